From an optimization exercise on the open Yosys and OpenROAD flow, aimed at small area and few clock cycles; shortcuts taken in it are not production practice. Where RTL was checked, it was by simulation tests only, not by an equivalence proof against the original. Runs are listed by start time; runs that overlapped did not see each other's results, and the first one shown may already differ from the original design. The series may have gaps, and a smaller design here may also do less where the tests do not look. For run 2, only the layout was checked, not whether the RTL still works. Power is estimated from default activity; no workload was simulated.

==> design/flow/design.v <==
module alu (
  input [32-1:0] a, b, 
  input [6-1:0] s,
  output [32-1:0] y,
  output zero );
  assign y = s==6'b100000 ? a+b:
  			 s==6'b100010 ? a-b:
             s==6'b100100 ? a & b:
             s==6'b100101 ? a | b:
             s==6'b100110 ? a ^ b:
             s==6'b100111 ? ~ (a | b):
  			 s==6'b100001 ? a+b:
			 b;
  assign zero = (y == 32'b0);
endmodule
module rfile (
 input clk,
 input [5-1:0] a1, a2, a3,
 output [32-1:0] rd1, rd2,
 input [32-1:0] wd3,
 input we3);
	reg [32-1:0] rf[0:32-1];
	assign rd1 = |a1 == 0 ? 0: rf[a1];
	assign rd2 = |a2 == 0 ? 0: rf[a2];
	always @(posedge clk) 
		if(we3) rf[a3] <= wd3;
endmodule
module mipse(
input clk, rst_n,
input [32-1:0] instr,
input [32-1:0] readdata,
output reg [32-1:0] pc, 
output [32-1:0] aluresult,
output [32-1:0] writedata,
output memwrite);
wire [32-1:0] srca, srcb, result;
wire [6-1:0] opcode;
wire [5-1:0] shamt;
wire [6-1:0] func;
wire [5-1:0] rs, rd, rt, writereg;
wire [6-1:0] com;
wire [32-1:0] signimm;
wire [32-1:0] unsignimm;
wire [32-1:0] pcplus4;
wire regwrite;
wire sw_op, beq_op, bne_op, addi_op, lw_op, j_op, jal_op, jr_op, alu_op;
wire ori_op, lui_op;
wire slt_op, slti_op, sltiu_op;
wire zero;
wire addiu_op, sltu_op, bltz_op, bgez_op, blez_op, sll_op, movz_op, movz_en;
assign {opcode, rs, rt, rd, shamt, func} = instr;
assign signimm = {{16{instr[15]}},instr[15:0]};
assign unsignimm = {16'b0,instr[15:0]};
assign sw_op = (opcode == 6'b101011);
assign lw_op = (opcode == 6'b100011);
assign alu_op = (opcode == 6'b000000) & (func[5:3] == 3'b100);
assign addi_op = (opcode == 6'b001000);
assign addiu_op = (opcode == 6'b001001);
assign slti_op = (opcode == 6'b001010);
assign sltiu_op = (opcode == 6'b001011);
assign ori_op = (opcode == 6'b001101);
assign lui_op = (opcode == 6'b001111);
assign beq_op = (opcode == 6'b000100);
assign bne_op = (opcode == 6'b000101);
assign j_op = (opcode == 6'b000010);
assign jal_op = (opcode == 6'b000011);
assign jr_op = (opcode == 6'b000000) & (func == 6'b001000);
assign slt_op = (opcode == 6'b000000) & (func == 6'b101010);
assign sltu_op = (opcode == 6'b000000) & (func == 6'b101001);
assign memwrite = sw_op;
assign bltz_op = (opcode == 6'b000001) & (rt == 5'b00000);
assign bgez_op = (opcode == 6'b000001) & (rt == 5'b00001);
assign blez_op = (opcode == 6'b000110);
assign sll_op = (opcode == 6'b000000) & (func == 6'b000000);
assign movz_op = (opcode == 6'b000000) & (func == 6'b010000);
assign srcb = (addi_op | lw_op | sw_op | slti_op) ? signimm : 
				lui_op ? {instr[15:0], 16'b0}:
				(ori_op | addiu_op | sltiu_op) ? unsignimm : 
								writedata;
assign com = (addi_op | addiu_op | lw_op | sw_op) ? 6'b100000: 
			ori_op ? 6'b100101:
			lui_op ? 6'b000001:
			(beq_op | bne_op | slt_op | sltu_op | slti_op | sltiu_op ) ? 6'b100010: func;
assign movz_en = movz_op & (writedata == 0);
assign result = slt_op | sltu_op | slti_op | sltiu_op ? {31'b0,aluresult[31]} :
		movz_en ?  srca:
		sll_op ? (writedata << shamt) :
		jal_op ? pcplus4:
		lw_op  ? readdata :
		aluresult;
assign regwrite = lw_op | alu_op | addi_op | addiu_op | jal_op | slt_op | sltu_op | slti_op | sltiu_op | sll_op | movz_en | ori_op | lui_op;
assign writereg = jal_op ? 5'b11111: alu_op | slt_op | sltu_op | sll_op | movz_en ? rd : rt;
alu alu_1(.a(srca), .b(srcb), .s(com), .y(aluresult), .zero(zero));
rfile rfile_1(.clk(clk), .rd1(srca), .a1(rs), .rd2(writedata), .a2(rt), 
	.wd3(result), .a3(writereg), .we3(regwrite));
assign pcplus4 = pc+4;
always @(posedge clk or negedge rst_n) 
begin 
   if(!rst_n) pc <= 0;
   else if (j_op | jal_op) 
   	 pc	<= {pc[31:28],instr[25:0],2'b0};
   else if (jr_op) 
   	 pc	<= srca;
   else if ((beq_op & zero) | (bne_op & !zero))
     pc <= pcplus4 +{signimm[29:0],2'b0} ;
	else if ((bltz_op & (srca < 0)) | (blez_op & (srca <= 0)) | (bgez_op & (srca > 0)))
     pc <= pcplus4 +{signimm[29:0],2'b0} ;
   else 
     pc <= pcplus4;
end
endmodule
==> design/flow/run.sh <==
#!/bin/bash
# synth_recipe.tcl (not shown) runs the flow's synth.tcl, then flattens the netlist and writes it again
# the make line also repeats each setting of config.mk as NAME=value (left out here)
make -C /OpenROAD-flow-scripts/flow DESIGN_CONFIG=/design/flow/config.mk WORK_HOME=/design/flow/orfs CLKGATE_MAP_FILE= SYNTH_SCRIPT=/design/flow/synth_recipe.tcl finish
==> design/flow/config.mk <==
export PLATFORM = sky130hd
export DESIGN_NAME = mipse
export DESIGN_NICKNAME = mipse
export VERILOG_FILES = /design/flow/design.v
export SDC_FILE = /design/flow/constraint.sdc
export NUM_CORES = 4
export LEC_CHECK = 0
export CAP_MARGIN = 20
export CORE_MARGIN = 2
export CORE_UTILIZATION = 40
export SLEW_MARGIN = 20
==> design/flow/constraint.sdc <==
create_clock -name core_clock -period 10.0 [get_ports {clk}]
set_input_delay 2.0000 -clock core_clock [delete_from_list [all_inputs] [get_ports {clk}]]
set_output_delay 2.0000 -clock core_clock [all_outputs]
set_load 0.01 [all_outputs]
==> run notes, run 1 <==
The max-slew violation count is 0, and the gate count after technology mapping is 4,546. TritonCTS built the clock tree. The initial DRC count is 7,144. The starting density of the core came out at 40.3%. In this run, the clock network consumes 31.0% of the power. Relative to the synthesized area, the layout overhead comes to 20.8%.

In this run, CTS created clock tree buffers numbering 111. In this design, the stage delay of the slowest critical-path cell is 490 ps. The final layout contains 5,351 nets. The endpoint identified for the worst register-to-register timing path is pc[9].

In this run the power spent charging and discharging nets is 0.00448 W. Among all stages on the critical path, the largest delay is contributed by clkdlybuf4s50_1. Across the run, the number of max-cap violations was 0.

Clock transition at the register clock pins on the worst setup and hold paths after CTS: 70 ps. The origin of the critical flop-to-flop path is rfile_1.rf[3][0]. The cell accounting for the most synthesized area was edfxtp_1. Power spread over the standard cell area amounts to 187 mW/mm^2. The worst path needs 9840 ps of the cycle, external delays included. STA classifies the critical path startpoint as a primary input. The total placed cells including tap cells is 7,112, and the highest attainable clock frequency is 102 MHz. Top-area cell type share of the netlist area: 50.3%. The post-route netlist has 28.3% of its cells at a drive strength greater than 1. The tools report the end of the worst hold path as pc[31].

Overall power consumption after layout is estimated at 0.0138 W. The top-level I/O count is 163. The post-synthesis cell area is 0.0612 mm^2, and the number of synthesized register bits is 1,056. After detailed routing, the average wire length per cell comes to 35.8 um. Yosys attributes the largest share of cell area to edfxtp_1 (50%), mux4_2 (16%), mux2i_1 (5.5%). Summed over all cells, the static leakage comes to 26.1 nW. In this run the number of H-tree levels came out at 3. Summed over all layers, the routed wires come to 262,000 um. Along the worst path, the maximum fanout reaches 20. Measured against its own limit, the worst slew margin works out to 21.0%. Global routing consumed, over all layers together, 32.9% of the routing resources.

The worst min-delay path startpoint was pc[31]. After synthesis, the mean cell area works out to 13.5 um^2. The total core area was 0.152 mm^2; the area used by multi-input combinational logic was 0.0281 mm^2. The share of flip-flops with an asynchronous set or reset after synthesis is 3.03%.

Cell at the root of the clock tree: clkbuf_16. The first detailed-routing pass took 7 iterations. The HPWL after detailed placement was 185,000 um; the part of the power in combinational logic was 30.0%. The worst-case vdd ir drop was 0.148 mV; the overall die height was 395 um. For the clock network latency to the later pin of the worst-skew pair, the log shows 770 ps. Across the routed clock network, the largest skew measured is 51.2 ps. The die is 395 um wide. The run gives 8000 ps as the required time at the worst-slack endpoint. The number of hold buffers added after CTS was 0. The first global-routing pass estimated 362,000 um of wire. The logs give 51.6% for the fraction of the yosys area taken by sequential cells and 0 for the number of nets still failing antenna checks after routing. Type of the most critical hold path: flip-flop to flip-flop. The via count of the first global-routing pass is 46,805, and the period utilization is 98.4%. The initial antenna violation count was 5; the worst-case clock buffer depth was 3. Clock tree synthesis found a total of 1,056 sinks.

The worst setup path is captured at an output port. The hold-critical path depth was 2; the overflow left after global routing was 0. The run gives 0 as the final number of setup-violating endpoints. Counting the fill cells in the layout gives 13,159. Registers are responsible for 39.0% of the overall power. The die covers 0.156 mm^2. For the pin with the worst max-slew slack, the measured transition is 1180 ps. For the remaining design rule violation count, the log shows 0. For this run, the number of standard cells in the final layout without fillers is 7,326.

The unique cell type count in the Yosys netlist is 112, and the number of failing hold endpoints at the final stage is 0. Prevailing post-synth register cell: edfxtp_1. Setup repair after global routing left no endpoint under its margin. The run gives 51 as the maximum number of pins on one net before global-route repair. In the routed layout, each cell is associated on average with a via count of 6.61. On the final layout, the worst hold slack is 660 ps. The switching part of the total works out to 32.5%. In this design, the critical path's most frequently occurring cell is buf_4.

Buffers placed on the I/O ports in this run total 162. The final weighted congestion of routability-driven global placement was 1.04. The tools report the data arrival time of the critical path as 7840 ps. The routed layout has 48,414 vias. By startpoint and endpoint, the worst setup path is classified as primary input to output port.

The internal power component is 0.00932 W. Row count: 143. The number of cells on the worst reg-to-reg path is 31. In this run, synthesis inferred 1,024 flip-flops with an integrated enable.

The minimum setup slack among reg-to-reg paths is 2410 ps. For the number of warnings issued by yosys, the log shows 2. The run finished with no timing, DRC or antenna violations.

Area occupied by registers: 0.0316 mm^2.
-- stage by stage --
step | util (%) | worst slack, ps | area, um^2 | TNS (ps)
2_1_floorplan | - | 5.25 | 61200 | 0
3_3_place_gp | 46.1 | -122 | 70000 | -411
3_5_place_dp | 46.1 | -106 | 70000 | -378
4_1_cts | 48.5 | 10.6 | 73700 | 0
5_1_grt | 48.7 | 9.89 | 73900 | 0
6_report | 48.7 | 162 | 73900 | 0
-- power groups by stage --
| stage | combinational, W | sequential, W | clock, W |
|---|---|---|---|
| after detailed placement | 0.00401 | 0.00548 | 0 |
| after global routing | 0.00436 | 0.00539 | 0.00447 |
| final | 0.00414 | 0.00539 | 0.00428 |
| after CTS | 0.00402 | 0.00538 | 0.00431 |
| after floorplan | 0.00212 | 0.00549 | 0 |
| after global placement | 0.00398 | 0.00547 | 0 |
-- cells in the final DEF (no fill, tap or decap), types with 20 or more instances in the layout --
master / synthesis / layout
a22oi_1: 137 / 136
nand2_1: 290 / 288
buf_4: 32 / 624
a21oi_2: 3 / 21
ha_1: 87 / 86
a21oi_1: 217 / 195
and2_1: 36 / 36
dfrtp_1: 32 / 32
o22ai_1: 52 / 52
xnor2_1: 76 / 76
nor2_1: 299 / 257
nand2b_1: 29 / 29
o221ai_1: 25 / 24
buf_12: 1 / 55
a21o_1: 22 / 22
mux2_2: 34 / 34
o21ai_1: 25 / 30
mux4_2: 431 / 431
nor2_4: 0 / 33
nand4_1: 31 / 31
a221oi_1: 25 / 25
clkinv_1: 2 / 20
xor2_1: 31 / 31
nand3_1: 112 / 112
mux2i_1: 334 / 333
clkdlybuf4s50_1: 0 / 150
o21ai_0: 158 / 153
a31oi_1: 46 / 38
nor3_1: 52 / 48
o211ai_1: 63 / 63
nor4_1: 23 / 20
nor2b_1: 34 / 32
edfxtp_1: 1024 / 1024
inv_1: 123 / 121
and3_1: 25 / 24
clkinv_2: 0 / 23
clkbuf_16: 0 / 112
a211oi_1: 49 / 45
-- how the worst max path moves through the flow --
stage                   start       endpoint  slack [ps]  depth (start not counted)
floorplan           instr[21]  aluresult[31]           5                         30
global placement    instr[16]  aluresult[29]        -120                         23
detailed placement  instr[16]  aluresult[23]        -110                         25
CTS                 instr[21]  aluresult[30]          10                         26
global route        instr[16]  aluresult[31]          10                         29
finish              instr[16]  aluresult[31]         160                         27
-- kinds of logic (layout without fill, tap and decap cells) --
family                   Yosys count  after routing  share of synthesized area, %
buffers and inverters            437           1184                          3.42
adder cells (fa/ha/maj)           88             88                          1.81
XOR/XNOR                         107            107                          1.53
AO/OA/AOI/OAI                   1025           1025                          11.4
AND/OR/NAND/NOR                 1026           1026                          8.03
multiplexers                     807            807                          22.3
other                              0              3                             0
flip-flops                      1056           1056                          51.6
-- routing by layer --
| layer | vias up | global-route usage (%) | share of wire (%) |
|---|---|---|---|
| met5 | - | 0 | 0.0050 |
| met4 | 2 | 18.8 | 6.7 |
| met3 | 720 | 6.04 | 11 |
| met2 | 3446 | 50.6 | 45 |
| met1 | 24568 | 43.9 | 37 |
| li1 | 19678 | - | - |
-- repair_timing --
item,CTS,global route
setup endpoints to repair,6,13
buffers inserted,0,3
resized for setup,4,39
-- state kept, by name (all words and copies together) (netlist names) --
register,cells
rfile_1.rf,1024
pc,32
-- worst max-delay path: cells and delay by family --
kind                     cells  cell delay, ps
adder cells (fa/ha/maj)      1             270
AND/OR/NAND/NOR              2             370
XOR/XNOR                     1             160
AO/OA/AOI/OAI               13            2470
multiplexers                 2             830
buffers and inverters        8            1680
-- final cells by class --
type / instances / area share [%]
Multi-Input combinational cell: 3053 / 38.1
Antenna cell: 3 / 0.0102
Sequential cell: 1056 / 42.7
Timing Repair Buffer: 846 / 10.1
Clock buffer: 129 / 3.88
Tap cell: 2030 / 3.44
Inverter: 129 / 0.657
Clock inverter: 80 / 1.18
-- synthesized netlist by cell type (87+ instances only) --
cell      count
edfxtp_1   1024
mux4_2      431
mux2i_1     334
nor2_1      299
nand2_1     290
a21oi_1     217
clkbuf_1    167
o21ai_0     158
a22oi_1     137
inv_1       123
nand3_1     112
ha_1         87
==> inputs of run 2 (changes only) <==
==> design/flow/design.v (replaced) <==
module alu (
  input [32-1:0] a, b,
  input sub,
  input [1:0] lsel,
  output [32-1:0] sum,
  output [32-1:0] lg);
  assign sum = a + (b ^ {32{sub}}) + {31'b0, sub};
  assign lg = lsel == 2'd0 ? a & b :
              lsel == 2'd1 ? a | b :
              lsel == 2'd2 ? a ^ b :
                             ~(a | b);
endmodule
module rfile (
 input clk,
 input [5-1:0] a1, a2, a3,
 output [32-1:0] rd1, rd2,
 input [32-1:0] wd3,
 input we3);
  wire [31:0] s1 = 32'b1 << a1;
  wire [31:0] s2 = 32'b1 << a2;
  wire [31:0] s3 = 32'b1 << a3;
  wire [32*32-1:0] q;
  assign q[31:0] = 32'b0;
  genvar i, b;
  generate
    for (i = 1; i < 32; i = i + 1) begin : r
      reg [32-1:0] v;
      always @(posedge clk)
        if (we3 & s3[i]) v <= wd3;
      assign q[i*32 +: 32] = v;
    end
    for (b = 0; b < 32; b = b + 1) begin : rb
      wire [31:0] col;
      for (i = 0; i < 32; i = i + 1) begin : c
        assign col[i] = q[i*32 + b];
      end
      rsel p1(.d(col), .s(s1), .y(rd1[b]));
      rsel p2(.d(col), .s(s2), .y(rd2[b]));
    end
  endgenerate
endmodule
module rsel (
  input [31:0] d,
  input [31:0] s,
  output y);
  wire [10:0] t;
  ao2n g0(.a0(d[1]), .s0(s[1]), .a1(d[2]), .s1(s[2]), .y(t[0]));
  genvar k;
  generate
    for (k = 1; k < 10; k = k + 1) begin : g
      ao3n g(.a0(d[3*k]), .s0(s[3*k]), .a1(d[3*k+1]), .s1(s[3*k+1]),
             .a2(d[3*k+2]), .s2(s[3*k+2]), .y(t[k]));
    end
  endgenerate
  ao2n g10(.a0(d[30]), .s0(s[30]), .a1(d[31]), .s1(s[31]), .y(t[10]));
  assign y = ~&t;
endmodule
module ao3n (input a0, s0, a1, s1, a2, s2, output y);
  assign y = ~((a0 & s0) | (a1 & s1) | (a2 & s2));
endmodule
module ao2n (input a0, s0, a1, s1, output y);
  assign y = ~((a0 & s0) | (a1 & s1));
endmodule
module mipse(
input clk, rst_n,
input [32-1:0] instr,
input [32-1:0] readdata,
output [32-1:0] pc,
output [32-1:0] aluresult,
output [32-1:0] writedata,
output memwrite);
wire [5:0] op = instr[31:26];
wire [4:0] rs = instr[25:21];
wire [4:0] rt = instr[20:16];
wire [4:0] rd = instr[15:11];
wire [4:0] sh = instr[10:6];
wire [5:0] fn = instr[5:0];
wire [15:0] imm = instr[15:0];
wire op0x  = op[5:3] == 3'b000;
wire r_t   = op == 6'b000000;
wire i_alu = ~op[5] & op[3];               
wire ld    = op[5] & ~op[3];               
wire st    = op[5] & op[3];                
wire jmp   = op0x & ~op[2] & op[1];        
wire jal   = jmp & op[0];
wire bcmp  = op0x & op[2] & ~op[1];        
wire blez  = op0x & op[2] & op[1];
wire bgez  = op0x & ~op[2] & ~op[1] & op[0] & rt[0];
wire jr    = r_t & ~fn[5] & fn[3];
wire movz  = r_t & ~fn[5] & fn[4];
wire [32-1:0] srca, rtv;
assign writedata = rtv;
wire sel_rt  = r_t | bcmp;
wire sel_imm = i_alu | ld | st;
wire se      = ~op[0] | op[5];
wire [32-1:0] srcb;
assign srcb[15:0]  = ({16{sel_rt}} & rtv[15:0]) | ({16{sel_imm}} & imm);
assign srcb[31:16] = ({16{sel_rt}} & rtv[31:16]) | {16{sel_imm & se & imm[15]}};
wire sub = r_t ? (fn[3] | fn[1]) : (i_alu & op[1]);
wire [1:0] lsel = r_t ? fn[1:0] : 2'b01;
wire [32-1:0] sum, lg;
alu alu_1(.a(srca), .b(srcb), .sub(sub), .lsel(lsel), .sum(sum), .lg(lg));
assign aluresult = sum;
wire eq = (srca ^ srcb) == 0;
wire rtz = rtv == 0;
reg [31:2] pcr;
assign pc = {pcr, 2'b00};
wire [31:2] pc4 = pcr + 30'd1;
wire [31:2] bt = pc4 + {{14{imm[15]}}, imm};
wire s_sum = (r_t & ((fn[5] & ~fn[3] & ~fn[2]) | movz)) | (i_alu & ~op[2] & ~op[1]);
wire s_slt = (r_t & fn[5] & fn[3]) | (i_alu & ~op[2] & op[1]);
wire s_log = (r_t & fn[5] & fn[2]) | (i_alu & op[2] & ~op[1]);
wire s_lui = i_alu & op[2] & op[1];
wire s_sll = r_t & ~fn[5] & ~fn[4];
wire [32-1:0] shv = rtv << sh;
wire [32-1:0] result =
    ({32{s_sum}} & sum) |
    {31'b0, s_slt & sum[31]} |
    ({32{s_log}} & lg) |
    {{16{s_lui}} & imm, 16'b0} |
    ({32{s_sll}} & shv) |
    ({32{jal}} & {pc4, 2'b00}) |
    ({32{ld}} & readdata);
wire regwrite = r_t ? (fn[5] | (~fn[3] & (~fn[4] | rtz))) : (i_alu | ld | jal);
wire [4:0] writereg = jal ? 5'd31 : r_t ? rd : rt;
rfile rfile_1(.clk(clk), .rd1(srca), .a1(rs), .rd2(rtv), .a2(rt),
  .wd3(result), .a3(writereg), .we3(regwrite));
assign memwrite = st;
wire taken = (bcmp | blez) & (op[0] ^ eq) | bgez & ~eq;
always @(posedge clk or negedge rst_n)
  if (!rst_n) pcr <= 30'd0;
  else if (jmp) pcr <= {pcr[31:28], instr[25:0]};
  else if (jr) pcr <= srca[31:2];
  else if (taken) pcr <= bt;
  else pcr <= pc4;
endmodule
--- a/design/flow/config.mk
+++ b/design/flow/config.mk
@@ -9,3 +9,5 @@
 export CORE_MARGIN = 2
 export CORE_UTILIZATION = 40
+export GPL_TIMING_DRIVEN = 0
 export SLEW_MARGIN = 20
+export SYNTH_HIERARCHICAL = 1
==> run notes, run 2 <==
The run gives 163 (unchanged) as the top-level I/O count. Total power after layout: 0.0119 W (-14%). The worst setup margin was -8.72 ps (-171 ps).

The leading cell type in the layout, fill and taps excluded was edfxtp_1. The max-slew violation count came out at 0 (unchanged). Highest attainable clock frequency: 99.9 MHz (-1.7%).

For the final number of setup-violating endpoints, the log shows 1 (+1). Setup repair after global routing left no endpoint under its margin. The per-instance average area after synthesis was 13.7 um^2 (+1.5%); the number of failing hold endpoints at the final stage was 0 (unchanged).

For the post-synthesis cell area, the log shows 0.0508 mm^2 (-17%). The cell at the root of the clock tree is clkbuf_16. The number of max-cap violations is 0 (unchanged), and the proportion of layout cells with a drive suffix above 1 is 16.5% (-12 points).

The run gives 20.1% (-0.84 points) as the worst slew margin relative to its limit. The worst setup path category is primary input to output port. The initial antenna violation count is 7 (+2), and the via count is 42,514 (-12%). The clock transition at the register clock pins on the worst setup and hold paths after CTS is 60 ps (about the same). The run gives 105 (-5.4%) as the number of clock buffers inserted by TritonCTS. The number of warnings issued by yosys was 8 (+6); the average wire length per cell after detail routing was 37.5 um (+4.9%). The overflow left after global routing was 0 (unchanged). The floorplan die width came out at 360 um (-8.8%). The period utilization was 100% (+1.7 points); the gate count after technology mapping was 3,719 (-18%). The clock network latency to the later pin of the worst-skew pair came out at 720 ps (-50 ps). The highest net fanout along the worst path is 16 (-20%), and the power density over the cells is 190 mW/mm^2 (+1.9%). The die area was 0.130 mm^2 (-17%); the standby leakage power was 20.7 nW (-21%). TritonCTS built the clock tree. The clock period minus worst slack came out at 10,010 ps (+171 ps). The largest register by flop count is rfile_1.r.v.

The final weighted congestion of routability-driven global placement is 1.07 (+3.3%), and the remaining design rule violation count is 0 (unchanged). The startpoint class of the critical path is a primary input. The overall die height was 360 um (-8.8%). The tightest min-delay check is of the flip-flop to flip-flop type.

The tools report the endpoint class of the critical path as an output port. For the layout net count, the log shows 4,362 (-18%). Post-route non-filler standard cell count: 5,896 (-20%). The number of port buffers was 159 (-1.9%).

In the final layout, the registers with the most flip-flops are rfile_1.r.v: 992 flops, pcr: 30 flops. The first-pass GRT wire length was 306,000 um (-16%); the fill cell instance count of the final layout was 10,759 (-18%). The worst-case vdd ir drop is 0.158 mV (+6.4%). The post-layout instance area was 0.0625 mm^2 (-15%). The tools report the required time at the worst-slack endpoint as 8000 ps (about the same). The placed instance area is 0.0588 mm^2 (-16%), and the flip-flop count of the largest register, all copies and words added is 992 (-3.1%). The slew at the pin closest to its max-slew limit was 1200 ps (+17.0 ps). The via density per instance works out to 7.21 (+9.1%).

The run gives 130 (-9.1%) as the row count. Initial DRC count: 8,837 (+24%). The total core area came out at 0.126 mm^2 (-17%). The cts-stage hold buffer count was 0 (unchanged). The number of detailed-route iterations in the first pass was 13 (+6); the area occupied by registers was 0.0305 mm^2 (-3.2%). Clock net sink count: 1,022 (-3.2%). Area used by multi-input combinational logic: 0.0206 mm^2 (-27%). The checks that failed were setup timing. The setup clock skew after layout is 41.4 ps (-9.81 ps).

The data arrival time of the critical path was 8010 ps (+170 ps). The via count of the first global-routing pass was 40,566 (-13%); the starting density of the core was 40.4% (+0.076 points). The overall fraction of global-route tracks in use is 32.8% (-0.092 points). The total wire length is 221,000 um (-16%).

The logs give 3 (unchanged) for the worst-case clock buffer depth and 3 (unchanged) for the deepest level of the CTS H-tree. The run gives 5,692 (-20%) as the total placed cells including tap cells. HPWL after detailed placement: 158,000 um (-15%). The flow ran to the end, but the layout failed its checks.

The area growth from synthesis to layout is 23.0%. The maximum number of pins on one net before global-route repair was 32 (-37%); the number of nets still failing antenna checks after routing was 0 (unchanged). In the layout the commonest cells are edfxtp_1 (992), a222oi_1 (603), nand2_1 (211), clkdlybuf4s50_1 (151), nand4_1 (149).
==> run 2: changes by cell type in the layout (fill, tap and decap cells not counted), sizes merged, moves of 81 or more <==
cell	previous run	this run
buf	696	206
mux2i	334	54
o21ai	183	96
a222oi	1	603
nor2	300	167
a21oi	220	137
clkbuf	129	210
nand4	32	149
mux4	438	18
==> run 2: per-stage QoR <==
| step | TNS [ps] | util, % | hold slack [ps] | worst slack (ps) |
|---|---|---|---|---|
| floorplan | 0 | - | 621 | 1000 |
| global placement | -4656190 | 43.3 | 701 | -5210 |
| detailed placement | -40670 | 46.7 | 702 | -1330 |
| CTS | 0 | 49.5 | 716 | 18.8 |
| global route | 0 | 49.6 | 775 | 0.417 |
| finish | -8.72 | 49.6 | 726 | -8.72 |
==> run 2: layout make-up <==
cell class / count / share of cell area, %
flip-flops and latches: 1022 / 48.9
multi-input cells: 2483 / 32.9
repair buffers: 335 / 8.28
clock buffers: 133 / 4.44
well taps: 1650 / 3.30
plain buffers: 101 / 0.751
clock inverters: 59 / 0.749
inverters: 112 / 0.673
diodes: 1 / 0.00400
==> run 2: timing repair <==
item                       in CTS  in global routing
gates cloned                    0                  1
pin swaps                       4                  3
setup endpoints to repair      29                 20
setup buffers                  10                  3
resized for setup              56                 49
==> run 2: per-layer routing <==
layer  GRT usage [%]  part of all wire, %
met4            21.8                  7.7
met5               0                0.035
met2            48.7                   43
met1            41.2                   35
met3            10.2                   14
==> run 2: critical path, stage by stage <==
cell and delay (ps):
clkdlybuf4s50_1 720, or3b_1 660, nor2_4 710, a222oi_1 240, nand4_1 260, or3_1 760
ha_1 450, a211oi_2 240, nor2_1 100, or3_1 390, o21ai_0 300, o21ai_1 160
xor2_2 360, clkdlybuf4s50_1 610
==> run 2: final timing paths <==
path	start	to	slack, ps	cells past startpoint
setup / recovery	instr[24]	aluresult[24]	-9	14
hold / removal	pcr[30]	pcr[30]	730	2
setup reg to reg	rfile_1.r[21].v[2]	rfile_1.r[27].v[22]	3380	18
hold reg to reg	pcr[30]	pcr[30]	730	2
max in group asynchronous	rst_n	pcr[28]	8420	2
min in group asynchronous	rst_n	pcr[20]	1160	1
==> run 2: power by group <==
part	leakage [nW]	switching (W)	total [W]	internal [W]
combinational	9.65	0.00197	0.00308	0.00111
sequential	9.46	0.000129	0.00502	0.00489
clock	1.58	0.00167	0.00379	0.00211
==> inputs of run 3 (changes only) <==
--- a/design/flow/design.v
+++ b/design/flow/design.v
@@ -5,9 +5,135 @@
   output [32-1:0] sum,
   output [32-1:0] lg);
-  assign sum = a + (b ^ {32{sub}}) + {31'b0, sub};
+  wire [31:0] bb = b ^ {32{sub}};
+  wire [31:0] p = a ^ bb;
+  wire [31:0] g = a & bb;
+  wire [31:0] c;
+  bk32 bk(.p(p), .g(g), .cin(sub), .c(c));
+  assign sum = p ^ c;
   assign lg = lsel == 2'd0 ? a & b :
               lsel == 2'd1 ? a | b :
               lsel == 2'd2 ? a ^ b :
                              ~(a | b);
+endmodule
+module bk32 (
+  input [31:0] p, g,
+  input cin,
+  output [31:0] c);
+  wire g0c = g[0] | (p[0] & cin);
+  wire G0 = g[1] | (p[1] & g0c);
+  wire P0 = p[1] & p[0];
+  wire G1 = g[3] | (p[3] & g[2]);
+  wire P1 = p[3] & p[2];
+  wire G2 = g[5] | (p[5] & g[4]);
+  wire P2 = p[5] & p[4];
+  wire G3 = g[7] | (p[7] & g[6]);
+  wire P3 = p[7] & p[6];
+  wire G4 = g[9] | (p[9] & g[8]);
+  wire P4 = p[9] & p[8];
+  wire G5 = g[11] | (p[11] & g[10]);
+  wire P5 = p[11] & p[10];
+  wire G6 = g[13] | (p[13] & g[12]);
+  wire P6 = p[13] & p[12];
+  wire G7 = g[15] | (p[15] & g[14]);
+  wire P7 = p[15] & p[14];
+  wire G8 = g[17] | (p[17] & g[16]);
+  wire P8 = p[17] & p[16];
+  wire G9 = g[19] | (p[19] & g[18]);
+  wire P9 = p[19] & p[18];
+  wire G10 = g[21] | (p[21] & g[20]);
+  wire P10 = p[21] & p[20];
+  wire G11 = g[23] | (p[23] & g[22]);
+  wire P11 = p[23] & p[22];
+  wire G12 = g[25] | (p[25] & g[24]);
+  wire P12 = p[25] & p[24];
+  wire G13 = g[27] | (p[27] & g[26]);
+  wire P13 = p[27] & p[26];
+  wire G14 = g[29] | (p[29] & g[28]);
+  wire P14 = p[29] & p[28];
+  wire G15 = g[31] | (p[31] & g[30]);
+  wire P15 = p[31] & p[30];
+  wire G16 = G1 | (P1 & G0);
+  wire P16 = P1 & P0;
+  wire G17 = G3 | (P3 & G2);
+  wire P17 = P3 & P2;
+  wire G18 = G5 | (P5 & G4);
+  wire P18 = P5 & P4;
+  wire G19 = G7 | (P7 & G6);
+  wire P19 = P7 & P6;
+  wire G20 = G9 | (P9 & G8);
+  wire P20 = P9 & P8;
+  wire G21 = G11 | (P11 & G10);
+  wire P21 = P11 & P10;
+  wire G22 = G13 | (P13 & G12);
+  wire P22 = P13 & P12;
+  wire G23 = G15 | (P15 & G14);
+  wire P23 = P15 & P14;
+  wire G24 = G17 | (P17 & G16);
+  wire P24 = P17 & P16;
+  wire G25 = G19 | (P19 & G18);
+  wire P25 = P19 & P18;
+  wire G26 = G21 | (P21 & G20);
+  wire P26 = P21 & P20;
+  wire G27 = G23 | (P23 & G22);
+  wire P27 = P23 & P22;
+  wire G28 = G25 | (P25 & G24);
+  wire P28 = P25 & P24;
+  wire G29 = G27 | (P27 & G26);
+  wire P29 = P27 & P26;
+  wire G30 = G29 | (P29 & G28);
+  wire P30 = P29 & P28;
+  wire G31 = G26 | (P26 & G28);
+  wire P31 = P26 & P28;
+  wire G32 = G18 | (P18 & G24);
+  wire P32 = P18 & P24;
+  wire G33 = G20 | (P20 & G28);
+  wire P33 = P20 & P28;
+  wire G34 = G22 | (P22 & G31);
+  wire P34 = P22 & P31;
+  wire G35 = G2 | (P2 & G16);
+  wire P35 = P2 & P16;
+  wire G36 = G4 | (P4 & G24);
+  wire P36 = P4 & P24;
+  wire G37 = G6 | (P6 & G32);
+  wire P37 = P6 & P32;
+  wire G38 = G8 | (P8 & G28);
+  wire P38 = P8 & P28;
+  wire G39 = G10 | (P10 & G33);
+  wire P39 = P10 & P33;
+  wire G40 = G12 | (P12 & G31);
+  wire P40 = P12 & P31;
+  wire G41 = G14 | (P14 & G34);
+  wire P41 = P14 & P34;
+  wire G42 = g[2] | (p[2] & G0);
+  wire P42 = p[2] & P0;
+  wire G43 = g[4] | (p[4] & G16);
+  wire P43 = p[4] & P16;
+  wire G44 = g[6] | (p[6] & G35);
+  wire P44 = p[6] & P35;
+  wire G45 = g[8] | (p[8] & G24);
+  wire P45 = p[8] & P24;
+  wire G46 = g[10] | (p[10] & G36);
+  wire P46 = p[10] & P36;
+  wire G47 = g[12] | (p[12] & G32);
+  wire P47 = p[12] & P32;
+  wire G48 = g[14] | (p[14] & G37);
+  wire P48 = p[14] & P37;
+  wire G49 = g[16] | (p[16] & G28);
+  wire P49 = p[16] & P28;
+  wire G50 = g[18] | (p[18] & G38);
+  wire P50 = p[18] & P38;
+  wire G51 = g[20] | (p[20] & G33);
+  wire P51 = p[20] & P33;
+  wire G52 = g[22] | (p[22] & G39);
+  wire P52 = p[22] & P39;
+  wire G53 = g[24] | (p[24] & G31);
+  wire P53 = p[24] & P31;
+  wire G54 = g[26] | (p[26] & G40);
+  wire P54 = p[26] & P40;
+  wire G55 = g[28] | (p[28] & G34);
+  wire P55 = p[28] & P34;
+  wire G56 = g[30] | (p[30] & G41);
+  wire P56 = p[30] & P41;
+  assign c = {G56, G41, G55, G34, G54, G40, G53, G31, G52, G39, G51, G33, G50, G38, G49, G28, G48, G37, G47, G32, G46, G36, G45, G24, G44, G35, G43, G16, G42, G0, g0c, cin};
 endmodule
 module rfile (
@@ -45,20 +171,16 @@
   output y);
   wire [10:0] t;
-  ao2n g0(.a0(d[1]), .s0(s[1]), .a1(d[2]), .s1(s[2]), .y(t[0]));
   genvar k;
   generate
-    for (k = 1; k < 10; k = k + 1) begin : g
-      ao3n g(.a0(d[3*k]), .s0(s[3*k]), .a1(d[3*k+1]), .s1(s[3*k+1]),
-             .a2(d[3*k+2]), .s2(s[3*k+2]), .y(t[k]));
+    for (k = 0; k < 10; k = k + 1) begin : g
+      ao3n g(.a0(d[3*k+1]), .s0(s[3*k+1]), .a1(d[3*k+2]), .s1(s[3*k+2]),
+             .a2(d[3*k+3]), .s2(s[3*k+3]), .y(t[k]));
     end
   endgenerate
-  ao2n g10(.a0(d[30]), .s0(s[30]), .a1(d[31]), .s1(s[31]), .y(t[10]));
+  assign t[10] = ~(d[31] & s[31]);
   assign y = ~&t;
 endmodule
 module ao3n (input a0, s0, a1, s1, a2, s2, output y);
   assign y = ~((a0 & s0) | (a1 & s1) | (a2 & s2));
-endmodule
-module ao2n (input a0, s0, a1, s1, output y);
-  assign y = ~((a0 & s0) | (a1 & s1));
 endmodule
 module mipse(
--- a/design/flow/config.mk
+++ b/design/flow/config.mk
@@ -10,4 +10,5 @@
 export CORE_UTILIZATION = 40
 export GPL_TIMING_DRIVEN = 0
+export SETUP_SLACK_MARGIN = 0.3
 export SLEW_MARGIN = 20
 export SYNTH_HIERARCHICAL = 1
==> run notes, run 3 <==
Gate count after technology mapping: 3,495 (-6.0%). The endpoint class of the critical path was an output port. The data arrival time of the critical path is 7760 ps (-250 ps), and the critical path buffer and inverter count is 7 (+5). Slew at the pin closest to its max-slew limit: 1130 ps (-71.2 ps). The highest cell delay on the worst timing path is 720 ps (-40 ps).

The starting density of the core was 40.3% (about the same); the worst slew margin relative to its limit was 24.9% (+4.7 points). The logs give 3170 ps (-210 ps) for the minimum setup slack among reg-to-reg paths and 0 (unchanged) for the cts-stage hold buffer count. The final number of setup-violating endpoints is 0 (-1).

The logs give 9,476 (+7.2%) for the initial DRC count and 0 (unchanged) for the number of nets still failing antenna checks after routing. The post-route non-filler standard cell count was 5,675 (-3.7%). The per-instance average area after synthesis was 14.3 um^2 (+4.6%). Highest attainable clock frequency: 102 MHz (+2.5%). The run gives 14 (+1) as the number of detailed-route iterations in the first pass.

In the final layout, the registers with the most flip-flops are rfile_1.r.v: 992 flops, pcr: 30 flops. The logs give -1950 ps (-620 ps) for the post-place setup slack and 21.4 nW (+3.3%) for the standby leakage power. The critical path starts at instr[18]. The proportion of layout cells with a drive suffix above 1 is 16.0% (-0.49 points), and the layout net count is 4,181 (-4.1%). The slowest stage of the critical path belongs to the cell a2111o_2. The type of the most critical hold path was flip-flop to flip-flop. The first-pass GRT wire length came out at 290,000 um (-5.3%). The via density per instance is 7.24 (+0.40%), and the highest net fanout along the worst path is 21 (+5). Total core area: 0.124 mm^2 (-1.7%). The family with the most delay on the worst path is compound AO/OA/AOI/OAI gates. The tools report the total placed cells including tap cells as 5,429 (-4.6%). Top-level I/O count: 163 (unchanged).

Setup repair after global routing could not meet its margin everywhere. The final core utilization came out at 49.8% (+0.18 points). The logs give 102 (-2.9%) for the number of clock buffers inserted by TritonCTS and 0.0499 mm^2 (-1.7%) for the post-synthesis cell area. The via count of the first global-routing pass is 38,793 (-4.4%).

The overall fraction of global-route tracks in use is 31.9% (-0.87 points), and the period utilization is 97.6% (-2.4 points). The worst setup margin was 236 ps (+245 ps). Walking the worst path, the cells encountered are buf_4 > nand2b_1 > clkbuf_8 > nor2_4 > buf_8 > a222oi_1 > nand4_1 > a2111o_2 > a41oi_2 > inv_1 > xor2_1 > ha_1 > nand3_1 > a2111o_1 > buf_4 > a31oi_1 > or2_2 > buf_4 > xor2_2 > clkdlybuf4s50_1. The library cells used most frequently in the layout, excluding fill and tap cells, are edfxtp_1 (992), a222oi_1 (672), nand2_1 (246), ha_1 (164), nand4_1 (147). The overall die height came out at 357 um (-0.85%). The tools report the clock network latency to the later pin of the worst-skew pair as 740 ps (+20 ps). The flip-flop count of the largest register, all copies and words added was 992 (unchanged). CTS placed an instance of clkbuf_16 at the clock tree root. The floorplan die width is 357 um (-0.85%).

The clock transition at the register clock pins on the worst setup and hold paths after CTS is 60 ps (about the same), and the die area is 0.128 mm^2 (-1.7%). The run gives 8 (unchanged) as the number of warnings issued by yosys. The power density over the cells is 189 mW/mm^2 (-0.52%). The library cell used most frequently in the layout, excluding fill and tap cells, is edfxtp_1.

For the worst hold slack across all endpoints, the log shows 674 ps (-51.9 ps). For the row count, the log shows 129 (-0.77%). Relative to the synthesized area, the layout overhead comes to 23.5%.

The worst register-to-register path begins at rfile_1.r[10].v[3]. The average wire length per cell after detail routing is 37.3 um (-0.68%). The largest register by flop count was rfile_1.r.v. The tools report the maximum number of pins on one net before global-route repair as 32 (unchanged).

The max-slew violation count came out at 0 (unchanged). The clock period minus worst slack works out to 9760 ps (-245 ps). For the setup clock skew after layout, the log shows 63.6 ps (+22.2 ps). The critical path's most frequent cell is buf_4.

The logs give 12 (+5) for the initial antenna violation count and 148,000 um (-6.4%) for the HPWL after detailed placement. The worst setup path is of the primary input to output port kind. The tools report the number of max-cap violations as 0 (unchanged). The run gives 0.138 mV (-13%) as the worst-case vdd ir drop. The clock net sink count came out at 1,022 (unchanged). The deepest level of the CTS H-tree was 3 (unchanged). The flow ran to the end and the layout has no timing, DRC or antenna violations.

The run gives 0.0117 W (-1.8%) as the total power after layout. The total wire length is 212,000 um (-4.4%). The run gives 8000 ps (about the same) as the required time at the worst-slack endpoint.

Number of port buffers: 160 (+0.63%). The worst hold path begins at pcr[29]. For the via count, the log shows 41,083 (-3.4%).

The worst setup path is launched from a primary input. Overflow left after global routing: 0 (unchanged). The worst-case clock buffer depth is 3 (unchanged). Number of failing hold endpoints at the final stage: 0 (unchanged). Final weighted congestion of routability-driven global placement: 1.03 (-4.1%). TritonCTS built the clock tree. For the remaining design rule violation count, the log shows 0 (unchanged).
## run 3: cell types whose count changed in the layout (fill, tap and decap cells not counted), moves of 34 or more
cell      delta
nor3_1      -38
nand2_1     +35
o21bai_1    -36
a2111o_1    +58
or3_1       -36
a21oi_1     -34
a222oi_1    +69
nor2b_1     -57
a22oi_2    -127
nand3_1     -48
buf_4       +62
## run 3: power by group
| group | internal, W | total [W] | switching (W) |
|---|---|---|---|
| logic | 0.00107 | 0.00283 | 0.00176 |
| clock network | 0.00217 | 0.00386 | 0.00169 |
| registers | 0.00489 | 0.00498 | 0.0000904 |
## run 3: path summary, 6_finish.rpt
path                                            end  depth (start not counted)
worst max register to register  rfile_1.r[19].v[26]                         20
worst max-delay path                  aluresult[24]                         20
max in group asynchronous                    pcr[4]                          2
worst min register to register              pcr[29]                          2
worst min-delay path                        pcr[29]                          2
min in group asynchronous                   pcr[13]                          1
## run 3: stage by stage
stage               cell area (um^2)  setup TNS [ps]
finish                         61700               0
global route                   61700               0
CTS                            61400               0
detailed placement             57500         -167770
global placement               53600        -4723920
floorplan                      49900               0
## run 3: timing repair
item | CTS | global route
endpoints found under the setup margin | 111 | 24
buffers inserted | 32 | 21
gates resized for setup | 115 | 28
pin swaps | 36 | 28
## run 3: routing by layer
layer | track usage (%) | vias to the layer above | share of wire (%)
li1 | - | 16532 | -
met1 | 40.8 | 20461 | 35
met2 | 48.2 | 3420 | 44
met3 | 8.44 | 658 | 14
met4 | 20.4 | 12 | 7.5
met5 | 0 | - | 0.038
## run 3: area by class of cell
class | count | area [um^2]
diodes | 6 | 15.0
plain buffers | 125 | 751
clock buffers | 123 | 2630
clock inverters | 64 | 711
fillers | 10468 | 62100
inverters | 129 | 484
multi-input cells | 2220 | 19400
flip-flops and latches | 1022 | 30500
well taps | 1637 | 2050
repair buffers | 349 | 5070
## run 3: worst min-delay path, stage by stage, from the launching register on
cell	delay (ps)
dfrtp_1	410
o22ai_1	110
a21oi_1	110
Testbench counts for the RTL of run 3, summed over its fixed seeds: cycles 115,339.
==> inputs of run 4 (changes only) <==
--- a/design/flow/config.mk
+++ b/design/flow/config.mk
@@ -9,4 +9,6 @@
 export CORE_MARGIN = 2
 export CORE_UTILIZATION = 40
+export CTS_BUF_LIST = sky130_fd_sc_hd__clkbuf_8
+export CTS_CLUSTER_SIZE = 40
 export GPL_TIMING_DRIVEN = 0
 export SETUP_SLACK_MARGIN = 0.3
==> run notes, run 4 <==
The post-layout instance area is 0.0613 mm^2 (-0.66%), and the fill cell instance count of the final layout is 10,630 (+1.5%). The busiest metal layer after global routing was met2. The overflow left after global routing came out at 0 (unchanged). The clock period minus worst slack was 9790 ps (+27.1 ps); the worst reg2reg path depth was 20 (unchanged). The average wire length per cell after detail routing was 36.9 um (-1.1%); the gate count after technology mapping was 3,495 (unchanged). The run gives 48.5% (+0.33 points) as the met2 capacity usage during global routing. The library cell used most frequently in the layout, excluding fill and tap cells, is edfxtp_1. The net load switching power was 0.00358 W (+0.99%).

The endpoint class of the critical path was an output port. The initial DRC count is 9,714 (+2.5%). The cell at the root of the clock tree was clkbuf_8. The tools report the required time at the worst-slack endpoint as 8000 ps (about the same).

The largest individual stage delay along the critical path comes from the cell a2111o_2. The global routing met1 resource utilization was 41.5% (+0.62 points). The area growth from synthesis to layout is 22.7%.

The post-place setup slack was -1950 ps (unchanged). The overall die height is 357 um (unchanged). The worst setup margin was 209 ps (-27.1 ps); the floorplan die width was 357 um (unchanged). The proportion of layout cells with a drive suffix above 1 is 17.0% (+0.96 points), and the layout net count is 4,231 (+1.2%).

The run gives 0 (unchanged) as the remaining design rule violation count. In this run the most critical hold path is launched from pcr[30]. In the layout the commonest cells are edfxtp_1 (992), a222oi_1 (672), nand2_1 (246), inv_1 (171), ha_1 (165). The logs give 0.124 mm^2 (unchanged) for the total core area and 30.8% (-2.3 points) for the share of power burned in the clock network.

In the final layout, the registers with the most flip-flops are rfile_1.r.v: 992 flops, pcr: 30 flops. The via count is 41,270 (+0.46%). The largest register by flop count is rfile_1.r.v. The final number of setup-violating endpoints was 0 (unchanged); the power density over the cells was 184 mW/mm^2 (-2.8%).

The deepest level of the CTS H-tree was 4 (+1); the worst slew margin relative to its limit was 24.4% (-0.46 points). The startpoint class of the critical path was a primary input. The tools report the minimum setup slack among reg-to-reg paths as 2980 ps (-190 ps). The tools report the number of nets still failing antenna checks after routing as 0 (unchanged). The run finished with no timing, DRC or antenna violations. The number of failing hold endpoints at the final stage is 0 (unchanged).

For the clock net sink count, the log shows 1,022 (unchanged). The clock network latency to the later pin of the worst-skew pair is 900 ps (+160 ps), and the HPWL after detailed placement is 148,000 um (unchanged). The final weighted congestion of routability-driven global placement was 1.03 (unchanged); the routing usage on met3 was 8.43% (-0.010 points).

The via density per instance is 7.15 (-1.2%), and the setup clock skew after layout is 54.5 ps (-9.11 ps). The worst-case clock buffer depth came out at 3 (unchanged). For the sequential share of power, the log shows 44.2% (+1.5 points). The signal on the critical path passes through buf_6 > nand3b_1 > buf_4 > nor2_4 > buf_16 > a222oi_1 > nand4_1 > a2111o_2 > a22o_2 > xor2_1 > ha_1 > and4_4 > nand2_1 > a2111o_1 > a311o_1 > o21ai_2 > a31o_1 > buf_4 > xor2_4 > buf_6. Data arrival time of the critical path: 7790 ps (+30 ps). The row count was 129 (unchanged).

The first-pass GRT wire length was 292,000 um (+0.81%); the starting density of the core was 40.3% (unchanged). The logs give 0.0499 mm^2 (unchanged) for the post-synthesis cell area and 675 ps (+0.823 ps) for the worst hold slack across all endpoints. Origin of the critical flop-to-flop path: rfile_1.r[19].v[3]. The logs give 161 (+58%) for the number of clock buffers inserted by TritonCTS and 32 (unchanged) for the maximum number of pins on one net before global-route repair.

The per-instance average area after synthesis works out to 14.3 um^2 (unchanged). The placed instance area was 0.0575 mm^2 (unchanged); the switching part of the total was 31.7% (+1.4 points). The worst-case vdd ir drop came out at 0.133 mV (-3.2%). Initial antenna violation count: 15 (+3). The highest cell delay on the worst timing path was 760 ps (+40 ps). The tools report the die area as 0.128 mm^2 (unchanged).

The path with the worst hold slack has its endpoint at pcr[30]. The part of the power in combinational logic is 25.0% (+0.8 points). The endpoint identified for the worst register-to-register timing path is rfile_1.r[21].v[26].

The total wire length is 213,000 um (+0.60%), and the total power after layout is 0.0113 W (-3.4%). The max-slew violation count was 0 (unchanged); the highest net fanout along the worst path was 17 (-19%). TritonCTS built the clock tree. The top-level I/O count was 163 (unchanged). The type of the most critical hold path was flip-flop to flip-flop. The number of port buffers is 160 (unchanged). The internal power component is 0.00770 W (-5.3%).

Setup repair after global routing left no endpoint under its margin. Flip-flop count of the largest register, all copies and words added: 992 (unchanged). The critical path is of the primary input to output port type. The hold-critical path depth was 2 (unchanged); the cts-stage hold buffer count was 0 (unchanged).

The highest attainable clock frequency was 102 MHz (-0.28%); the number of warnings issued by yosys was 8 (unchanged). The standby leakage power is 21.4 nW (+0.23%), and the slew at the pin closest to its max-slew limit is 1130 ps (+6.92 ps). The period utilization is 97.9% (+0.27 points). The number of detailed-route iterations in the first pass is 11 (-3), and the via count of the first global-routing pass is 39,225 (+1.1%).

Overall fraction of global-route tracks in use: 32.3% (+0.36 points). The final core utilization is 49.5% (-0.33 points), and the clock transition at the register clock pins on the worst setup and hold paths after CTS is 60 ps (about the same). The number of max-cap violations was 0 (unchanged).
[run 4: layout make-up]
type	count	area (um^2)	share of cell area, %
flip-flops and latches	1022	30500	49.8
multi-input cells	2220	19400	31.7
repair buffers	340	4960	8.09
clock buffers	163	2240	3.66
well taps	1637	2050	3.34
clock inverters	130	826	1.35
plain buffers	125	759	1.24
inverters	129	484	0.790
diodes	5	12.5	0.0204
[run 4: how the worst max path moves through the flow]
stage,startpoint,endpoint,slack (ps)
detailed placement,instr[19],aluresult[31],-1950
global route,instr[16],aluresult[31],270
floorplan,instr[16],aluresult[31],1510
global placement,instr[16],aluresult[31],-3500
CTS,instr[19],aluresult[20],210
finish,instr[16],aluresult[31],210
[run 4: critical path, delay by kind of cell]
family / cells / cell delay, ps
buffers and inverters: 5 / 850
and+or+nand+nor: 5 / 1320
xor gates and xnor gates: 2 / 460
adders and majority gates: 1 / 370
AOI/OAI and AO/OA: 7 / 2720
[run 4: power groups by stage]
stage	combinational, W	clock [W]	sequential, W
6_report	0.00282	0.00347	0.00498
5_1_grt	0.00295	0.00368	0.00499
4_1_cts	0.00273	0.00350	0.00498
3_5_place_dp	0.00266	0	0.00507
3_3_place_gp	0.00252	0	0.00508
2_1_floorplan	0.00141	0	0.00508
[run 4: stage by stage]
step / setup TNS [ps] / instances
global route: 0 / 5768
global placement: -4723920 / 5293
finish: 0 / 5771
detailed placement: -167770 / 5429
CTS: 0 / 5752
floorplan: 0 / 3496
[run 4: layer usage]
layer  wire length (um)  up-vias  part of all wire [%]
met2              93000     3488                    44
met4              15400       12                   7.3
met5                 85        -                 0.040
met3              29600      634                    14
met1              74700    20482                    35
li1                   -    16654                     -
[run 4: repair_timing]
item,in CTS,in global routing
pin swaps,35,23
setup endpoints to repair,62,25
gates resized for setup,110,43
buffers inserted,30,14
==> inputs of run 5 (changes only) <==
--- a/design/flow/design.v
+++ b/design/flow/design.v
@@ -2,17 +2,11 @@
   input [32-1:0] a, b,
   input sub,
-  input [1:0] lsel,
-  output [32-1:0] sum,
-  output [32-1:0] lg);
+  output [32-1:0] sum, p, g);
   wire [31:0] bb = b ^ {32{sub}};
-  wire [31:0] p = a ^ bb;
-  wire [31:0] g = a & bb;
   wire [31:0] c;
+  assign p = a ^ bb;
+  assign g = a & bb;
   bk32 bk(.p(p), .g(g), .cin(sub), .c(c));
   assign sum = p ^ c;
-  assign lg = lsel == 2'd0 ? a & b :
-              lsel == 2'd1 ? a | b :
-              lsel == 2'd2 ? a ^ b :
-                             ~(a | b);
 endmodule
 module bk32 (
@@ -170,5 +164,6 @@
   input [31:0] s,
   output y);
-  wire [10:0] t;
+  wire [11:0] t;
+  wire [2:0] n;
   genvar k;
   generate
@@ -178,9 +173,24 @@
     end
   endgenerate
-  assign t[10] = ~(d[31] & s[31]);
-  assign y = ~&t;
+  nand2c g10(.a(d[31]), .b(s[31]), .y(t[10]));
+  nand4c n0(.a(t[0]), .b(t[1]), .c(t[2]), .d(t[3]), .y(n[0]));
+  nand4c n1(.a(t[4]), .b(t[5]), .c(t[6]), .d(t[7]), .y(n[1]));
+  nand3c n2(.a(t[8]), .b(t[9]), .c(t[10]), .y(n[2]));
+  or3c o(.a(n[0]), .b(n[1]), .c(n[2]), .y(y));
 endmodule
 module ao3n (input a0, s0, a1, s1, a2, s2, output y);
   assign y = ~((a0 & s0) | (a1 & s1) | (a2 & s2));
+endmodule
+module nand2c (input a, b, output y);
+  assign y = ~(a & b);
+endmodule
+module nand3c (input a, b, c, output y);
+  assign y = ~(a & b & c);
+endmodule
+module nand4c (input a, b, c, d, output y);
+  assign y = ~(a & b & c & d);
+endmodule
+module or3c (input a, b, c, output y);
+  assign y = a | b | c;
 endmodule
 module mipse(
@@ -211,4 +221,6 @@
 wire jr    = r_t & ~fn[5] & fn[3];
 wire movz  = r_t & ~fn[5] & fn[4];
+wire rlog  = r_t & fn[5] & fn[2];          
+wire ori   = i_alu & op[2] & ~op[1];
 wire [32-1:0] srca, rtv;
 assign writedata = rtv;
@@ -219,29 +231,27 @@
 assign srcb[15:0]  = ({16{sel_rt}} & rtv[15:0]) | ({16{sel_imm}} & imm);
 assign srcb[31:16] = ({16{sel_rt}} & rtv[31:16]) | {16{sel_imm & se & imm[15]}};
-wire sub = r_t ? (fn[3] | fn[1]) : (i_alu & op[1]);
-wire [1:0] lsel = r_t ? fn[1:0] : 2'b01;
-wire [32-1:0] sum, lg;
-alu alu_1(.a(srca), .b(srcb), .sub(sub), .lsel(lsel), .sum(sum), .lg(lg));
+wire sub = r_t ? (fn[3] | (fn[1] & ~fn[2])) : (i_alu & ~op[2] & op[1]);
+wire [32-1:0] sum, p, g;
+alu alu_1(.a(srca), .b(srcb), .sub(sub), .sum(sum), .p(p), .g(g));
 assign aluresult = sum;
-wire eq = (srca ^ srcb) == 0;
-wire rtz = rtv == 0;
+wire eq = ~|p;
+wire rtz = ~|rtv;
 reg [31:2] pcr;
 assign pc = {pcr, 2'b00};
-wire [31:2] pc4 = pcr + 30'd1;
-wire [31:2] bt = pc4 + {{14{imm[15]}}, imm};
+wire [31:2] pc4, bt;
+pcadd pcadd_1(.pc(pcr), .imm(imm), .pc4(pc4), .bt(bt));
 wire s_sum = (r_t & ((fn[5] & ~fn[3] & ~fn[2]) | movz)) | (i_alu & ~op[2] & ~op[1]);
 wire s_slt = (r_t & fn[5] & fn[3]) | (i_alu & ~op[2] & op[1]);
-wire s_log = (r_t & fn[5] & fn[2]) | (i_alu & op[2] & ~op[1]);
+wire s_g   = (rlog & ~fn[1]) | ori;
+wire s_p   = (rlog & (fn[1] ^ fn[0])) | ori;
+wire s_nor = rlog & fn[1] & fn[0];
 wire s_lui = i_alu & op[2] & op[1];
 wire s_sll = r_t & ~fn[5] & ~fn[4];
-wire [32-1:0] shv = rtv << sh;
-wire [32-1:0] result =
-    ({32{s_sum}} & sum) |
-    {31'b0, s_slt & sum[31]} |
-    ({32{s_log}} & lg) |
-    {{16{s_lui}} & imm, 16'b0} |
-    ({32{s_sll}} & shv) |
-    ({32{jal}} & {pc4, 2'b00}) |
-    ({32{ld}} & readdata);
+wire [32-1:0] shv;
+sll16 sll_1(.x(rtv), .sh(sh[3:0]), .y(shv));
+wire [32-1:0] result;
+wbmux wbmux_1(.sum(sum), .p(p), .g(g), .shv(shv), .pc4(pc4), .rdata(readdata), .imm(imm),
+  .s_sum(s_sum), .s_slt(s_slt), .s_g(s_g), .s_p(s_p), .s_nor(s_nor), .s_lui(s_lui),
+  .s_sll0(s_sll & ~sh[4]), .s_sll16(s_sll & sh[4]), .s_jal(jal), .s_ld(ld), .y(result));
 wire regwrite = r_t ? (fn[5] | (~fn[3] & (~fn[4] | rtz))) : (i_alu | ld | jal);
 wire [4:0] writereg = jal ? 5'd31 : r_t ? rd : rt;
@@ -250,9 +260,79 @@
 assign memwrite = st;
 wire taken = (bcmp | blez) & (op[0] ^ eq) | bgez & ~eq;
+wire [31:2] npc;
+pcmux pcmux_1(.pc(pcr), .instr(instr[25:0]), .rs(srca[31:2]), .bt(bt), .pc4(pc4),
+  .jmp(jmp), .jr(jr), .taken(taken), .y(npc));
 always @(posedge clk or negedge rst_n)
   if (!rst_n) pcr <= 30'd0;
-  else if (jmp) pcr <= {pcr[31:28], instr[25:0]};
-  else if (jr) pcr <= srca[31:2];
-  else if (taken) pcr <= bt;
-  else pcr <= pc4;
-endmodule
+  else pcr <= npc;
+endmodule
+module sll16(input [31:0] x, input [3:0] sh, output [31:0] y);
+  wire [3:0] d0 = 4'b1 << sh[1:0];
+  wire [3:0] d1 = 4'b1 << sh[3:2];
+  wire [34:0] xe = {x, 3'b0};
+  wire [31:0] s1;
+  wire [43:0] s1e = {s1, 12'b0};
+  genvar i;
+  generate
+    for (i = 0; i < 32; i = i + 1) begin : b
+      assign s1[i] = (xe[i+3] & d0[0]) | (xe[i+2] & d0[1]) | (xe[i+1] & d0[2]) | (xe[i] & d0[3]);
+      assign y[i] = (s1e[i+12] & d1[0]) | (s1e[i+8] & d1[1]) | (s1e[i+4] & d1[2]) | (s1e[i] & d1[3]);
+    end
+  endgenerate
+endmodule
+module pcadd(input [31:2] pc, input [15:0] imm, output [31:2] pc4, bt);
+  wire [32:2] t;
+  assign t[2] = 1'b1;
+  genvar i;
+  generate
+    for (i = 2; i < 32; i = i + 1) begin : inc
+      assign pc4[i] = pc[i] ^ t[i];
+      assign t[i+1] = pc[i] & t[i];
+    end
+  endgenerate
+  wire [7:0] sa, s0, s1;
+  wire ca, c0, c1;
+  assign {ca, sa} = {1'b0, pc[9:2]} + {1'b0, imm[7:0]} + 9'd1;
+  assign {c0, s0} = {1'b0, pc[17:10]} + {1'b0, imm[15:8]};
+  assign {c1, s1} = {1'b0, pc[17:10]} + {1'b0, imm[15:8]} + 9'd1;
+  wire c18 = ca ? c1 : c0;
+  assign bt[9:2] = sa;
+  assign bt[17:10] = ca ? s1 : s0;
+  wire [32:18] q;
+  assign q[18] = 1'b1;
+  generate
+    for (i = 18; i < 32; i = i + 1) begin : hi
+      assign q[i+1] = q[i] & (pc[i] ^ imm[15]);
+      assign bt[i] = pc[i] ^ (q[i] & (c18 ^ imm[15]));
+    end
+  endgenerate
+endmodule
+module wbmux(
+  input [31:0] sum, p, g, shv, rdata,
+  input [31:2] pc4,
+  input [15:0] imm,
+  input s_sum, s_slt, s_g, s_p, s_nor, s_lui, s_sll0, s_sll16, s_jal, s_ld,
+  output [31:0] y);
+  assign y =
+    ({32{s_sum}} & sum) |
+    {31'b0, s_slt & sum[31]} |
+    ({32{s_g}} & g) |
+    ({32{s_p}} & p) |
+    ({32{s_nor}} & ~(p | g)) |
+    {{16{s_lui}} & imm, 16'b0} |
+    ({32{s_sll0}} & shv) |
+    {{16{s_sll16}} & shv[15:0], 16'b0} |
+    ({32{s_jal}} & {pc4, 2'b00}) |
+    ({32{s_ld}} & rdata);
+endmodule
+module pcmux(
+  input [31:2] pc, rs, bt, pc4,
+  input [25:0] instr,
+  input jmp, jr, taken,
+  output [31:2] y);
+  wire s_r = ~jmp & jr;
+  wire s_b = ~jmp & ~jr & taken;
+  wire s_4 = ~jmp & ~jr & ~taken;
+  assign y = ({30{jmp}} & {pc[31:28], instr}) | ({30{s_r}} & rs) |
+             ({30{s_b}} & bt) | ({30{s_4}} & pc4);
+endmodule
==> design/flow/flow/run.sh (new file) <==
#!/bin/bash
# Own layout flow.
#  - Synthesis: the standard synthesis script (ORFS synth.tcl, -nofsm -noshare,
#    hierarchical, then flattened and renamed) with only ABC's final mapping
#    changed: the modules that are off the critical paths are mapped with an
#    area-oriented ABC script (flow/area.abc); registers are untouched.
#  - Layout: the standard ORFS steps, with ports buffered by buf_2 instead of the
#    default pick (a slow delay cell) and clock tree synthesis without dummy loads, with clkbuf_16 and larger sink clusters.
# Each step's full output goes to a log file here; ORFS's own logs are in orfs/logs.
set -uo pipefail
here=$(pwd)
bash standard.sh "SYNTH_SCRIPT=$here/flow/synth.tcl" "MY_ABC_SCRIPT=$here/flow/area.abc" \
  "AREA_MODULES=sll16 pcadd rsel ao3n nand2c nand3c nand4c or3c wbmux pcmux" synth \
  > log_synth.txt 2>&1 || { tail -50 log_synth.txt; exit 1; }
bash standard.sh \
  "BUFFER_PORTS_ARGS=-buffer_cell sky130_fd_sc_hd__buf_2" \
  "CTS_ARGS=-sink_clustering_enable -repair_clock_nets -dont_use_dummy_load -buf_list sky130_fd_sc_hd__clkbuf_16 -sink_clustering_size 20 -sink_clustering_max_diameter 80" \
  finish > log_layout.txt 2>&1 || { tail -50 log_layout.txt; exit 1; }
tail -5 log_layout.txt
==> design/flow/flow/area.abc (new file) <==
strash; ifraig; dc2; strash; &get -n; &st; &dch; &nf -a -R 1000; &put; topo; stime -c
==> design/flow/flow/synth.tcl (new file) <==
proc synth {args} { yosys synth -nofsm -noshare {*}$args }
# ORFS's synth.tcl, with the final ABC mapping split in two: the modules named in
# AREA_MODULES are mapped with an area-oriented script (MY_ABC_SCRIPT), the rest
# with ORFS's own script and arguments (it leaves the area-mapped modules alone).
set f [open $::env(SCRIPTS_DIR)/synth.tcl]
set s [read $f]
close $f
set old {log_cmd abc {*}$abc_args}
set new {
  log_cmd abc {*}[lreplace $abc_args 1 1 $::env(MY_ABC_SCRIPT)] {*}$::env(AREA_MODULES)
  log_cmd abc {*}$abc_args
}
if { [string first $old $s] < 0 } { error "synth.tcl: abc call not found" }
set s [string map [list $old $new] $s]
uplevel #0 $s
# left out here: clear keep_hierarchy, flatten, clean up, hide names made inside functions, write 1_2_yosys.v
==> design/flow/standard.sh (new file) <==
#!/bin/bash
# synth_recipe.tcl (not shown) runs the flow's synth.tcl, then flattens the netlist and writes it again
# the make line also repeats each setting of config.mk as NAME=value (left out here)
make -C /OpenROAD-flow-scripts/flow DESIGN_CONFIG=/design/flow/config.mk WORK_HOME=/design/flow/orfs CLKGATE_MAP_FILE= SYNTH_SCRIPT=/design/flow/synth_recipe.tcl "${@:-finish}"
==> design/flow/config.mk (replaced) <==
export PLATFORM = sky130hd
export DESIGN_NAME = mipse
export DESIGN_NICKNAME = mipse
export VERILOG_FILES = /design/flow/design.v
export SDC_FILE = /design/flow/constraint.sdc
export NUM_CORES = 4
export LEC_CHECK = 0
export CAP_MARGIN = 10
export CORE_MARGIN = 2
export CORE_UTILIZATION = 40
export GPL_TIMING_DRIVEN = 0
export SETUP_SLACK_MARGIN = 0.3
export SLEW_MARGIN = 10
export SYNTH_HIERARCHICAL = 1
removed: design/flow/run.sh
==> run notes, run 5 <==
The run gives 1 (+1) as the number of nets still failing antenna checks after routing. Number of max-cap violations: 1 (+1). The run gives 32.2% (-0.054 points) as the overall fraction of global-route tracks in use.

The initial antenna violation count came out at 18 (+3). For the overflow left after global routing, the log shows 0 (unchanged). The power density over the cells was 172 mW/mm^2 (-6.4%). The share of power burned in the clock network was 25.4% (-5.4 points); the post-synthesis cell area was 0.0463 mm^2 (-7.3%). The library cell used most frequently in the layout, excluding fill and tap cells, is edfxtp_1.

The switching part of the total came out at 30.0% (-1.7 points). Relative to the synthesized area, the layout overhead comes to 18.0%. The part of the power in combinational logic was 21.8% (-3.2 points). The floorplan die width was 344 um (-3.7%). The overall die height came out at 344 um (-3.7%).

The run finished, with violations left. For the sequential share of power, the log shows 52.8% (+8.6 points). The worst slew margin relative to its limit came out at -0.864% (-25 points). rfile_1.r.v holds more flip-flops than any other register. The per-instance average area after synthesis came out at 15.0 um^2 (+4.8%). The largest registers in the layout are rfile_1.r.v: 992 flops, pcr: 30 flops.

The worst-case vdd ir drop is 0.157 mV (+18%). The highest net fanout along the worst path was 24 (+7). The run gives 1,022 (unchanged) as the clock net sink count.

The setup clock skew after layout was 138 ps (+84.0 ps). The tools report the layout net count as 3,610 (-15%). The data arrival time of the critical path is 7700 ps (-90 ps).

The required time at the worst-slack endpoint was 8000 ps (about the same). For the top-level I/O count, the log shows 163 (unchanged). The cell sitting at the root of the clock tree is a clkbuf_16.

Area occupied by registers: 0.0305 mm^2 (unchanged). The post-place setup slack was -914 ps (+1030 ps); the number of detailed-route iterations in the first pass was 14 (+3). The worst-case clock buffer depth is 3 (unchanged), and the via count is 38,149 (-7.6%). The tools report the total power after layout as 0.00941 W (-17%). Setup repair after global routing left no endpoint under its margin.

The slew at the pin closest to its max-slew limit was 1510 ps (+373 ps). The setup path with the least slack is of type primary input to output port. The via density per instance was 7.65 (+7.0%); the starting density of the core was 40.4% (+0.059 points).

For the fill cell instance count of the final layout, the log shows 9,772 (-8.1%). The proportion of layout cells with a drive suffix above 1 works out to 17.1% (+0.084 points). The via count of the first global-routing pass was 35,440 (-9.6%); the number of warnings issued by yosys was 8 (unchanged). The startpoint class of the critical path is a primary input. Worst setup margin: 302 ps (+93.0 ps). Average wire length per cell after detail routing: 39.7 um (+7.6%). The logs give 124 (-3.9%) for the row count and 1.02 (-1.0%) for the final weighted congestion of routability-driven global placement. The standby leakage power came out at 18.4 nW (-14%). The tools report the area used by multi-input combinational logic as 0.0163 mm^2 (-16%).

The highest attainable clock frequency is 103 MHz (+0.96%). The min-delay analysis places its worst path in the category flip-flop to flip-flop. The total core area was 0.115 mm^2 (-7.4%); the max-slew violation count was 9 (+9). The top cell types in the final layout, fill and taps aside, are edfxtp_1 (992), a222oi_1 (748), nand2_1 (273), buf_2 (162), nand4_1 (145). The number of failing hold endpoints at the final stage is 0 (unchanged), and the clock period minus worst slack is 9700 ps (-93.0 ps). The endpoint class of the critical path is an output port. The clock transition at the register clock pins on the worst setup and hold paths after CTS is 60 ps (about the same), and the period utilization is 97.0% (-0.93 points). The tools report the maximum number of pins on one net before global-route repair as 36 (+13%). The tools report the net load switching power as 0.00283 W (-21%).

The layout checks failed on antenna rules, capacitance limit, slew limit. The logs give 3,093 (-12%) for the gate count after technology mapping and 198,000 um (-7.0%) for the total wire length. The number of port buffers was 157 (-1.9%). The deepest level of the CTS H-tree was 2 (-2); the flip-flop count of the largest register, all copies and words added was 992 (unchanged). The die area is 0.119 mm^2 (-7.2%). The tools report the first-pass GRT wire length as 271,000 um (-7.3%). For the remaining design rule violation count, the log shows 0 (unchanged). The run gives 59 (-63%) as the number of clock buffers inserted by TritonCTS. The tools report the final number of setup-violating endpoints as 0 (unchanged).

The HPWL after detailed placement was 136,000 um (-8.1%). The tools report the initial DRC count as 9,747 (+0.34%). The run gives 750 ps (-150 ps) as the clock network latency to the later pin of the worst-skew pair.

The internal power component came out at 0.00659 W (-14%). TritonCTS built the clock tree.
[run 5: what timing repair did]
| item | 4_1_cts | 5_1_grt |
|---|---|---|
| pin swaps | 7 | 8 |
| buffers inserted | 2 | 8 |
| gates resized for setup | 26 | 18 |
| cloned | 1 | 0 |
| setup endpoints to repair | 24 | 9 |
| hold buffers | 0 | 0 |
[run 5: worst paths after layout]
check / cells after the start / endpoint / startpoint / slack [ps]
worst max-delay path: 22 / aluresult[31] / instr[16] / 300
min in group asynchronous: 1 / pcr[30] / rst_n / 1380
worst min register to register: 3 / pcr[18] / pcr[18] / 630
worst max register to register: 29 / rfile_1.r[25].v[29] / pcr[3] / 2440
max in group asynchronous: 1 / pcr[2] / rst_n / 8040
worst min-delay path: 3 / pcr[18] / pcr[18] / 630
[run 5: final cells by class]
| cell class | instances | share of cell area [%] |
|---|---|---|
| repair buffers | 305 | 6.98 |
| diodes | 14 | 0.0641 |
| clock buffers | 59 | 2.70 |
| flip-flops and latches | 1022 | 55.9 |
| well taps | 1512 | 3.46 |
| multi-input cells | 1985 | 29.9 |
| plain buffers | 57 | 0.808 |
| inverters | 31 | 0.213 |
[run 5: metal layers]
layer | part of all wire, % | up-vias | global-route usage [%]
li1 | - | 15042 | -
met1 | 36 | 19161 | 42.5
met2 | 42 | 3441 | 47.3
met3 | 16 | 497 | 11.0
met4 | 5.9 | 8 | 16.4
met5 | 0.023 | - | 0
[run 5: power groups by stage]
stage | Sequential, W | Combinational (W) | Clock (W)
after global routing | 0.00498 | 0.00213 | 0.00254
after floorplan | 0.00507 | 0.00101 | 0
after detailed placement | 0.00507 | 0.00192 | 0
after CTS | 0.00497 | 0.00194 | 0.00240
after global placement | 0.00508 | 0.00180 | 0
final | 0.00497 | 0.00205 | 0.00240
[run 5: metrics by stage]
stage               cells  util [%]  area [um^2]  hold WS (ps)  setup TNS, ps
floorplan            3094         -        46300           640              0
global placement     4763      42.7        49000           619       -2211490
detailed placement   4900      46.1        52800           617         -14490
CTS                  4962      47.5        54400           628              0
global route         4971      47.6        54600           688              0
finish               4985      47.7        54600           630              0
[run 5: worst max-delay path: stages]
cell and delay (ps):
buf_2 400, or3b_4 320, nor2_4 110, buf_12 200
a222oi_1 450, nand4_1 490, or3_4 650, nand2_1 80
o21ai_0 100, xor2_1 170, ha_1 380, a21oi_1 190
nand2_1 130, o211ai_4 250, o21ai_2 140, a2111oi_4 450
o31ai_4 160, o311ai_4 310, a21oi_1 120, buf_4 170
xor2_4 200, buf_2 180
==> inputs of run 6 (changes only) <==
--- a/design/flow/design.v
+++ b/design/flow/design.v
@@ -137,15 +137,25 @@
  input [32-1:0] wd3,
  input we3);
-  wire [31:0] s1 = 32'b1 << a1;
-  wire [31:0] s2 = 32'b1 << a2;
-  wire [31:0] s3 = 32'b1 << a3;
+  wire [3:0] l1, l2, l3;
+  wire [7:0] h1, h2, h3;
+  predec pd1(.a(a1), .en(1'b1), .lo_n(l1), .hi_n(h1));
+  predec pd2(.a(a2), .en(1'b1), .lo_n(l2), .hi_n(h2));
+  predec pd3(.a(a3), .en(we3), .lo_n(l3), .hi_n(h3));
   wire [32*32-1:0] q;
   assign q[31:0] = 32'b0;
-  genvar i, b;
+  wire [4*32-1:0] s1, s2, s3;
+  genvar i, b, k;
   generate
+    for (k = 0; k < 4; k = k + 1) begin : grp
+      selgrp g1(.lo_n(l1), .hi_n(h1), .s(s1[32*k +: 32]));
+      selgrp g2(.lo_n(l2), .hi_n(h2), .s(s2[32*k +: 32]));
+      selgrp g3(.lo_n(l3), .hi_n(h3), .s(s3[32*k +: 32]));
+    end
     for (i = 1; i < 32; i = i + 1) begin : r
       reg [32-1:0] v;
-      always @(posedge clk)
-        if (we3 & s3[i]) v <= wd3;
+      for (k = 0; k < 4; k = k + 1) begin : w
+        always @(posedge clk)
+          if (s3[32*k + i]) v[8*k +: 8] <= wd3[8*k +: 8];
+      end
       assign q[i*32 +: 32] = v;
     end
@@ -155,9 +165,25 @@
         assign col[i] = q[i*32 + b];
       end
-      rsel p1(.d(col), .s(s1), .y(rd1[b]));
-      rsel p2(.d(col), .s(s2), .y(rd2[b]));
+      rsel p1(.d(col), .s(s1[32*(b/8) +: 32]), .y(rd1[b]));
+      rsel p2(.d(col), .s(s2[32*(b/8) +: 32]), .y(rd2[b]));
+    end
+  endgenerate
+endmodule
+module predec (input [4:0] a, input en, output [3:0] lo_n, output [7:0] hi_n);
+  assign lo_n = ~(4'b1 << a[1:0]);
+  assign hi_n = ~({7'b0, en} << a[4:2]);
+endmodule
+module selgrp (input [3:0] lo_n, input [7:0] hi_n, output [31:0] s);
+  assign s[0] = 1'b0;
+  genvar i;
+  generate
+    for (i = 1; i < 32; i = i + 1) begin : g
+      nor2c n(.a(lo_n[i % 4]), .b(hi_n[i / 4]), .y(s[i]));
     end
   endgenerate
 endmodule
+module nor2c (input a, b, output y);
+  assign y = ~(a | b);
+endmodule
 module rsel (
   input [31:0] d,
--- a/design/flow/flow/run.sh
+++ b/design/flow/flow/run.sh
@@ -11,9 +11,9 @@
 here=$(pwd)
 bash standard.sh "SYNTH_SCRIPT=$here/flow/synth.tcl" "MY_ABC_SCRIPT=$here/flow/area.abc" \
-  "AREA_MODULES=sll16 pcadd rsel ao3n nand2c nand3c nand4c or3c wbmux pcmux" synth \
+  "AREA_MODULES=sll16 pcadd rsel ao3n nand2c nand3c nand4c or3c nor2c selgrp wbmux pcmux" synth \
   > log_synth.txt 2>&1 || { tail -50 log_synth.txt; exit 1; }
 bash standard.sh \
   "BUFFER_PORTS_ARGS=-buffer_cell sky130_fd_sc_hd__buf_2" \
-  "CTS_ARGS=-sink_clustering_enable -repair_clock_nets -dont_use_dummy_load -buf_list sky130_fd_sc_hd__clkbuf_16 -sink_clustering_size 20 -sink_clustering_max_diameter 80" \
+  "CTS_ARGS=-sink_clustering_enable -repair_clock_nets -dont_use_dummy_load -buf_list sky130_fd_sc_hd__clkbuf_16 -sink_clustering_size 26 -sink_clustering_max_diameter 100" \
   finish > log_layout.txt 2>&1 || { tail -50 log_layout.txt; exit 1; }
 tail -5 log_layout.txt
==> design/flow/config.mk (replaced) <==
export PLATFORM = sky130hd
export DESIGN_NAME = mipse
export DESIGN_NICKNAME = mipse
export VERILOG_FILES = /design/flow/design.v
export SDC_FILE = /design/flow/constraint.sdc
export NUM_CORES = 4
export LEC_CHECK = 0
export CAP_MARGIN = 20
export CORE_MARGIN = 2
export CORE_UTILIZATION = 45
export GPL_TIMING_DRIVEN = 0
export SETUP_SLACK_MARGIN = 0.35
export SLEW_MARGIN = 20
export SYNTH_HIERARCHICAL = 1
==> run notes, run 6 <==
The initial DRC count came out at 10,272 (+5.4%). The logs give 0 (unchanged) for the overflow left after global routing and 636 ps (+6.63 ps) for the worst hold slack across all endpoints. The run gives 0 (-1) as the number of nets still failing antenna checks after routing. The overall die height works out to 328 um (-4.6%). The logs give 1,022 (unchanged) for the clock net sink count and 0.0169 mm^2 (+3.7%) for the area used by multi-input combinational logic.

The final core utilization was 51.0% (+3.3 points); the average wire length per cell after detail routing was 37.6 um (-5.2%). The largest registers in the layout are rfile_1.r.v: 992 flops, pcr: 30 flops. The tools report the worst slew margin relative to its limit as 34.3% (+35 points).

rfile_1.r.v holds more flip-flops than any other register. The period utilization is 97.3% (+0.34 points). The post-place setup slack was -701 ps (+213 ps); the worst setup margin was 268 ps (-33.9 ps). The routed length on met1 was 69,900 um (-0.74%). The deepest level of the CTS H-tree came out at 2 (unchanged). The most numerous cell type found on the critical path is a21o_1. By startpoint and endpoint, the worst setup path is classified as primary input to output port. The logs give 0 (unchanged) for the final number of setup-violating endpoints and 55.6 ps (-82.8 ps) for the setup clock skew after layout. Data arrival time of the critical path: 7730 ps (+30 ps).

The tools report the post-synthesis cell area as 0.0474 mm^2 (+2.3%). The tools report the remaining design rule violation count as 0 (unchanged). For the overall fraction of global-route tracks in use, the log shows 34.4% (+2.2 points). Number of port buffers: 157 (unchanged). The starting density of the core is 45.2% (+4.8 points), and the clock transition at the register clock pins on the worst setup and hold paths after CTS is 90 ps (+30 ps). The power density over the cells came out at 166 mW/mm^2 (-3.7%).

Compared with the post-synthesis result, the final layout area differs by 12.8%. The tools report the number of warnings issued by yosys as 8 (unchanged). Signal routing reaches up to met5. The run gives 119 (-4.0%) as the row count. The highest net fanout along the worst path was 10 (-58%); the worst-case vdd ir drop was 0.125 mV (-21%). The number of max-cap violations came out at 0 (-1).

Setup repair after global routing left no endpoint under its margin. Via count of the first global-routing pass: 36,143 (+2.0%). The cell at the root of the clock tree was clkbuf_16. The type of the most critical hold path is flip-flop to flip-flop. The highest attainable clock frequency is 103 MHz (-0.35%), and the total wire length is 192,000 um (-2.9%). For the number of detailed-route iterations in the first pass, the log shows 13 (-1). The floorplan die width is 328 um (-4.6%). The flow ran to the end and the layout has no timing, DRC or antenna violations.

The highest cell delay on the worst timing path came out at 680 ps (+30 ps). The library cell used most frequently in the layout, excluding fill and tap cells, is edfxtp_1. The area occupied by registers came out at 0.0305 mm^2 (unchanged). The signal on the critical path passes through buf_2 > nand4bb_4 > buf_8 > nor2_1 > a222oi_1 > nand4_1 > or3_4 > nand2_1 > o21ai_0 > xor2_1 > ha_1 > a21o_1 > and4_4 > o211ai_4 > o211ai_1 > a21o_1 > a21o_1 > a21o_1 > buf_4 > xor2_1 > buf_2.

Max-slew violation count: 0 (-9). The worst setup path is captured at an output port. TritonCTS built the clock tree. The initial antenna violation count is 17 (-1), and the slew at the pin closest to its max-slew limit is 985 ps (-521 ps).

For the required time at the worst-slack endpoint, the log shows 8000 ps (about the same). The logs give 0.108 mm^2 (-9.0%) for the die area and 82,100 um (-1.9%) for the routed length on met2. The tools report the maximum number of pins on one net before global-route repair as 36 (unchanged). For the first-pass GRT wire length, the log shows 265,000 um (-2.0%). For the final weighted congestion of routability-driven global placement, the log shows 0.998 (-1.7%). The worst-case clock buffer depth is 3 (unchanged), and the via density per instance is 7.74 (+1.2%). For the via count, the log shows 39,536 (+3.6%).

Top-level I/O count: 163 (unchanged). The per-instance average area after synthesis came out at 14.1 um^2 (-6.0%). The number of failing hold endpoints at the final stage is 0 (unchanged), and the clock network latency to the later pin of the worst-skew pair is 690 ps (-60 ps). HPWL after detailed placement: 137,000 um (+0.17%). The critical path's slowest cell is a222oi_1. The layout net count was 3,858 (+6.9%); the clock period minus worst slack was 9730 ps (+33.9 ps). The cts-stage hold buffer count was 0 (unchanged); the number of clock buffers inserted by TritonCTS was 46 (-22%). Proportion of layout cells with a drive suffix above 1: 12.8% (-4.3 points). The tools report the fill cell instance count of the final layout as 9,012 (-7.8%).

The library cells used most frequently in the layout, excluding fill and tap cells, are edfxtp_1 (992), a222oi_1 (748), nor2_1 (389), nand2_1 (271), buf_2 (163). The gate count after technology mapping is 3,364 (+8.8%), and the standby leakage power is 18.4 nW (about the same). STA classifies the critical path startpoint as a primary input. The flip-flop count of the largest register, all copies and words added was 992 (unchanged); the met3 routed wirelength was 27,900 um (-13%). The total core area came out at 0.105 mm^2 (-8.6%).
==> run 6: changes by cell type in the layout (fill, tap and decap cells not counted), sizes merged, moves of 6 or more <==
cell     previous run  this run
nor2              113       391
nand3b              9         3
nand4b              3         9
diode              14         8
or3b                8         2
nand4bb             3         9
conb                2        18
clkbuf             71        52
buf               350       321
==> run 6: report_power, final <==
group	switching (W)	internal (W)	leakage, nW
combinational	0.00120	0.000571	8.27
clock	0.00129	0.000826	0.567
sequential	0.000114	0.00486	9.52
total	0.00260	0.00626	18.4
==> run 6: layer usage <==
layer,global-route usage [%],up-vias
li1,-,15835
met1,46.7,19742
met2,50.5,3345
met3,9.89,598
met4,17.4,16
met5,0,-
==> run 6: repair_timing <==
action / in CTS / in global routing
endpoints found under the setup margin: 19 / 14
cloned: 1 / 1
buffers inserted: 18 / 10
resized for setup: 17 / 15
pin swaps: 6 / 11
==> run 6: worst paths after layout <==
check | slack (ps) | start | to | depth (start not counted)
min | 640 | pcr[31] | pcr[31] | 3
max in group asynchronous | 7940 | rst_n | pcr[13] | 1
min reg2reg | 640 | pcr[31] | pcr[31] | 3
max reg2reg | 2650 | pcr[3] | rfile_1.r[27].v[30] | 30
min in group asynchronous | 1440 | rst_n | pcr[2] | 1
max | 270 | instr[20] | aluresult[18] | 21
==> run 6: critical path, delay by kind of cell <==
family / cells / cell delay (ps)
adder cells (fa/ha/maj): 1 / 360
AND/OR/NAND/NOR: 6 / 1600
AO/OA/AOI/OAI: 8 / 2100
buffers and inverters: 4 / 920
XOR/XNOR: 2 / 720
==> run 6: area by class of cell <==
| cell class | instances | area share [%] |
|---|---|---|
| Antenna cell | 8 | 0.0375 |
| Buffer | 48 | 0.721 |
| Clock buffer | 46 | 2.15 |
| Inverter | 31 | 0.218 |
| Multi-Input combinational cell | 2281 | 31.7 |
| Sequential cell | 1022 | 57.2 |
| Tap cell | 1391 | 3.26 |
| Timing Repair Buffer | 279 | 4.78 |
==> run 6: through the flow <==
step | setup TNS (ps) | total power [W] | instance area (um^2) | instances
after CTS | 0 | 0.00881 | 53300 | 5087
final | 0 | 0.00886 | 53400 | 5106
after detailed placement | -1660 | 0.00675 | 51800 | 5022
after global routing | 0 | 0.00911 | 53400 | 5098
after floorplan | 0 | 0.00592 | 47400 | 3380
after global placement | -2759070 | 0.00666 | 50000 | 4928
Testbench counts for the RTL of run 6, summed over its fixed seeds: cycles 115,339.
==> inputs of run 7 (changes only) <==
--- a/design/flow/config.mk
+++ b/design/flow/config.mk
@@ -8,5 +8,5 @@
 export CAP_MARGIN = 20
 export CORE_MARGIN = 2
-export CORE_UTILIZATION = 45
+export CORE_UTILIZATION = 55
 export GPL_TIMING_DRIVEN = 0
 export SETUP_SLACK_MARGIN = 0.35
==> run notes, run 7 <==
Initial DRC count: 11,150 (+8.5%). The row count came out at 107 (-10%). The worst-case clock buffer depth is 3 (unchanged), and the worst reg2reg path depth is 29 (-3.3%).

Clock period minus worst slack: 9670 ps (-64.5 ps). The tools report the standby leakage power as 18.2 nW (-0.68%). For the number of failing hold endpoints at the final stage, the log shows 0 (unchanged). Setup repair after global routing left no endpoint under its margin. The total power after layout is 0.00883 W (-0.37%), and the post-synthesis cell area is 0.0474 mm^2 (unchanged). The clock network latency to the later pin of the worst-skew pair was 660 ps (-30 ps). The final weighted congestion of routability-driven global placement was 1.02 (+2.7%). The flow ran to the end and the layout has no timing, DRC or antenna violations. The slew at the pin closest to its max-slew limit works out to 1160 ps (+176 ps). The setup clock skew after layout is 36.8 ps (-18.8 ps). The worst min-delay path startpoint was pcr[18].

The per-instance average area after synthesis is 14.1 um^2 (unchanged), and the gate count after technology mapping is 3,364 (unchanged). The worst-case vdd ir drop was 0.177 mV (+41%); the post-synthesis to final-layout area growth was 11.6%. The via count of the first global-routing pass is 37,966 (+5.0%). The overall die height is 297 um (-9.4%).

The via density per instance is 8.35 (+7.8%). The max-slew violation count was 0 (unchanged). The worst slew margin relative to its limit was 22.6% (-12 points); the highest attainable clock frequency was 103 MHz (+0.67%). In this run the critical register-to-register path is launched from pcr[3]. TritonCTS built the clock tree. Leaving out fill and tap cells, the most frequent cell in the layout is edfxtp_1.

The overflow left after global routing came out at 0 (unchanged). For the final number of setup-violating endpoints, the log shows 0 (unchanged). The path class of the tightest hold or removal check is flip-flop to flip-flop. The run gives 0 (unchanged) as the cts-stage hold buffer count. Maximum number of pins on one net before global-route repair: 36 (unchanged).

The run gives 62.0% (+11 points) as the final core utilization. STA classifies the critical path startpoint as a primary input. The required time at the worst-slack endpoint is 8000 ps (about the same). The first-pass GRT wire length is 270,000 um (+2.0%), and the fill cell instance count of the final layout is 6,495 (-28%). The minimum setup slack among reg-to-reg paths was 2560 ps (-90 ps); the highest net fanout along the worst path was 18 (+8).

The hold-critical path depth is 3 (unchanged), and the total placed cells including tap cells is 4,776 (-4.9%). The worst hold slack across all endpoints came out at 656 ps (+19.7 ps). The aggregate negative setup slack was 0 ps (unchanged). The via count was 40,393 (+2.2%). The HPWL after detailed placement is 139,000 um (+1.6%). The floorplan die width came out at 297 um (-9.4%).

Leaving out fill and tap cells, the most frequent cells in the layout are edfxtp_1 (992), a222oi_1 (748), nor2_1 (385), nand2_1 (271), buf_2 (165). The average wire length per cell after detail routing works out to 40.1 um (+6.6%). The proportion of layout cells with a drive suffix above 1 came out at 12.4% (-0.35 points). The clock transition at the register clock pins on the worst setup and hold paths after CTS was 100 ps (about the same); the number of warnings issued by yosys was 8 (unchanged). Initial antenna violation count: 19 (+2). The tools report the number of clock buffers inserted by TritonCTS as 45 (-2.2%). The critical path is of the primary input to output port type.

The run gives 0 (unchanged) as the remaining design rule violation count. Post-route non-filler standard cell count: 4,839 (-5.2%). The run gives 1,022 (unchanged) as the clock net sink count. The period utilization came out at 96.7% (-0.65 points). The number of max-cap violations was 0 (unchanged); the top-level I/O count was 163 (unchanged).

For the number of nets still failing antenna checks after routing, the log shows 0 (unchanged). The die area is 0.0885 mm^2 (-18%), and the power density over the cells is 167 mW/mm^2 (+0.70%). The largest registers in the layout are rfile_1.r.v: 992 flops, pcr: 30 flops. The number of port buffers was 157 (unchanged). The run gives 55.5% (+10 points) as the starting density of the core. The run gives 3,841 (-0.44%) as the layout net count. The most critical setup path has its startpoint at instr[17].

The logs give 0.0853 mm^2 (-19%) for the total core area and 20 (+7) for the number of detailed-route iterations in the first pass. The cell at the root of the clock tree was clkbuf_16. The tools report the deepest level of the CTS H-tree as 2 (unchanged). The data arrival time of the critical path came out at 7670 ps (-60 ps). The flip-flop count of the largest register, all copies and words added came out at 992 (unchanged).

Overall fraction of global-route tracks in use: 42.3% (+7.9 points). The total wire length was 194,000 um (+1.0%). Ranked by flip-flop count, first place goes to rfile_1.r.v. STA classifies the critical path endpoint as an output port.
-- run 7: changes by cell type in the layout (fill, tap and decap cells not counted), moves of 3 or more --
cell / delta
buf_6: +7
nor2_2: +4
buf_8: -4
buf_4: -11
nor2_1: -4
diode_2: -3
buf_12: -12
buf_16: +3
-- run 7: power breakdown --
part | switching, W | internal, W | leakage, nW
logic | 0.00123 | 0.000573 | 8.16
clock network | 0.00125 | 0.000808 | 0.555
registers | 0.000109 | 0.00486 | 9.52
-- run 7: worst paths after layout --
path,end
min in group asynchronous,pcr[17]
setup / recovery,aluresult[18]
hold reg to reg,pcr[18]
setup reg to reg,rfile_1.r[11].v[29]
max in group asynchronous,pcr[23]
hold / removal,pcr[18]
-- run 7: critical path, cell delays in order --
cell and delay [ps]:
buf_2 230, nand2_4 400, buf_12 280, nor2_1 180, a222oi_1 550, nand4_1 310
or3_1 630, nand2_1 120, o21ai_0 100, xor2_1 190, ha_1 400, a21oi_1 170
o21ai_0 130, nand3_1 150, o211ai_1 110, buf_4 180, a21o_1 200, a21o_1 210
a21o_1 200, buf_4 130, xor2_1 520, buf_2 250
-- run 7: routing by layer --
metal	up-vias	global-route usage, %	wire length, um
met5	-	0	98
met4	16	22.2	12600
met3	748	13.2	32700
met2	4027	62.8	83400
met1	19817	56.1	65100
li1	15785	-	-
-- run 7: area by class of cell --
cell class / instances / area [um^2] / area share, %
inverters: 31 / 116 / 0.220
flip-flops and latches: 1022 / 30500 / 57.8
repair buffers: 263 / 2350 / 4.45
diodes: 5 / 12.5 / 0.0237
multi-input cells: 2281 / 16900 / 32.0
well taps: 1144 / 1430 / 2.71
plain buffers: 48 / 385 / 0.729
clock buffers: 45 / 1130 / 2.13
-- run 7: what timing repair did --
item	CTS	global route
gates resized for setup	11	22
cloned	2	1
pin swaps	4	8
buffers inserted	6	4
setup endpoints to repair	17	15
-- run 7: metrics by stage --
stage,instance area (um^2),worst slack [ps]
6_report,52900,333
5_1_grt,52900,363
4_1_cts,52700,359
3_5_place_dp,51400,-488
3_3_place_gp,49600,-3080
2_1_floorplan,47400,1580

afterwards: timing with drivers on the ports:
The results above use ideal ports. As a check the final layouts listed here were re-extracted and re-timed, cells and wires unchanged.
Step 1 sets driving cells, clkbuf_16 on the clock port and buf_2 on the other inputs (assumed; they add their load-dependent delay and slew).
Step 2 times the ports against the registers' clock, not the clock port: input delays grow and output delays shrink by t, the midpoint of the rising clock arrivals with the driver on.
a / b / c = no drivers / after step 1 / after step 2; a / b = the first two.
| run | t, ns | setup WS [ns] | slew at the worst register clock pin (ns) | pins driven straight from the clock port |
|---|---|---|---|---|
| run 1 | 0.812 | 0.162 / 0.111 / 0.111 | 0.07 / 0.07 | 1 |
| run 2 | 0.764 | -0.009 / -0.077 / -0.077 | 0.07 / 0.07 | 1 |
| run 3 | 0.787 | 0.236 / 0.205 / 0.205 | 0.07 / 0.07 | 1 |
| run 4 | 0.941 | 0.209 / 0.157 / 0.157 | 0.07 / 0.07 | 1 |
| run 5 | 0.760 | 0.302 / 0.254 / 0.254 | 0.09 / 0.09 | 1 |
| run 6 | 0.733 | 0.268 / 0.245 / 0.245 | 0.11 / 0.11 | 1 |
| run 7 | 0.708 | 0.333 / 0.265 / 0.265 | 0.11 / 0.11 | 1 |
